Context: an optimization exercise on an open-source flow, tuned for small area. The choices shown serve that exercise and are no tape-out recipe.
Only simulation tests tie the RTL to the original design; equivalence was not proved.
Order is by start time. A run may have started before the one above it ended, and the first run may already hold edits.
Not every run is shown, and edits may drop behaviour that the tests do not exercise.
The clock cells of runs 3 to 8 come from the design's own scripts or RTL, not from TritonCTS.
No driver is modelled on the clock port, so clock power and skew are understated where the tree is cut down; a real chip needs a root buffer or a tree.
Power is estimated from default activity; no workload was simulated.

**design.v**
```verilog
module top_module(
    input clk,
    input reset,
    input ena,
    output pm,
    output [7:0] hh,
    output [7:0] mm,
    output [7:0] ss);
    reg [3:0] s1;    
    reg [2:0] s10;   
    reg [3:0] m1;    
    reg [2:0] m10;   
    reg [3:0] h1;    
    reg       h10;   
    reg       pm_r;
    wire s1_t1 = ena & (s1[0] & ~s1[3]);     
    wire s1_t2 = ena & (s1[0] & s1[1]);      
    wire s1_t3 = ena & (s1[0] & (s1[3] | (s1[1] & s1[2])));   
    wire c_s10 = ena & (s1[0] & s1[3]);      
    wire s10_t1 = c_s10 & (s10[0] & ~s10[2]);           
    wire s10_t2 = c_s10 & (s10[0] & (s10[1] | s10[2]));  
    wire c_m1   = c_s10 & (s10[0] & s10[2]);            
    wire m1_t1 = c_m1 & (m1[0] & ~m1[3]);
    wire m1_t2 = c_m1 & (m1[0] & m1[1]);
    wire m1_t3 = c_m1 & (m1[0] & (m1[3] | (m1[1] & m1[2])));
    wire c_m10 = c_m1 & (m1[0] & m1[3]);
    wire m10_t1 = c_m10 & (m10[0] & ~m10[2]);
    wire m10_t2 = c_m10 & (m10[0] & (m10[1] | m10[2]));
    wire c_h    = c_m10 & (m10[0] & m10[2]);
    wire h_t1  = c_h & ((h1[0] & ~h1[3]) | (h10 & h1[1]));
    wire h_t2  = c_h & (h1[0] & h1[1]);
    wire h_t3  = c_h & (h1[0] & (h1[3] | (h1[1] & h1[2])));
    wire h_t10 = c_h & ((h1[0] & h1[3]) | (h10 & h1[1]));
    wire h_pm  = c_h & (h1[0] & h10);        
    always @(posedge clk) begin
        if (reset) begin
            s1 <= 4'd0; s10 <= 3'd0; m1 <= 4'd0; m10 <= 3'd0;
            h1 <= 4'd2; h10 <= 1'b1; pm_r <= 1'b0;
        end else begin
            s1[0]  <= s1[0] ^ ena;
            s1[1]  <= s1[1] ^ s1_t1;
            s1[2]  <= s1[2] ^ s1_t2;
            s1[3]  <= s1[3] ^ s1_t3;
            s10[0] <= s10[0] ^ c_s10;
            s10[1] <= s10[1] ^ s10_t1;
            s10[2] <= s10[2] ^ s10_t2;
            m1[0]  <= m1[0] ^ c_m1;
            m1[1]  <= m1[1] ^ m1_t1;
            m1[2]  <= m1[2] ^ m1_t2;
            m1[3]  <= m1[3] ^ m1_t3;
            m10[0] <= m10[0] ^ c_m10;
            m10[1] <= m10[1] ^ m10_t1;
            m10[2] <= m10[2] ^ m10_t2;
            h1[0]  <= h1[0] ^ c_h;
            h1[1]  <= h1[1] ^ h_t1;
            h1[2]  <= h1[2] ^ h_t2;
            h1[3]  <= h1[3] ^ h_t3;
            h10    <= h10 ^ h_t10;
            pm_r   <= pm_r ^ h_pm;
        end
    end
    assign ss = {1'b0, s10, s1};
    assign mm = {1'b0, m10, m1};
    assign hh = {3'b000, h10, h1};
    assign pm = pm_r;
endmodule
```
**flow/run.sh**
```bash
#!/bin/bash
# Standard layout (standard.sh) with these changes:
#  - synthesis maps logic with an area-recovery ABC script (flow/area.abc);
#  - port buffers use the smallest buffer, sky130_fd_sc_hd__buf_1;
#  - CTS uses a small clock buffer and no dummy loads.
set -euo pipefail
export MY_WORK_DIR=$PWD
export MY_FLOW_DIR=$PWD/flow
export BUFFER_PORTS_ARGS="-buffer_cell sky130_fd_sc_hd__buf_1"
export CTS_ARGS="-sink_clustering_enable -repair_clock_nets -dont_use_dummy_load -root_buf sky130_fd_sc_hd__clkbuf_4 -buf_list sky130_fd_sc_hd__clkbuf_4 -sink_clustering_size 30 -sink_clustering_max_diameter 200"
bash standard.sh SYNTH_SCRIPT=$MY_FLOW_DIR/synth_area.tcl finish > standard.log 2>&1
```
**flow/area.abc**
```
strash
&get -n
&fraig -x
&put
scorr
dc2
dretime
strash
&get -n
&dch -f
&nf -R 1000
&put
```
**flow/synth_area.tcl**
```tcl
# The standard synthesis (synth_recipe.tcl), with one change: the
# combinational mapping runs flow/area.abc, an area-recovery ABC script.
# Registers are mapped by dfflibmap before abc and are left as they are.
proc abc {args} {
  set i [lsearch -exact $args -script]
  if { $i >= 0 } {
    lset args [expr { $i + 1 }] $::env(MY_FLOW_DIR)/area.abc
  }
  yosys abc {*}$args
}
source $::env(MY_WORK_DIR)/synth_recipe.tcl
```
**standard.sh**
```bash
#!/bin/bash
# synth_recipe.tcl (not shown) runs the flow's synth.tcl, then flattens the netlist and writes it again
# the make line also repeats each setting of config.mk as NAME=value (left out here)
make -C /OpenROAD-flow-scripts/flow DESIGN_CONFIG=/design/flow/config.mk WORK_HOME=/design/flow/orfs CLKGATE_MAP_FILE= SYNTH_SCRIPT=/design/flow/synth_recipe.tcl "${@:-finish}"
```
**config.mk**
```make
export PLATFORM = sky130hd
export DESIGN_NAME = top_module
export DESIGN_NICKNAME = top_module
export VERILOG_FILES = /design/flow/design.v
export SDC_FILE = /design/flow/constraint.sdc
export NUM_CORES = 4
export LEC_CHECK = 0
export CAP_MARGIN = 20
export CORE_MARGIN = 2
export CORE_UTILIZATION = 70
export CTS_BUF_LIST = sky130_fd_sc_hd__clkbuf_2 sky130_fd_sc_hd__clkbuf_4
export CTS_CLUSTER_DIAMETER = 50
export CTS_CLUSTER_SIZE = 20
export SLEW_MARGIN = 20
```
**constraint.sdc**
```tcl
create_clock -name core_clock -period 5.0 [get_ports {clk}]
set_input_delay 1.0000 -clock core_clock [delete_from_list [all_inputs] [get_ports {clk}]]
set_output_delay 1.0000 -clock core_clock [all_outputs]
set_load 0.01 [all_outputs]
```
==> out/results.txt, run 1 <==
Sw Ratio: 22.6%
Worst setup SP type: input pin
Antenna diodes: 0
Max_cap viols: 0
Largest family of logic cells by synthesized area: simple AND/OR/NAND/NOR gates
DR vias: 747
Initial DRC Count: 40
Tmin final: 2.88 ns
Met2 global-route usage: 54.4%
Die area: 0.00139 mm^2
Initial antenna violation count: 0
Synth Area in Adders: 0%
Post-CTS setup buffer count: 0
Syn Std Cell Area: 777 um^2
Yosys warnings: 1
Syn Inst Count: 89
Critical Path Stages: 9
Hold WS: 0.508 ns
Post-synth ARST share: 0%
DR pass1 iterations: 5
Clock Tree Buf Depth: 2
WP data required: 5.19 ns
Most Crowded Layer GR: met2
Root Driver: clkbuf_4
Post_cts resized: 0
CTS sink cnt: 20
Area share of the largest cell type after synthesis: 51.5%
Crit path buf inv count: 1
Worst setup EP type: register
Comb pwr share: 3.8%
Top-count cell post-synth: dfxtp_1
Cells along the critical path: buf_1 > and3_1 > and2_0 > and3_1 > and3_1 > and3_1 > nand2_1 > a31oi_1 > o21ai_0
Met1 Use GR: 30.3%
Reg-to-Reg Start: s1[0]
Share of cells above drive strength 1: 2.68%
Post-synthesis cell type count: 19
Pin count of the biggest net entering global routing: 19
R2r setup slk: 2.60 ns
CP max stage delay: 0.32 ns
Std-Cell Rows: 11
Initial Util: 79.5%
Vias per inst: 5.98
Mux contribution to synthesized area: 0%
RR Endpoint: h10
Final Max Slew Viols: 0
Crit-path most repeated cell: and3_1
CTS Buf Count: 3
Crit path arrival time: 3.06 ns
Area contributors post-synth: dfxtp_1 52%, a21oi_1 8.4%, nor3_1 5.8%, buf_4 5.8%, and3_1 5.6%
H-tree lvl count: 1
Slew @ Worst Pin: 0.779 ns
Max_slew headroom: 48.1%
Cell taking the most area after synthesis: dfxtp_1
Register share of total power: 65.8%
Area added between synthesis and finish: 11.8%
Pleak: 0.344 nW
FF-to-FF path depth: 8
Sw power: 0.0557 mW
IO Pins: 28
DP HPWL: 1.18 mm
Power Density: 284 mW/mm^2
Setup Skew: 0.0224 ns
ANT nets after route: 0
CTS Hold Bufs: 0
Critical Path Start: ena
RSZ-0062 raised after global routing: false
Slowest-stage cell, CP: and3_1
Period utilisation layout: 57.5%
Post-synth top cells: 20 x dfxtp_1, 13 x a21oi_1, 9 x nor3_1
Setup TNS: 0 ns
Ys flop type: dfxtp_1
Hold WC Path Type: reg2reg
GRT Total Usage: 28.2%
Top Family by Delay on Critical Path: simple AND/OR/NAND/NOR gates
Layout net count: 117
Simple-gate share of the synthesized area: 23.2%
Final core utilization: 88.9%
PortBufs: 22
WL per Instance: 14.2 um
Seq/Total Area, Yosys: 51.5%
EDFF count, synth: 0
Yosys reg bits: 20
GR Overflow Total: 0
DIE HEIGHT: 37.3 um
Hold Startpoint: m10[1]
Crit Path Class: in2reg
# DRC: 0
Post-synthesis xor/xnor area fraction: 0%
Crit Path Max Fanout: 8
# setup viols final: 0
Core area: 977 um^2
Worst setup path endpoint: h10
Worst-path clk slew: 0.12 ns
Outcome: complete, no violations
Number of global-route vias before repair: 640
Compound-Gate Fraction of Synth Area: 18.5%
FMAX: 348 MHz
Clock power frac: 30.4%
Total wire length: 1.78 mm
Internal: 0.191 mW
Fin. Hold Viols: 0
Die Width: 37.3 um
Clock latency on the worst-skew pair: 0.31 ns
Final Power: 0.247 mW
CTS tree: done
Peak supply drop: 0.186 mV
Syn_area_per_cell: 8.73 um^2
Global-route wire length before repair: 2.72 mm
Routability cong.: 0.753
Met3 usage: 3.57%
==> per-stage QoR <==
step	worst slack, ns	cell area (um^2)	std cells
final	2.12	868	125
after global routing	2.03	868	125
after CTS	2.23	868	125
after detailed placement	1.96	846	122
after global placement	2.14	846	122
after floorplan	2.45	792	93
==> placed cells by master, fill, tap and decap left out <==
master	netlist	layout
a211oi_1	1	1
a21oi_1	13	13
a31oi_1	3	3
and2_0	1	1
and3_1	7	7
and4_1	1	1
buf_1	0	22
clkbuf_4	0	3
clkinv_1	1	1
conb_1	1	5
dfxtp_1	20	20
nand2_1	7	7
nand2b_1	1	1
nand3_1	3	3
nor2_1	6	6
nor2b_1	1	1
nor3_1	9	9
o211a_1	1	1
o21a_1	3	3
o21ai_0	4	4
==> state kept, by name (all words and copies together), names as in the netlist <==
register  cells
pm_r          1
m10           3
s10           3
h10           1
s1            4
h1            4
m1            4
==> power groups by stage <==
| stage | combinational [mW] | sequential (mW) | clock, mW |
|---|---|---|---|
| 6_report | 0.00942 | 0.162 | 0.0749 |
| 5_1_grt | 0.0106 | 0.163 | 0.0797 |
| 4_1_cts | 0.00913 | 0.162 | 0.0724 |
| 3_5_place_dp | 0.00910 | 0.166 | 0 |
| 3_3_place_gp | 0.00886 | 0.166 | 0 |
| 2_1_floorplan | 0.00709 | 0.166 | 0 |
==> worst min-delay path by stage <==
stage / end / slack [ns] / depth (start not counted)
finish: m10[2] / 0.51 / 2
detailed placement: m10[2] / 0.49 / 2
global placement: s10[2] / 0.47 / 2
CTS: m10[2] / 0.50 / 2
floorplan: h10 / 0.49 / 1
global route: m10[2] / 0.53 / 2
==> cell families after synthesis <==
kind of cell | Yosys count
AOI/OAI and AO/OA | 25
buffers and inverters | 7
DFF | 20
and+or+nand+nor | 36
other | 1
==> worst reg2reg max path, stage by stage, from the launching register on <==
cell     delay [ns]
dfxtp_1        0.43
and3_1         0.27
and2_0         0.20
and3_1         0.32
and3_1         0.28
and3_1         0.32
nand2_1        0.14
a31oi_1        0.20
o21ai_0        0.14
==> per-layer routing <==
metal	up-vias	share of wire [%]
li1	358	-
met1	345	40
met2	39	52
met3	5	6.5
met4	0	1.6
met5	-	0
==> cell type report <==
class / instances / area (um^2)
Multi-Input combinational cell: 66 / 343
Fill cell: 51 / 109
Inverter: 1 / 3.75
Sequential cell: 20 / 400
Tap cell: 13 / 16.3
Timing Repair Buffer: 22 / 82.6
Clock buffer: 3 / 22.5
==> run 2: changes to the inputs <==
==> flow/run.sh (replaced) <==
#!/bin/bash
# Standard layout (standard.sh) with these changes:
#  - synthesis maps logic with an area-recovery ABC script (flow/area.abc);
#  - port buffers use the smallest buffer, sky130_fd_sc_hd__buf_1;
#  - the clock tree is one clock buffer (flow/cts_one_buffer.tcl);
#  - one tie cell drives all constant outputs.
set -euo pipefail
export MY_WORK_DIR=$PWD
export MY_FLOW_DIR=$PWD/flow
export MY_CLOCK_BUFFER=sky130_fd_sc_hd__clkbuf_4
export BUFFER_PORTS_ARGS="-buffer_cell sky130_fd_sc_hd__buf_1"
export PRE_CTS_TCL=$MY_FLOW_DIR/cts_one_buffer.tcl
export SKIP_REPAIR_TIE_FANOUT=1
bash standard.sh SYNTH_SCRIPT=$MY_FLOW_DIR/synth_area.tcl finish > standard.log 2>&1
==> flow/cts_one_buffer.tcl (new file) <==
# PRE_CTS_TCL hook: the design has only a few registers, so the clock tree is a
# single clock buffer placed at the centroid of the registers' clock pins.
# clock_tree_synthesis is then a no-op for the rest of the CTS step.
set block [ord::get_db_block]
set sx 0
set sy 0
set n 0
foreach it [[$block findNet clk] getITerms] {
  set inst [$it getInst]
  set box [$inst getBBox]
  set sx [expr { $sx + ([$box xMin] + [$box xMax]) / 2 }]
  set sy [expr { $sy + ([$box yMin] + [$box yMax]) / 2 }]
  incr n
}
set dbu [$block getDbUnitsPerMicron]
set cx [expr { double($sx) / $n / $dbu }]
set cy [expr { double($sy) / $n / $dbu }]
puts "clock: $n sinks, buffer at ($cx, $cy)"
insert_buffer -buffer_cell $::env(MY_CLOCK_BUFFER) -net clk \
  -location [list $cx $cy] -buffer_name clkbuf_root -net_name clknet_root
[$block findNet clknet_root] setSigType CLOCK
[$block findNet clk] setSigType CLOCK
proc clock_tree_synthesis { args } {
  puts "clock_tree_synthesis skipped: clock buffered by cts_one_buffer.tcl"
  set_propagated_clock [all_clocks]
}
==> config.mk (replaced) <==
export PLATFORM = sky130hd
export DESIGN_NAME = top_module
export DESIGN_NICKNAME = top_module
export VERILOG_FILES = /design/flow/design.v
export SDC_FILE = /design/flow/constraint.sdc
export NUM_CORES = 4
export LEC_CHECK = 0
export CAP_MARGIN = 20
export CORE_AREA = 3 3 47 47
export DIE_AREA = 0 0 50 50
export SLEW_MARGIN = 20
==> run 2 against run 1 <==
Area after synthesis unchanged. Synthesized cell count unchanged. The run now fails in clock tree synthesis.
==> out/results.txt, run 2 <==
Post-synthesis cell type count: 19 (unchanged)
Syn Std Cell Area: 777 um^2 (unchanged)
Ys flop type: dfxtp_1
Top-count cell post-synth: dfxtp_1
IO Pins: 28 (unchanged)
EDFF count, synth: 0 (unchanged)
Failing step: clock tree synthesis
Area share of the largest cell type after synthesis: 51.5% (unchanged)
Cell taking the most area after synthesis: dfxtp_1
Syn Inst Count: 89 (unchanged)
Area contributors post-synth: dfxtp_1 52%, a21oi_1 8.4%, nor3_1 5.8%, buf_4 5.8%, and3_1 5.6%
DIE HEIGHT: 50 um (+34%)
Yosys reg bits: 20 (unchanged)
Yosys warnings: 1 (unchanged)
Outcome: stopped before the end
PortBufs: 22 (unchanged)
Seq/Total Area, Yosys: 51.5% (unchanged)
DP HPWL: 1.05 mm (-11%)
Routability cong.: 0.733 (-2.6%)
Post-synth ARST share: 0% (unchanged)
Initial Util: 43.6% (-36 points)
Post-DP Area: 846 um^2 (unchanged)
Die Width: 50 um (+34%)
Post-synth top cells: 20 x dfxtp_1, 13 x a21oi_1, 9 x nor3_1
Std-Cell Rows: 15 (+4)
Log Error: Error: cts.tcl, 6 invalid command name "NULL"
Syn_area_per_cell: 8.73 um^2 (unchanged)
==> run 2: cell families after synthesis <==
logic type             Yosys count  share of synthesized area, %
and+or+nand+nor                 36                          23.2
AOI/OAI and AO/OA               25                          18.5
DFF                             20                          51.5
buffers and inverters            7                          6.28
other                            1                         0.483
==> run 2: through the flow <==
stage | worst slack, ns | std cells | hold WS (ns)
after detailed placement | 2.01 | 130 | 0.473
after floorplan | 2.45 | 89 | 0.487
after global placement | 2.07 | 130 | 0.469
==> run 2: how the worst min path moves through the flow <==
stage                         to  slack (ns)  depth (start not counted)
after detailed placement  m10[2]        0.47                          2
after global placement    m10[2]        0.47                          2
after floorplan              h10        0.49                          1
==> run 2: power groups by stage <==
stage | combinational (mW) | sequential (mW) | clock, mW
3_5_place_dp | 0.00917 | 0.166 | 0
2_1_floorplan | 0.00709 | 0.166 | 0
3_3_place_gp | 0.00919 | 0.166 | 0
==> run 3: changes to the inputs <==
==> design.v (replaced) <==
module top_module(
    input clk,
    input reset,
    input ena,
    output pm,
    output [7:0] hh,
    output [7:0] mm,
    output [7:0] ss);
    reg [3:0] s1;    
    reg [2:0] s10;   
    reg [3:0] m1;    
    reg [2:0] m10;   
    reg [3:0] h1;    
    reg       h10;   
    reg       pm_r;
    wire s1_k = ena & s1[0];
    wire s1_t1 = ena & (s1[0] & ~s1[3]);
    wire s1_t2 = ena & (s1[0] & s1[1]);
    wire s1_co = ena & (s1[0] & s1[3]);
    wire s10_t1 = s1_co & (s10[0] & ~s10[2]);
    wire s10_co = s1_co & (s10[0] & s10[2]);
    wire m1_k = s10_co & m1[0];
    wire m1_t1 = s10_co & (m1[0] & ~m1[3]);
    wire m1_t2 = s10_co & (m1[0] & m1[1]);
    wire m1_co = s10_co & (m1[0] & m1[3]);
    wire m10_t1 = m1_co & (m10[0] & ~m10[2]);
    wire m10_co = m1_co & (m10[0] & m10[2]);
    always @(posedge clk) begin
        if (reset) begin
            s1 <= 4'd0; s10 <= 3'd0; m1 <= 4'd0; m10 <= 3'd0;
            h1 <= 4'd2; h10 <= 1'b1; pm_r <= 1'b0;
        end else begin
            s1[0] <= s1[0] ^ ena;
            s1[1] <= s1[1] ^ s1_t1;
            s1[2] <= s1[2] ^ s1_t2;
            s1[3] <= s1[3] ^ (ena & (s1[0] & (s1[3] | (s1[1] & s1[2]))));
            s10[0] <= s10[0] ^ s1_co;
            s10[1] <= s10[1] ^ s10_t1;
            s10[2] <= s10[2] ^ (s1_co & (s10[0] & (s10[1] | s10[2])));
            m1[0] <= m1[0] ^ s10_co;
            m1[1] <= m1[1] ^ m1_t1;
            m1[2] <= m1[2] ^ m1_t2;
            m1[3] <= m1[3] ^ (s10_co & (m1[0] & (m1[3] | (m1[1] & m1[2]))));
            m10[0] <= m10[0] ^ m1_co;
            m10[1] <= m10[1] ^ m10_t1;
            m10[2] <= m10[2] ^ (m1_co & (m10[0] & (m10[1] | m10[2])));
            h1[0] <= h1[0] ^ m10_co;
            h1[1] <= h1[1] ^ (m10_co & ((h1[0] & ~h1[3]) | (h10 & h1[1])));
            h10 <= h10 ^ (m10_co & ((h1[0] & h1[3]) | (h10 & h1[1])));
            h1[2] <= h1[2] ^ (m10_co & (h1[0] & h1[1]));
            h1[3] <= h1[3] ^ (m10_co & (h1[0] & (h1[3] | (h1[1] & h1[2]))));
            pm_r <= pm_r ^ (m10_co & (h1[0] & h10));
        end
    end
    assign ss = {1'b0, s10, s1};
    assign mm = {1'b0, m10, m1};
    assign hh = {3'b000, h10, h1};
    assign pm = pm_r;
endmodule
--- a/flow/run.sh
+++ b/flow/run.sh
@@ -8,5 +8,5 @@
 export MY_WORK_DIR=$PWD
 export MY_FLOW_DIR=$PWD/flow
-export MY_CLOCK_BUFFER=sky130_fd_sc_hd__clkbuf_4
+export MY_CLOCK_BUFFER=sky130_fd_sc_hd__clkbuf_8
 export BUFFER_PORTS_ARGS="-buffer_cell sky130_fd_sc_hd__buf_1"
 export PRE_CTS_TCL=$MY_FLOW_DIR/cts_one_buffer.tcl
--- a/flow/cts_one_buffer.tcl
+++ b/flow/cts_one_buffer.tcl
@@ -19,6 +19,4 @@
 insert_buffer -buffer_cell $::env(MY_CLOCK_BUFFER) -net clk \
   -location [list $cx $cy] -buffer_name clkbuf_root -net_name clknet_root
-[$block findNet clknet_root] setSigType CLOCK
-[$block findNet clk] setSigType CLOCK
 proc clock_tree_synthesis { args } {
   puts "clock_tree_synthesis skipped: clock buffered by cts_one_buffer.tcl"
--- a/config.mk
+++ b/config.mk
@@ -7,5 +7,5 @@
 export LEC_CHECK = 0
 export CAP_MARGIN = 20
-export CORE_AREA = 3 3 47 47
-export DIE_AREA = 0 0 50 50
+export CORE_AREA = 2.3 2.72 60.72 59.84
+export DIE_AREA = 0 0 63 63
 export SLEW_MARGIN = 20
==> run 3 against run 2 <==
The run now finishes clean. Area after synthesis rose by 1.3%. Synthesized cell count up 2.2%.
==> out/results.txt, run 3 <==
Syn_area_per_cell: 8.65 um^2 (-0.94%)
PortBufs: 22 (unchanged)
Worst setup EP type: register
R2r setup slk: 2.66 ns
Layout net count: 113
Register share of total power: 70.6%
Initial DRC Count: 55
DP HPWL: 1.18 mm (+12%)
Clock latency on the worst-skew pair: 0.17 ns
Top-count cell post-synth: dfxtp_1
Antenna diodes: 0
Crit Path Class: in2reg
Simple-gate share of the synthesized area: 26.1% (+2.9 points)
Setup Skew: 0.00170 ns
ANT nets after route: 0
Post-synth ARST share: 0% (unchanged)
Crit-path most repeated cell: and3_1
Worst-path clk slew: 0.12 ns
DIE HEIGHT: 63 um (+26%)
Mux contribution to synthesized area: 0% (unchanged)
Final Max Slew Viols: 0
Syn Std Cell Area: 787 um^2 (+1.3%)
Post-CTS setup buffer count: 0
Max_cap viols: 0
Setup TNS: 0 ns
Non-Filler Instances: 154
EDFF count, synth: 0 (unchanged)
Post-synth top cells: 20 x dfxtp_1, 14 x a21oi_1, 10 x nor3_1
Initial Util: 23.6% (-20 points)
Slowest-stage cell, CP: and3_1
Internal: 0.182 mW
Core area: 0.00334 mm^2
Post-DP Area: 882 um^2 (+4.3%)
DR pass1 iterations: 4
Total wire length: 1.55 mm
GRT Total Usage: 7.49%
Max_slew headroom: 44.0%
Seq/Total Area, Yosys: 50.9% (-0.66 points)
# setup viols final: 0
Post-synthesis cell type count: 18 (-1)
GR Overflow Total: 0
Ys flop type: dfxtp_1
Worst setup SP type: input pin
Placed cell count: 153 (+18%)
Sw power: 0.0475 mW
Slew @ Worst Pin: 0.840 ns
Period utilisation layout: 57.1%
Synth Area in Adders: 0% (unchanged)
Largest family of logic cells by synthesized area: simple AND/OR/NAND/NOR gates
Fin. Hold Viols: 0
CTS Hold Bufs: 0
Yosys reg bits: 20 (unchanged)
Share of cells above drive strength 1: 0.926%
WL per Instance: 10.1 um
Peak supply drop: 0.0931 mV
Clock power frac: 25.4%
Initial antenna violation count: 0
Pleak: 0.325 nW
Std-Cell Rows: 21 (+6)
Cell taking the most area after synthesis: dfxtp_1
Compound-Gate Fraction of Synth Area: 16.9% (-1.7 points)
CP max stage delay: 0.33 ns
Post-synthesis xor/xnor area fraction: 0% (unchanged)
IO Pins: 28 (unchanged)
Pin count of the biggest net entering global routing: 21
RSZ-0062 raised after global routing: false
Cells along the critical path: buf_1 > and3_1 > and2_0 > and3_1 > and3_1 > and3_1 > nand2_1 > nand2_1 > a31oi_1 > or3_1
FMAX: 350 MHz
Die Width: 63 um (+26%)
Final core utilization: 26.8%
Die area: 0.00397 mm^2
WP data required: 5.07 ns
DR vias: 696
Crit path arrival time: 2.92 ns
Routability cong.: 0.753 (+2.7%)
Area added between synthesis and finish: 13.8%
# DRC: 0
Sw Ratio: 20.7%
Power Density: 256 mW/mm^2
Pre-CTS setup slack: 1.95 ns (-0.0558 ns)
Most frequent cells in the layout: 22 x buf_1, 20 x dfxtp_1, 14 x a21oi_1
Comb pwr share: 4.0%
Design area: 896 um^2
Post_cts resized: 0
Area share of the largest cell type after synthesis: 50.9% (-0.66 points)
Number of global-route vias before repair: 584
Global-route wire length before repair: 2.57 mm
Tmin final: 2.86 ns
Largest registers: h1 (4), m1 (4), s1 (4)
Setup slack after layout: 2.14 ns
Area contributors post-synth: dfxtp_1 51%, a21oi_1 8.9%, and3_1 6.4%, nor3_1 6.4%, buf_4 5.7%
Hold WC Path Type: reg2reg
Syn Inst Count: 91 (+2.2%)
Vias per inst: 4.52
Outcome: complete, no violations
Most common cell after layout, fill and taps aside: buf_1
Crit Path Max Fanout: 8
Yosys warnings: 1 (unchanged)
run 3: final cells by class, clock buffers not listed:
type | count | area [um^2]
well taps | 46 | 57.6
multi-input cells | 65 | 342
flip-flops and latches | 20 | 400
repair buffers | 22 | 82.6
fillers | 389 | 2440
run 3: cells by family (layout without fill, tap and decap cells):
kind of cell | Yosys count | in the layout
simple gates | 41 | 41
compound gates | 23 | 23
flops | 20 | 20
buf+inv | 6 | 23
other cells | 1 | 1
run 3: final timing paths:
| check | startpoint | end | cells after the start |
|---|---|---|---|
| max | ena | h10 | 10 |
| min | m10[1] | m10[2] | 2 |
| max reg2reg | s1[3] | h10 | 9 |
| min reg2reg | m10[1] | m10[2] | 2 |
run 3: through the flow:
step / hold WS, ns / power, mW
detailed placement: 0.481 / 0.175
global route: 0.525 / 0.239
global placement: 0.468 / 0.175
finish: 0.498 / 0.229
CTS: 0.498 / 0.232
floorplan: 0.494 / 0.173
run 3: power by group through the flow:
stage / clock network (mW) / logic [mW] / registers, mW
final: 0.0583 / 0.00924 / 0.162
after global routing: 0.0662 / 0.0104 / 0.162
after CTS: 0.0610 / 0.00940 / 0.162
after detailed placement: 0 / 0.00938 / 0.165
after global placement: 0 / 0.00915 / 0.165
after floorplan: 0 / 0.00735 / 0.166
run 3: metal layers:
metal | up-vias | GRT usage (%) | share of wire (%) | wire, um
met1 | 322 | 10.2 | 47 | 735
met4 | 0 | 0.556 | 0.65 | 10
met3 | 2 | 0.901 | 5.2 | 80
met2 | 16 | 13.2 | 47 | 722
li1 | 356 | - | - | -
met5 | - | 0 | 0 | 0
run 3: critical path: cells and delay by family:
family	cells	cell delay (ns)
compound gates	1	0.03
buf+inv	1	0.10
simple gates	8	1.79
==> run 4: changes to the inputs <==
==> design.v (replaced) <==
module top_module(
    input clk,
    input reset,
    input ena,
    output pm,
    output [7:0] hh,
    output [7:0] mm,
    output [7:0] ss);
    reg [3:0] s1;    
    reg [2:0] s10;   
    reg [3:0] m1;    
    reg [2:0] m10;   
    reg [3:0] h1;    
    reg       h10;   
    reg       pm_r;
    wire s1_t1 = ena & (s1[0] & ~s1[3]);     
    wire s1_t2 = ena & (s1[0] & s1[1]);      
    wire s1_t3 = ena & (s1[0] & (s1[3] | (s1[1] & s1[2])));   
    wire c_s10 = ena & (s1[0] & s1[3]);      
    wire s10_t1 = c_s10 & (s10[0] & ~s10[2]);           
    wire s10_t2 = c_s10 & (s10[0] & (s10[1] | s10[2]));  
    wire c_m1   = c_s10 & (s10[0] & s10[2]);            
    wire m1_t1 = c_m1 & (m1[0] & ~m1[3]);
    wire m1_t2 = c_m1 & (m1[0] & m1[1]);
    wire m1_t3 = c_m1 & (m1[0] & (m1[3] | (m1[1] & m1[2])));
    wire c_m10 = c_m1 & (m1[0] & m1[3]);
    wire m10_t1 = c_m10 & (m10[0] & ~m10[2]);
    wire m10_t2 = c_m10 & (m10[0] & (m10[1] | m10[2]));
    wire c_h    = c_m10 & (m10[0] & m10[2]);
    wire h_t1  = c_h & ((h1[0] & ~h1[3]) | (h10 & h1[1]));
    wire h_t2  = c_h & (h1[0] & h1[1]);
    wire h_t3  = c_h & (h1[0] & (h1[3] | (h1[1] & h1[2])));
    wire h_t10 = c_h & ((h1[0] & h1[3]) | (h10 & h1[1]));
    wire h_pm  = c_h & (h1[0] & h10);        
    always @(posedge clk) begin
        if (reset) begin
            s1 <= 4'd0; s10 <= 3'd0; m1 <= 4'd0; m10 <= 3'd0;
            h1 <= 4'd2; h10 <= 1'b1; pm_r <= 1'b0;
        end else begin
            s1[0]  <= s1[0] ^ ena;
            s1[1]  <= s1[1] ^ s1_t1;
            s1[2]  <= s1[2] ^ s1_t2;
            s1[3]  <= s1[3] ^ s1_t3;
            s10[0] <= s10[0] ^ c_s10;
            s10[1] <= s10[1] ^ s10_t1;
            s10[2] <= s10[2] ^ s10_t2;
            m1[0]  <= m1[0] ^ c_m1;
            m1[1]  <= m1[1] ^ m1_t1;
            m1[2]  <= m1[2] ^ m1_t2;
            m1[3]  <= m1[3] ^ m1_t3;
            m10[0] <= m10[0] ^ c_m10;
            m10[1] <= m10[1] ^ m10_t1;
            m10[2] <= m10[2] ^ m10_t2;
            h1[0]  <= h1[0] ^ c_h;
            h1[1]  <= h1[1] ^ h_t1;
            h1[2]  <= h1[2] ^ h_t2;
            h1[3]  <= h1[3] ^ h_t3;
            h10    <= h10 ^ h_t10;
            pm_r   <= pm_r ^ h_pm;
        end
    end
    assign ss = {1'b0, s10, s1};
    assign mm = {1'b0, m10, m1};
    assign hh = {3'b000, h10, h1};
    assign pm = pm_r;
endmodule
==> flow/area.abc (replaced) <==
strash
&get -n
&fraig -x
&put
scorr
dc2
dretime
strash
&get -n
&dch -f
&nf -R 1000 -p
&put
==> run 4 against run 3 <==
Worst hold slack better by 0.0029 ns. Sequential share of layout area rose by 0.57 points. Worst setup slack gained 0.080 ns. Die area did not move. Largest power group unchanged.
==> out/results.txt, run 4 <==
Max_slew headroom: 46.1% (+2.1 points)
Setup Skew: 0.00144 ns (-0.000265 ns)
Core area: 0.00334 mm^2 (unchanged)
Crit Path Class: in2reg
Crit-path most repeated cell: and3_1
Peak supply drop: 0.0812 mV (-13%)
Final Max Slew Viols: 0 (unchanged)
Largest registers: h1 (4), m1 (4), s1 (4)
Post-synth top cells: 20 x dfxtp_1, 10 x a21oi_1, 9 x nor2_1, 9 x nor3_1
GRT Total Usage: 7.25% (-0.24 points)
Seq/Total Area, Yosys: 51.6% (+0.74 points)
Share of cells above drive strength 1: 0.943% (+0.017 points)
Initial Util: 23.2% (-0.34 points)
Sequential standard cell area: 400 um^2 (unchanged)
Area added between synthesis and finish: 14.0%
Outcome: complete, no violations
FMAX: 360 MHz (+2.9%)
RR Endpoint: h1[1]
Crit Path Max Fanout: 8 (unchanged)
Antenna diodes: 0 (unchanged)
Final Power: 0.229 mW (about the same)
M1 WL: 722 um (-1.8%)
Die Width: 63 um (unchanged)
Global-route wire length before repair: 2.50 mm (-2.4%)
Post-CTS setup buffer count: 0 (unchanged)
CP max stage delay: 0.31 ns (-0.02 ns)
Ys flop type: dfxtp_1
Post-synth ARST share: 0% (unchanged)
Crit path arrival time: 2.83 ns (-0.09 ns)
Pin count of the biggest net entering global routing: 21 (unchanged)
# DRC: 0 (unchanged)
Top-count cell post-synth: dfxtp_1
Tmin final: 2.78 ns (-0.0796 ns)
Routed wl met2: 712 um (-1.4%)
Hold Path End: s10[2]
DR pass1 iterations: 4 (unchanged)
EDFF count, synth: 0 (unchanged)
Setup TNS: 0 ns (unchanged)
Worst setup EP type: register
DR vias: 657 (-5.6%)
Number of global-route vias before repair: 561 (-3.9%)
Post-synthesis cell type count: 20 (+2)
Cells along the critical path: buf_1 > and3_1 > and2_0 > and3_1 > and3_1 > and3_1 > nand2b_1 > a31oi_1 > o21ai_0
Die area: 0.00397 mm^2 (unchanged)
Area contributors post-synth: dfxtp_1 52%, a21oi_1 6.5%, nor3_1 5.8%, buf_4 5.8%, and3_1 5.6%
Cell taking the most area after synthesis: dfxtp_1
Routability cong.: 0.822 (+9.2%)
Initial DRC Count: 17 (-69%)
PortBufs: 22 (unchanged)
R2r setup slk: 2.78 ns (+0.12 ns)
Fillers: 376 (-3.3%)
Yosys reg bits: 20 (unchanged)
Yosys warnings: 1 (unchanged)
Syn Std Cell Area: 776 um^2 (-1.4%)
CTS Hold Bufs: 0 (unchanged)
# setup viols final: 0 (unchanged)
Slowest-stage cell, CP: and3_1
Top Metal Used: met4
Worst hold path depth: 2 (unchanged)
Slew @ Worst Pin: 0.809 ns (-0.0309 ns)
Syn_area_per_cell: 8.72 um^2 (+0.78%)
Clock latency on the worst-skew pair: 0.17 ns (about the same)
Hold Startpoint: s10[1]
Reg-to-Reg Start: s1[0]
Power Density: 259 mW/mm^2 (+1.2%)
DP HPWL: 1.16 mm (-1.7%)
Max_cap viols: 0 (unchanged)
Most common cell after layout, fill and taps aside: buf_1
Pleak: 0.321 nW (-1.2%)
Worst-path clk slew: 0.12 ns (about the same)
Std-Cell Rows: 21 (unchanged)
GR Overflow Total: 0 (unchanged)
Post_cts resized: 0 (unchanged)
Layout net count: 111 (-1.8%)
Fin. Hold Viols: 0 (unchanged)
Vias per inst: 4.32 (-4.4%)
Most frequent cells in the layout: 22 x buf_1, 20 x dfxtp_1, 10 x a21oi_1
WP data required: 5.05 ns (-0.02 ns)
Worst setup SP type: input pin
DIE HEIGHT: 63 um (unchanged)
Total wire length: 1.54 mm (-0.84%)
RSZ-0062 raised after global routing: false
Initial antenna violation count: 0 (unchanged)
ANT nets after route: 0 (unchanged)
Syn Inst Count: 89 (-2.2%)
WL per Instance: 10.1 um (+0.46%)
IO Pins: 28 (unchanged)
Area share of the largest cell type after synthesis: 51.6% (+0.74 points)
FF-to-FF path depth: 8 (-1)
Area of the multi-input gates: 327 um^2 (-4.4%)
Period utilisation layout: 55.6% (-1.6 points)
Metal3 WL: 72 um (-10%)
Hold WC Path Type: reg2reg
[run 4: cell types whose count changed after synthesis, sizes merged, moves of 2 or more]
cell	previous run	this run
a21oi	14	10
nor3b	0	3
o21ai	1	3
o21a	3	1
nor2	7	9
[run 4: final cells by class, clock buffers not listed]
type,instances,share of cell area [%]
inverters,1,0.424
well taps,46,6.51
multi-input cells,62,36.9
repair buffers,22,9.34
flip-flops and latches,20,45.3
[run 4: how the worst max path moves through the flow]
stage | from | to | slack (ns) | depth (start not counted)
after floorplan | ena | h10 | 2.45 | 8
after global placement | ena | h10 | 2.14 | 9
after detailed placement | ena | h1[1] | 2.04 | 9
after CTS | ena | h1[1] | 2.24 | 9
after global routing | ena | h1[1] | 2.10 | 9
final | ena | h1[1] | 2.22 | 9
[run 4: metal layers]
metal / GRT usage, % / vias to the layer above
met3: 0.721 / 2
li1: - / 346
met1: 9.24 / 296
met2: 13.3 / 13
met5: 0 / -
met4: 1.11 / 0
[run 4: worst max-delay path, delay by kind of cell]
| kind | cells | cell delay [ns] |
|---|---|---|
| buffers and inverters | 1 | 0.14 |
| AND/OR/NAND/NOR | 6 | 1.41 |
| AO/OA/AOI/OAI | 2 | 0.28 |
[run 4: metrics by stage]
stage / instances / utilization (%) / cell area (um^2) / setup WS [ns] / hold WS [ns]
after detailed placement: 151 / 26.1 / 871 / 2.04 / 0.480
final: 152 / 26.5 / 885 / 2.22 / 0.501
after floorplan: 89 / - / 776 / 2.45 / 0.487
after global placement: 151 / 26.1 / 871 / 2.14 / 0.468
after CTS: 152 / 26.5 / 885 / 2.24 / 0.501
after global routing: 152 / 26.5 / 885 / 2.10 / 0.523
[run 4: logic make-up after synthesis]
logic type | after synthesis | share of synthesized area (%)
AOI/OAI and AO/OA | 19 | 14.0
and+or+nand+nor | 42 | 27.6
other | 1 | 0.483
DFF | 20 | 51.6
buffers and inverters | 7 | 6.29
[run 4: power breakdown]
group	leakage [nW]	switching [mW]	internal, mW
clock	0.00719	0.0395	0.0188
sequential	0.162	0.00152	0.161
combinational	0.152	0.00656	0.00224
total	0.321	0.0476	0.182
==> run 5: changes to the inputs <==
==> flow/area.abc (replaced) <==
strash
dc2
strash
&get -n
&nf -R 1000 -p
&put
mfs3 -a
==> run 5 against run 4 <==
Total power is 0.78% higher. Worst setup slack better by 0.12 ns. Sequential cell count stayed put. Synthesized cell count is 4.5% lower. Critical path depth stayed put. Final cell count is 2.6% lower. Core utilization is 0.19 points lower. Wire length is 2.9% lower. Combinational power is 9.7% higher. Area after synthesis is 0.81% lower. Die area stayed put.
==> out/results.txt, run 5 <==
Outcome: complete, no violations
Syn Inst Count: 85 (-4.5%)
DR vias: 643 (-2.1%)
Slew @ Worst Pin: 0.692 ns (-0.117 ns)
Area added between synthesis and finish: 14.1%
Fin. Hold Viols: 0 (unchanged)
GR Overflow Total: 0 (unchanged)
RR Endpoint: h10
Routability cong.: 0.729 (-11%)
Initial Util: 23.1% (-0.19 points)
Area share of the largest cell type after synthesis: 52.0% (+0.42 points)
Design area: 878 um^2 (-0.71%)
Setup Skew: 0.00141 ns (-0.0000334 ns)
Post_cts resized: 0 (unchanged)
Worst-path clk slew: 0.12 ns (about the same)
Cell taking the most area after synthesis: dfxtp_1
Hold WC Path Type: reg2reg
EDFF count, synth: 0 (unchanged)
Final Max Slew Viols: 0 (unchanged)
Die area: 0.00397 mm^2 (unchanged)
Total wire length: 1.49 mm (-2.9%)
Pre-CTS setup slack: 2.13 ns (+0.0901 ns)
Std-Cell Rows: 21 (unchanged)
# DRC: 0 (unchanged)
Clock latency on the worst-skew pair: 0.17 ns (about the same)
Share of cells above drive strength 1: 0.980% (+0.037 points)
Top-count cell post-synth: dfxtp_1
Crit path arrival time: 2.76 ns (-0.07 ns)
GRT Total Usage: 7.56% (+0.30 points)
Area contributors post-synth: dfxtp_1 52%, a21oi_1 7.2%, and3_1 6.5%, nor3_1 5.9%, buf_4 5.9%
Power Density: 263 mW/mm^2 (+1.5%)
Antenna diodes: 0 (unchanged)
Peak supply drop: 0.0945 mV (+16%)
R2r setup slk: 2.86 ns (+0.08 ns)
Post-DP Area: 865 um^2 (-0.72%)
Worst hold path depth: 1 (-1)
CTS Hold Bufs: 0 (unchanged)
Syn Std Cell Area: 769 um^2 (-0.81%)
DP HPWL: 1.13 mm (-2.5%)
Ys flop type: dfxtp_1
Setup TNS: 0 ns (unchanged)
Max_slew headroom: 53.9% (+7.8 points)
Post-synth ARST share: 0% (unchanged)
Most common cell after layout, fill and taps aside: buf_1
Reg-to-Reg Start: s1[3]
Layout net count: 107 (-3.6%)
Tmin final: 2.66 ns (-0.118 ns)
Setup slack after layout: 2.34 ns (+0.118 ns)
Hold Path End: m10[1]
WL per Instance: 10.1 um (-0.31%)
Most frequent cells in the layout: 22 x buf_1, 20 x dfxtp_1, 11 x a21oi_1
PortBufs: 22 (unchanged)
Post-synth top cells: 20 x dfxtp_1, 11 x a21oi_1, 9 x nor3_1
Post-CTS setup buffer count: 0 (unchanged)
Number of global-route vias before repair: 563 (+0.36%)
Yosys reg bits: 20 (unchanged)
Pleak: 0.320 nW (-0.36%)
Global-route wire length before repair: 2.58 mm (+3.0%)
FF-to-FF path depth: 8 (unchanged)
FMAX: 376 MHz (+4.4%)
Core area: 0.00334 mm^2 (unchanged)
Pin count of the biggest net entering global routing: 21 (unchanged)
# setup viols final: 0 (unchanged)
RSZ-0062 raised after global routing: false
Crit Path Max Fanout: 7 (-1)
Vias per inst: 4.34 (+0.51%)
Period utilisation layout: 53.2% (-2.4 points)
IO Pins: 28 (unchanged)
ANT nets after route: 0 (unchanged)
DIE HEIGHT: 63 um (unchanged)
Max_cap viols: 0 (unchanged)
WP data required: 5.10 ns (+0.05 ns)
Initial DRC Count: 41 (+24)
Die Width: 63 um (unchanged)
Worst setup SP type: input pin
Initial antenna violation count: 0 (unchanged)
Hold Startpoint: m10[1]
Syn_area_per_cell: 9.05 um^2 (+3.9%)
Seq/Total Area, Yosys: 52.0% (+0.42 points)
Yosys warnings: 1 (unchanged)
Crit Path Class: in2reg
Post-synthesis cell type count: 19 (-5.0%)
Worst setup EP type: register
DR pass1 iterations: 4 (unchanged)
Fillers: 387 (+2.9%)
Largest registers: h1 (4), m1 (4), s1 (4)
[run 5: cell types whose count changed after synthesis, moves of 3 or more]
cell and delta:
nand2_1 -6, nor2_1 -3, nor2b_1 +4, nor3b_1 -3, o21ai_0 +4
[run 5: report_power, final]
group          internal, mW  switching (mW)
registers             0.161         0.00129
clock network        0.0188          0.0406
logic               0.00236         0.00729
[run 5: worst max-delay path by stage]
stage / endpoint / from
after CTS: h10 / ena
after floorplan: h1[3] / ena
final: h10 / ena
after global placement: h1[1] / ena
after detailed placement: h10 / ena
after global routing: h10 / ena
[run 5: final cells by class, clock buffers not listed]
class | count | area [um^2] | share of cell area (%)
Tap cell | 46 | 57.6 | 6.55
Inverter | 1 | 3.75 | 0.427
Multi-Input combinational cell | 58 | 320 | 36.5
Sequential cell | 20 | 400 | 45.6
Timing Repair Buffer | 22 | 82.6 | 9.40
[run 5: cell families (layout without fill, tap and decap cells)]
kind of cell | after synthesis | count (layout) | synth area share [%]
xor+xnor | 1 | 1 | 1.14
buf+inv | 7 | 24 | 6.34
simple gates | 33 | 33 | 22.9
compound gates | 23 | 23 | 17.1
other cells | 1 | 1 | 0.487
flops | 20 | 20 | 52.0
[run 5: worst max-delay path: stages]
cell and delay (ns):
buf_1 0.11, and3_1 0.20, and2_0 0.20, and3_1 0.28, and3_1 0.28, and3_1 0.29, nand2_1 0.11, xor2_1 0.14
o21ai_0 0.15
[run 5: stage by stage]
step	hold WS [ns]	cells	util, %	total power [mW]
floorplan	0.484	85	-	0.174
global placement	0.455	147	25.9	0.175
detailed placement	0.462	147	25.9	0.175
CTS	0.487	148	26.3	0.234
global route	0.530	148	26.3	0.241
finish	0.484	148	26.3	0.231
[run 5: per-layer routing]
metal	track usage [%]	up-vias	share of wire, %
met2	12.6	16	45
met5	0	-	0
met1	10.8	291	48
met3	0.721	2	5.9
li1	-	334	-
met4	0.833	0	0.74
==> run 6: changes to the inputs <==
==> flow/area.abc (replaced) <==
strash
dc2
strash
&get -n
&dch -f
&nf -R 1000 -p
&put
mfs3 -a
==> run 6 against run 5 <==
Total power shrank 0.23%. Sequential cell count is the same. Global-route usage grew 0.12 points. Synthesized cell count grew 4.7%. Die area is the same. Sequential share of layout area grew 0.20 points. First-iteration DRC count shrank 83%. Worst hold slack gained 0.023 ns. Largest cell class unchanged. Highest routed layer unchanged.
==> out/results.txt, run 6 <==
Syn Inst Count: 89 (+4.7%)
Area added between synthesis and finish: 14.2% (about the same)
CP max stage delay: 0.31 ns (+0.02 ns)
Final core utilization: 26.2% (-0.11 points)
Setup slack after layout: 2.21 ns (-0.129 ns)
Post-synth ARST share: 0% (unchanged)
Core area: 0.00334 mm^2 (unchanged)
Outcome: complete, no violations
Fin. Hold Viols: 0 (unchanged)
Worst setup EP type: register
Std-Cell Rows: 21 (unchanged)
Period utilisation layout: 55.8% (+2.6 points)
IO Pins: 28 (unchanged)
EDFF count, synth: 0 (unchanged)
Pin count of the biggest net entering global routing: 21 (unchanged)
Area share of the largest cell type after synthesis: 52.3% (+0.26 points)
Initial DRC Count: 7 (-83%)
Crit path arrival time: 2.85 ns (+0.09 ns)
Yosys reg bits: 20 (unchanged)
DP HPWL: 1.19 mm (+5.6%)
Power Density: 264 mW/mm^2 (+0.20%)
Max_cap viols: 0 (unchanged)
Routability cong.: 0.726 (-0.32%)
Layout net count: 111 (+3.7%)
Total wire length: 1.57 mm (+5.6%)
Syn Std Cell Area: 766 um^2 (-0.49%)
# DRC: 0 (unchanged)
PortBufs: 22 (unchanged)
Hold Startpoint: m10[1]
Crit path buf inv count: 1 (unchanged)
Crit-path most repeated cell: and3_1
Antenna diodes: 0 (unchanged)
Design area: 875 um^2 (-0.43%)
Post_cts resized: 0 (unchanged)
Final Max Slew Viols: 0 (unchanged)
Post-CTS setup buffer count: 0 (unchanged)
Pleak: 0.312 nW (-2.5%)
WP data required: 5.06 ns (-0.04 ns)
Hold WC Path Type: reg2reg
Number of global-route vias before repair: 613 (+8.9%)
Worst setup SP type: input pin
Share of cells above drive strength 1: 0.943% (-0.037 points)
Pre-CTS setup slack: 2.02 ns (-0.111 ns)
DIE HEIGHT: 63 um (unchanged)
Placed cell count: 151 (+2.7%)
Setup TNS: 0 ns (unchanged)
DR vias: 670 (+4.2%)
# setup viols final: 0 (unchanged)
Syn_area_per_cell: 8.60 um^2 (-5.0%)
DR pass1 iterations: 4 (unchanged)
Slowest-stage cell, CP: and3_1
Area contributors post-synth: dfxtp_1 52%, a21oi_1 6.5%, nor3_1 5.9%, buf_4 5.9%, and3_1 5.7%
Post-synthesis cell type count: 18 (-1)
Crit Path Max Fanout: 8 (+1)
Cell taking the most area after synthesis: dfxtp_1
ANT nets after route: 0 (unchanged)
WL per Instance: 10.3 um (+2.8%)
Worst-path clk slew: 0.12 ns (about the same)
Final Power: 0.230 mW (-0.23%)
Global-route wire length before repair: 2.66 mm (+3.2%)
Top Family by Delay on Critical Path: simple AND/OR/NAND/NOR gates
Setup Skew: 0.00151 ns (+0.000101 ns)
Non-Filler Instances: 152 (+2.7%)
RSZ-0062 raised after global routing: false
Crit Path Class: in2reg
Die Width: 63 um (unchanged)
Ys flop type: dfxtp_1
Hold WS: 0.507 ns (+0.0229 ns)
Most common cell after layout, fill and taps aside: buf_1
Max_slew headroom: 44.6% (-9.3 points)
Clock latency on the worst-skew pair: 0.17 ns (about the same)
Cells along the critical path: buf_1 > and3_1 > and2_0 > and3_1 > and3_1 > and3_1 > nand2_1 > a31oi_1 > o21ai_0
GRT Total Usage: 7.67% (+0.12 points)
Peak supply drop: 0.0791 mV (-16%)
Tmin final: 2.79 ns (+0.129 ns)
Vias per inst: 4.41 (+1.5%)
Critical Path Start: ena
Die area: 0.00397 mm^2 (unchanged)
Slew @ Worst Pin: 0.832 ns (+0.140 ns)
Initial Util: 22.9% (-0.11 points)
Post-synth top cells: 20 x dfxtp_1, 10 x a21oi_1, 10 x nor2_1
GR Overflow Total: 0 (unchanged)
Largest registers: h1 (4), m1 (4), s1 (4)
CTS Hold Bufs: 0 (unchanged)
Top-count cell post-synth: dfxtp_1
Seq/Total Area, Yosys: 52.3% (+0.26 points)
Yosys warnings: 1 (unchanged)
Initial antenna violation count: 0 (unchanged)
Reg-to-Reg Start: s1[0]
Most frequent cells in the layout: 22 x buf_1, 20 x dfxtp_1, 10 x a21oi_1, 10 x nor2_1, 9 x nor3_1
FMAX: 359 MHz (-4.6%)
Post-DP Area: 861 um^2 (-0.43%)
==> run 6: cell families after synthesis <==
group / after synthesis / synth area share [%]
other cells: 1 / 0.490
simple gates: 40 / 25.5
compound gates: 22 / 15.9
flops: 20 / 52.3
buf+inv: 6 / 5.88
==> run 6: worst min-delay path, delay by kind of cell, from the launching register on <==
family | cells | cell delay [ns]
AOI/OAI and AO/OA | 1 | 0.06
DFF | 1 | 0.34
and+or+nand+nor | 1 | 0.07
==> run 6: layer usage <==
layer,vias to the layer above,share of wire [%],GRT usage [%]
li1,345,-,-
met1,308,52,10.9
met2,15,41,12.1
met3,2,6.2,1.26
met4,0,0.76,1.67
met5,-,0,0
==> run 6: worst paths after layout <==
kind	end	slack, ns	cells after the start
worst min-delay path	m10[2]	0.51	2
worst max register to register	h10	2.78	8
worst min register to register	m10[2]	0.51	2
worst max-delay path	h10	2.21	9
==> run 6: cell type report, clock buffers not listed <==
class                   instances  area [um^2]
repair buffers                 22         82.6
flip-flops and latches         20          400
fillers                       381         2460
well taps                      46         57.6
multi-input cells              63          320
==> run 6: power by group <==
part | internal, mW | switching [mW] | total (mW)
combinational | 0.00216 | 0.00657 | 0.00872
clock | 0.0188 | 0.0408 | 0.0597
sequential | 0.161 | 0.00147 | 0.162
==> run 7: changes to the inputs <==
--- a/flow/run.sh
+++ b/flow/run.sh
@@ -8,5 +8,5 @@
 export MY_WORK_DIR=$PWD
 export MY_FLOW_DIR=$PWD/flow
-export MY_CLOCK_BUFFER=sky130_fd_sc_hd__clkbuf_8
+export MY_CLOCK_BUFFER=sky130_fd_sc_hd__buf_6
 export BUFFER_PORTS_ARGS="-buffer_cell sky130_fd_sc_hd__buf_1"
 export PRE_CTS_TCL=$MY_FLOW_DIR/cts_one_buffer.tcl
--- a/config.mk
+++ b/config.mk
@@ -9,3 +9,4 @@
 export CORE_AREA = 2.3 2.72 60.72 59.84
 export DIE_AREA = 0 0 63 63
+export PLACE_DENSITY = 0.9
 export SLEW_MARGIN = 20
==> run 7 against run 6 <==
Clock power down 9.7%. Total power shrank 2.6%. Wire length shrank 6.7%. Area after synthesis stayed put. Design area is 0.29% lower. Global-route usage down 0.15 points. Critical path type unchanged. Largest power group unchanged.
==> out/results.txt, run 7 <==
Largest registers: h1 (4), m1 (4), s1 (4)
Global-route wire length before repair: 2.57 mm (-3.4%)
WL per Instance: 9.65 um (-6.7%)
RSZ-0062 raised after global routing: false
Area share of the largest cell type after synthesis: 52.3% (unchanged)
Crit Path Class: in2reg
GR Overflow Total: 0 (unchanged)
GRT Total Usage: 7.53% (-0.15 points)
Crit Path Max Fanout: 8 (unchanged)
Period utilisation layout: 55.8% (about the same)
Met2 global-route usage: 12.0% (-0.13 points)
Clock latency on the worst-skew pair: 0.14 ns (-0.03 ns)
Setup Skew: 0.00144 ns (-0.0000697 ns)
Sw Ratio: 20.2% (-0.96 points)
Post-synth ARST share: 0% (unchanged)
WP data required: 5.04 ns (-0.02 ns)
Yosys reg bits: 20 (unchanged)
Most Crowded Layer GR: met2
Worst-path clk slew: 0.12 ns (about the same)
Max_cap viols: 0 (unchanged)
Layout net count: 111 (unchanged)
Pleak: 0.311 nW (-0.37%)
Most common cell after layout, fill and taps aside: buf_1
Die Width: 63 um (unchanged)
Die area: 0.00397 mm^2 (unchanged)
Pre-CTS setup slack: 2.05 ns (+0.0329 ns)
Std-Cell Rows: 21 (unchanged)
R2r setup slk: 2.80 ns (+0.02 ns)
FMAX: 359 MHz (about the same)
Met3 usage: 1.26% (unchanged)
Fillers: 378 (-0.79%)
Total wire length: 1.47 mm (-6.7%)
Outcome: complete, no violations
Initial DRC Count: 15 (+8)
Hold WC Path Type: reg2reg
Clock power frac: 24.0% (-1.9 points)
Slowest-stage cell, CP: and3_1
Design area: 872 um^2 (-0.29%)
Power Density: 257 mW/mm^2 (-2.3%)
Hold Path End: m10[2]
Worst hold path depth: 2 (unchanged)
DP HPWL: 1.15 mm (-4.0%)
Area added between synthesis and finish: 13.9%
Initial antenna violation count: 0 (unchanged)
Vias per inst: 4.30 (-2.4%)
Area contributors post-synth: dfxtp_1 52%, a21oi_1 6.5%, nor3_1 5.9%, buf_4 5.9%, and3_1 5.7%
Crit-path most repeated cell: and3_1
Tmin final: 2.79 ns (+0.000110 ns)
Initial Util: 22.9% (unchanged)
Post-synth top cells: 20 x dfxtp_1, 10 x a21oi_1, 10 x nor2_1
Reg-to-Reg Start: s1[0]
Sw power: 0.0454 mW (-7.0%)
Fin. Hold Viols: 0 (unchanged)
PortBufs: 22 (unchanged)
Final Max Slew Viols: 0 (unchanged)
Max_slew headroom: 45.3% (+0.74 points)
Most frequent cells in the layout: 22 x buf_1, 20 x dfxtp_1, 10 x a21oi_1, 10 x nor2_1, 9 x nor3_1
DR vias: 654 (-2.4%)
Final core utilization: 26.1% (-0.075 points)
Core area: 0.00334 mm^2 (unchanged)
CP max stage delay: 0.30 ns (about the same)
RR Endpoint: h10
Comb pwr share: 3.8% (about the same)
Ys flop type: dfxtp_1
CTS Hold Bufs: 0 (unchanged)
Routability cong.: 0.817 (+13%)
Met1 Use GR: 11.2% (+0.23 points)
Setup slack after layout: 2.21 ns (-0.000110 ns)
# setup viols final: 0 (unchanged)
Cell taking the most area after synthesis: dfxtp_1
# DRC: 0 (unchanged)
DIE HEIGHT: 63 um (unchanged)
Post_cts resized: 0 (unchanged)
Register share of total power: 72.2% (+1.9 points)
Slew @ Worst Pin: 0.821 ns (-0.0111 ns)
Worst setup EP type: register
Internal: 0.179 mW (-1.4%)
Peak supply drop: 0.0910 mV (+15%)
Setup TNS: 0 ns (unchanged)
Hold Startpoint: m10[1]
Share of cells above drive strength 1: 0.943% (unchanged)
EDFF count, synth: 0 (unchanged)
Seq/Total Area, Yosys: 52.3% (unchanged)
FF-to-FF path depth: 8 (unchanged)
Post-DP Area: 861 um^2 (unchanged)
Worst setup SP type: input pin
Post-synthesis cell type count: 18 (unchanged)
Pin count of the biggest net entering global routing: 21 (unchanged)
Post-CTS setup buffer count: 0 (unchanged)
Top-count cell post-synth: dfxtp_1
IO Pins: 28 (unchanged)
Syn Inst Count: 89 (unchanged)
Cells along the critical path: buf_1 > and3_1 > and2_0 > and3_1 > and3_1 > and3_1 > nand2_1 > a31oi_1 > o21ai_0
Number of global-route vias before repair: 591 (-3.6%)
Yosys warnings: 1 (unchanged)
Syn_area_per_cell: 8.60 um^2 (unchanged)
ANT nets after route: 0 (unchanged)
Crit path arrival time: 2.83 ns (-0.02 ns)
DR pass1 iterations: 3 (-1)
Syn Std Cell Area: 766 um^2 (unchanged)
Antenna diodes: 0 (unchanged)
-- run 7: cell counts after synthesis --
No cell type changed its count.
-- run 7: how the worst max path moves through the flow --
| stage | startpoint | end | slack [ns] | cells after the start |
|---|---|---|---|---|
| floorplan | ena | h10 | 2.46 | 8 |
| global placement | ena | h10 | 2.16 | 9 |
| detailed placement | ena | h10 | 2.05 | 9 |
| CTS | ena | h10 | 2.23 | 9 |
| global route | ena | h10 | 1.93 | 9 |
| finish | ena | h10 | 2.21 | 9 |
-- run 7: layout make-up, clock buffers not listed --
class | instances | area, um^2 | share of cell area (%)
Multi-Input combinational cell | 63 | 320 | 36.7
Sequential cell | 20 | 400 | 45.9
Tap cell | 46 | 57.6 | 6.60
Timing Repair Buffer | 22 | 82.6 | 9.47
-- run 7: logic make-up after synthesis --
logic type	after synthesis	synth area share, %
flip-flops	20	52.3
other	1	0.490
AND/OR/NAND/NOR	40	25.5
AO/OA/AOI/OAI	22	15.9
buffers and inverters	6	5.88
-- run 7: critical path: cells and delay by family --
family,cells,cell delay (ns)
and+or+nand+nor,6,1.41
buffers and inverters,1,0.15
AOI/OAI and AO/OA,2,0.27
-- run 7: through the flow --
stage               hold WS (ns)  instances  power (mW)
detailed placement         0.483        151       0.174
finish                     0.495        152       0.224
CTS                        0.502        152       0.228
floorplan                  0.487         89       0.173
global placement           0.472        151       0.174
global route               0.552        152       0.235
-- run 7: power by group through the flow --
stage / Combinational [mW] / Clock, mW / Sequential (mW)
6_report: 0.00856 / 0.0539 / 0.162
5_1_grt: 0.00988 / 0.0625 / 0.162
4_1_cts: 0.00860 / 0.0570 / 0.162
3_5_place_dp: 0.00862 / 0 / 0.166
3_3_place_gp: 0.00857 / 0 / 0.165
2_1_floorplan: 0.00667 / 0 / 0.166
-- run 7: per-layer routing --
metal,part of all wire (%),wire length (um)
met1,54,794
met2,41,606
met3,4.6,67
met4,0,0
met5,0,0
==> run 8: changes to the inputs <==
==> design.v (replaced) <==
module top_module(
    input clk,
    input reset,
    input ena,
    output pm,
    output [7:0] hh,
    output [7:0] mm,
    output [7:0] ss);
    reg [3:0] s1;    
    reg [2:0] s10;   
    reg [3:0] m1;    
    reg [2:0] m10;   
    reg [3:0] h1;    
    reg       h10;   
    reg       pm_r;
    wire s1_k = ena & s1[0];
    wire s1_t1 = ena & (s1[0] & ~s1[3]);
    wire s1_t2 = ena & (s1[0] & s1[1]);
    wire s1_co = ena & (s1[0] & s1[3]);
    wire s10_t1 = s1_co & (s10[0] & ~s10[2]);
    wire s10_co = s1_co & (s10[0] & s10[2]);
    wire m1_k = s10_co & m1[0];
    wire m1_t1 = s10_co & (m1[0] & ~m1[3]);
    wire m1_t2 = s10_co & (m1[0] & m1[1]);
    wire m1_co = s10_co & (m1[0] & m1[3]);
    wire m10_t1 = m1_co & (m10[0] & ~m10[2]);
    wire m10_co = m1_co & (m10[0] & m10[2]);
    always @(posedge clk) begin
        if (reset) begin
            s1 <= 4'd0; s10 <= 3'd0; m1 <= 4'd0; m10 <= 3'd0;
            h1 <= 4'd2; h10 <= 1'b1; pm_r <= 1'b0;
        end else begin
            s1[0] <= s1[0] ^ ena;
            s1[1] <= s1[1] ^ s1_t1;
            s1[2] <= s1[2] ^ s1_t2;
            s1[3] <= (s1[3] & ~(ena & s1[0])) | (s1_t2 & s1[2]);
            s10[0] <= s10[0] ^ s1_co;
            s10[1] <= s10[1] ^ s10_t1;
            s10[2] <= (s10[2] & ~(s1_co & s10[0])) | (s10_t1 & s10[1]);
            m1[0] <= m1[0] ^ s10_co;
            m1[1] <= m1[1] ^ m1_t1;
            m1[2] <= m1[2] ^ m1_t2;
            m1[3] <= (m1[3] & ~(s10_co & m1[0])) | (m1_t2 & m1[2]);
            m10[0] <= m10[0] ^ m1_co;
            m10[1] <= m10[1] ^ m10_t1;
            m10[2] <= (m10[2] & ~(m1_co & m10[0])) | (m10_t1 & m10[1]);
            h1[0] <= h1[0] ^ m10_co;
            h1[1] <= h1[1] ^ (m10_co & ((h1[0] & ~h1[3]) | (h10 & h1[1])));
            h10 <= h10 ^ (m10_co & ((h1[0] & h1[3]) | (h10 & h1[1])));
            h1[2] <= h1[2] ^ (m10_co & (h1[0] & h1[1]));
            h1[3] <= h1[3] ^ (m10_co & (h1[0] & (h1[3] | (h1[1] & h1[2]))));
            pm_r <= pm_r ^ (m10_co & (h1[0] & h10));
        end
    end
    assign ss = {1'b0, s10, s1};
    assign mm = {1'b0, m10, m1};
    assign hh = {3'b000, h10, h1};
    assign pm = pm_r;
endmodule
==> flow/run.sh (replaced) <==
#!/bin/bash
# Standard layout (standard.sh) with these changes:
#  - synthesis skips adder extraction and maps logic with an area-recovery
#    ABC script (flow/synth_area.tcl, flow/area.abc);
#  - port buffers use the smallest buffer, sky130_fd_sc_hd__buf_1;
#  - the clock tree is one clock buffer (flow/cts_one_buffer.tcl);
#  - one tie cell drives all constant outputs.
set -euo pipefail
export MY_WORK_DIR=$PWD
export MY_FLOW_DIR=$PWD/flow
export MY_CLOCK_BUFFER=sky130_fd_sc_hd__clkbuf_8
export BUFFER_PORTS_ARGS="-buffer_cell sky130_fd_sc_hd__buf_1"
export PRE_CTS_TCL=$MY_FLOW_DIR/cts_one_buffer.tcl
export SKIP_REPAIR_TIE_FANOUT=1
bash standard.sh SYNTH_SCRIPT=$MY_FLOW_DIR/synth_area.tcl finish > standard.log 2>&1
==> flow/synth_area.tcl (replaced) <==
# The standard synthesis (synth_recipe.tcl), with two changes: half/full
# adder extraction is skipped (the counters' XOR/AND pairs map smaller as
# plain gates), and the combinational mapping runs flow/area.abc, an
# area-recovery ABC script. Registers are mapped by dfflibmap before either
# step and are left as they are.
proc extract_fa {args} {
  puts "extract_fa skipped by synth_area.tcl"
}
proc abc {args} {
  set i [lsearch -exact $args -script]
  if { $i >= 0 } {
    lset args [expr { $i + 1 }] $::env(MY_FLOW_DIR)/area.abc
  }
  yosys abc {*}$args
}
source $::env(MY_WORK_DIR)/synth_recipe.tcl
==> run 8 against run 7 <==
Still clean on timing, DRC and antenna. Wire length shrank 0.89%. Design area shrank 0.14%. Combinational power grew about 10%. Final cell count unchanged. Maximum frequency is 2.6% higher. Global-route usage shrank 0.34 points. Total power grew 1.7%.
==> out/results.txt, run 8 <==
Area added between synthesis and finish: 14.3%
CTS Hold Bufs: 0 (unchanged)
Post-synth top cells: 20 x dfxtp_1, 15 x a21oi_1, 8 x nand2_1
Initial DRC Count: 10 (-5)
Cell taking the most area after synthesis: dfxtp_1
Crit path arrival time: 2.79 ns (-0.04 ns)
Ys flop type: dfxtp_1
DP HPWL: 1.09 mm (-4.6%)
Slew @ Worst Pin: 0.835 ns (+0.0148 ns)
Crit-path most repeated cell: and3_1
Total wire length: 1.45 mm (-0.89%)
Antenna diodes: 0 (unchanged)
Peak supply drop: 0.101 mV (+11%)
Hold WC Path Type: reg2reg
Routability cong.: 0.686 (-16%)
# DRC: 0 (unchanged)
Fin. Hold Viols: 0 (unchanged)
Layout net count: 111 (unchanged)
DR pass1 iterations: 4 (+1)
EDFF count, synth: 0 (unchanged)
Crit Path Class: in2reg
Crit path buf inv count: 3 (+2)
Global-route wire length before repair: 2.49 mm (-3.2%)
Yosys reg bits: 20 (unchanged)
Setup TNS: 0 ns (unchanged)
Slowest-stage cell, CP: and3_1
Post_cts resized: 0 (unchanged)
Pleak: 0.297 nW (-4.4%)
RSZ-0062 raised after global routing: false
FMAX: 368 MHz (+2.6%)
ANT nets after route: 0 (unchanged)
Top Family by Delay on Critical Path: simple AND/OR/NAND/NOR gates
Placed cell count: 151 (unchanged)
GR Overflow Total: 0 (unchanged)
GRT Total Usage: 7.19% (-0.34 points)
Seq/Total Area, Yosys: 52.5% (+0.26 points)
Die Width: 63 um (unchanged)
Max_slew headroom: 44.3% (-0.98 points)
Syn Std Cell Area: 762 um^2 (-0.49%)
WL per Instance: 9.57 um (-0.89%)
Std-Cell Rows: 21 (unchanged)
Core area: 0.00334 mm^2 (unchanged)
Syn Inst Count: 89 (unchanged)
Initial Util: 22.8% (-0.11 points)
Non-Filler Instances: 152 (unchanged)
DR vias: 656 (+0.31%)
Crit Path Max Fanout: 8 (unchanged)
Post-synthesis cell type count: 16 (-2)
CP max stage delay: 0.27 ns (-0.03 ns)
Clock latency on the worst-skew pair: 0.17 ns (+0.03 ns)
Initial antenna violation count: 0 (unchanged)
Pin count of the biggest net entering global routing: 21 (unchanged)
Area share of the largest cell type after synthesis: 52.5% (+0.26 points)
Post-CTS setup buffer count: 0 (unchanged)
Yosys warnings: 1 (unchanged)
Fillers: 363 (-4.0%)
Share of cells above drive strength 1: 0.943% (unchanged)
Die area: 0.00397 mm^2 (unchanged)
# setup viols final: 0 (unchanged)
PortBufs: 22 (unchanged)
Hold WS: 0.500 ns (+0.00489 ns)
Most frequent cells in the layout: 22 x buf_1, 20 x dfxtp_1, 15 x a21oi_1
Top-count cell post-synth: dfxtp_1
DIE HEIGHT: 63 um (unchanged)
WP data required: 5.08 ns (+0.04 ns)
Area contributors post-synth: dfxtp_1 53%, a21oi_1 9.9%, buf_4 5.9%, nor3_1 4.6%, and3_1 4.1%
Worst-path clk slew: 0.11 ns (about the same)
IO Pins: 28 (unchanged)
Syn_area_per_cell: 8.56 um^2 (-0.49%)
Period utilisation layout: 54.4% (-1.4 points)
Power Density: 262 mW/mm^2 (+1.8%)
Largest registers: h1 (4), m1 (4), s1 (4)
Tmin final: 2.72 ns (-0.0704 ns)
Worst setup SP type: input pin
Number of global-route vias before repair: 591 (unchanged)
Vias per inst: 4.32 (+0.31%)
Cells along the critical path: buf_1 > nand2_1 > clkinv_1 > and3_1 > nand3_1 > clkinv_1 > and3_1 > and3_1 > and3_1 > o21a_1
Pre-CTS setup slack: 2.11 ns (+0.0556 ns)
Max_cap viols: 0 (unchanged)
Worst setup EP type: register
Outcome: complete, no violations
Setup slack after layout: 2.28 ns (+0.0704 ns)
Final Max Slew Viols: 0 (unchanged)
Post-synth ARST share: 0% (unchanged)
Setup Skew: 0.00152 ns (+0.0000800 ns)
Most common cell after layout, fill and taps aside: buf_1
==> run 8: kinds of logic after synthesis <==
logic type	count (synthesis)	share of synthesized area [%]
other cells	1	0.492
compound gates	24	17.1
buf+inv	8	6.90
flops	20	52.5
simple gates	36	23.0
==> run 8: worst reg2reg max path, stage by stage, from the launching register on <==
cell and delay, ns:
dfxtp_1 0.34, nand2_1 0.11, clkinv_1 0.16, and3_1 0.25
nand3_1 0.13, clkinv_1 0.16, and3_1 0.26, and3_1 0.27
and3_1 0.22, o21a_1 0.16
==> run 8: final cells by class, clock buffers not listed <==
class                           instances  area [um^2]  share of cell area, %
Sequential cell                        20          400                   46.0
Multi-Input combinational cell         61          309                   35.5
Timing Repair Buffer                   22         82.6                   9.48
Inverter                                2         7.51                  0.862
Tap cell                               46         57.6                   6.61
==> run 8: metrics by stage <==
stage	cell area (um^2)	util, %	total power, mW
CTS	871	26.1	0.232
global route	871	26.1	0.239
global placement	857	25.7	0.175
floorplan	762	-	0.173
finish	871	26.1	0.228
detailed placement	857	25.7	0.175
==> run 8: per-layer routing <==
metal | part of all wire (%) | routed length (um) | vias to the layer above | global-route usage, %
li1 | - | - | 346 | -
met1 | 48 | 691 | 295 | 8.73
met2 | 44 | 637 | 13 | 12.9
met3 | 6.7 | 98 | 2 | 1.80
met4 | 1.9 | 27 | 0 | 1.11
met5 | 0 | 0 | - | 0
==> run 8: worst paths after layout <==
check | start | to | slack, ns | depth (start not counted)
hold reg to reg | s1[0] | s1[0] | 0.50 | 2
setup reg to reg | s1[0] | h1[3] | 2.85 | 9
setup / recovery | ena | h1[3] | 2.28 | 10
hold / removal | s1[0] | s1[0] | 0.50 | 2
==> run 8: power breakdown <==
part           leakage, nW  internal, mW  switching [mW]
combinational        0.128       0.00233         0.00710
clock              0.00719        0.0187          0.0383
sequential           0.162         0.161         0.00115
total                0.297         0.182          0.0466

## port drivers added, routing unchanged
The flow's constraints put no driver on any port. The routed layouts listed below were extracted and timed again, unchanged, in two steps. Step 1 (the two cells are an assumption about what drives the block):
set clk [get_ports {clk}]
set_driving_cell -lib_cell sky130_fd_sc_hd__clkbuf_16 $clk
set_driving_cell -lib_cell sky130_fd_sc_hd__buf_2 [delete_from_list [all_inputs] $clk]
Step 2 also shifts input and output timing later by t, the mid clock arrival at the registers, as if the neighbouring blocks saw the same clock. Slacks: ideal / step 1 / step 2; pairs: ideal / step 1.
run | t, ns | setup slack, ns | clock arrival spread, ns | worst slew at a driven data input, ns | cell pins on the clock port's net
run 1 | 0.315 | 2.123 / 2.118 / 1.803 | 0.022 / 0.023 | 0.03 | 1
run 3 | 0.192 | 2.143 / 2.141 / 1.950 | 0.002 / 0.001 | 0.03 | 1
run 4 | 0.191 | 2.222 / 2.224 / 2.034 | 0.002 / 0.001 | 0.03 | 1
run 5 | 0.194 | 2.340 / 2.343 / 2.149 | 0.001 / 0.001 | 0.03 | 1
run 6 | 0.194 | 2.212 / 2.214 / 2.020 | 0.002 / 0.002 | 0.03 | 1
run 7 | 0.165 | 2.212 / 2.208 / 2.043 | 0.001 / 0.002 | 0.03 | 1
run 8 | 0.190 | 2.282 / 2.288 / 2.098 | 0.001 / 0.002 | 0.03 | 1
After both steps setup and hold are still met in every run listed. The setup slack of run 1, which loses most, moves by -0.005 ns with the drivers and by -0.320 ns with both steps.
